Context: an optimization exercise on an open-source flow, tuned for small area, a short achievable clock period and few clock cycles. The choices shown serve that exercise and are no tape-out recipe.
In this exercise RTL edits were held to simulation tests only and were not proved equivalent to the original.
Order is by start time. A run may have started before the one above it ended, and the first run may already hold edits.
Not every run is shown, and edits may drop behaviour that the tests do not exercise.
No activity file was given, so power comes from the tool's default toggle rates.

$ cat design/flow/config.mk
export PLATFORM = sky130hd
export DESIGN_NAME = TPU
export DESIGN_NICKNAME = TPU
export VERILOG_FILES = /design/flow/design.v
export SDC_FILE = /design/flow/constraint.sdc
export NUM_CORES = 4
export LEC_CHECK = 0
export CAP_MARGIN = 20
export CORE_MARGIN = 2
export CORE_UTILIZATION = 40
export SLEW_MARGIN = 20
$ cat design/flow/constraint.sdc
create_clock -name core_clock -period 10.0 [get_ports {clk}]
set_input_delay 2.0000 -clock core_clock [delete_from_list [all_inputs] [get_ports {clk}]]
set_output_delay 2.0000 -clock core_clock [all_outputs]
set_load 0.01 [all_outputs]
$ cat design/flow/design.v
module PE(
    input           clk,
    input           rst_n,
    input           done,
    input [7:0]     west_in,
    input [7:0]     north_in,
    output reg [7:0]    east_out,
    output reg [7:0]    south_out,
    output reg [31:0]   result
);
reg [31:0] mult_res;
always @(negedge clk or negedge rst_n) begin
    if(!rst_n) begin
        east_out <= 8'b0;
        south_out <= 8'b0;
        result <= 32'b0;
        mult_res <= 32'b0;
    end
    else if(done) begin
        mult_res <= 32'b0;
        result <= 32'b0;
    end
    else begin
        mult_res <= west_in * north_in;
        result <= result + mult_res;
        east_out <= west_in;
        south_out <= north_in;
    end
end
endmodule
module TPU(
    clk,
    rst_n,
    in_valid,
    K,
    M,
    N,
    busy,
    A_wr_en,
    A_index,
    A_data_in,
    A_data_out,
    B_wr_en,
    B_index,
    B_data_in,
    B_data_out,
    C_wr_en,
    C_index,
    C_data_in,
    C_data_out
);
input               clk;
input               rst_n;
input               in_valid;
input [7:0]         K;
input [7:0]         M;
input [7:0]         N;
output reg          busy;
output reg          A_wr_en;
output reg [15:0]   A_index;
output reg [31:0]   A_data_in;
input      [31:0]   A_data_out;
output reg          B_wr_en;
output reg [15:0]   B_index;
output reg [31:0]   B_data_in;
input      [31:0]   B_data_out;
output reg          C_wr_en;
output reg [15:0]   C_index;
output reg [127:0]  C_data_in;
input      [127:0]  C_data_out;
integer i, j;
reg     done;
wire [7:0]      east_out[3:0][3:0];
wire [7:0]      south_out[3:0][3:0];
wire [127:0]    result[3:0];
reg [7:0]   A_data_reg [3:0][3:0];
reg [7:0]   B_data_reg [3:0][3:0];
reg [15:0]  counter;
reg [7:0]   K_reg, M_per_compute, M_reg, N_per_compute, N_reg;
reg [7:0]   M_div, M_mod, N_div, N_mod;
reg [7:0]   row_grp, col_grp;
PE P00(clk, rst_n, done, A_data_reg[0][0], B_data_reg[0][0], east_out[0][0], south_out[0][0], result[0][127:96]);
PE P01(clk, rst_n, done, east_out[0][0], B_data_reg[1][0], east_out[0][1], south_out[0][1], result[0][95:64]);
PE P02(clk, rst_n, done, east_out[0][1], B_data_reg[2][0], east_out[0][2], south_out[0][2], result[0][63:32]);
PE P03(clk, rst_n, done, east_out[0][2], B_data_reg[3][0], east_out[0][3], south_out[0][3], result[0][31:0]);
PE P10(clk, rst_n, done, A_data_reg[1][0], south_out[0][0], east_out[1][0], south_out[1][0], result[1][127:96]);
PE P11(clk, rst_n, done, east_out[1][0], south_out[0][1], east_out[1][1], south_out[1][1], result[1][95:64]);
PE P12(clk, rst_n, done, east_out[1][1], south_out[0][2], east_out[1][2], south_out[1][2], result[1][63:32]);
PE P13(clk, rst_n, done, east_out[1][2], south_out[0][3], east_out[1][3], south_out[1][3], result[1][31:0]);
PE P20(clk, rst_n, done, A_data_reg[2][0], south_out[1][0], east_out[2][0], south_out[2][0], result[2][127:96]);
PE P21(clk, rst_n, done, east_out[2][0], south_out[1][1], east_out[2][1], south_out[2][1], result[2][95:64]);
PE P22(clk, rst_n, done, east_out[2][1], south_out[1][2], east_out[2][2], south_out[2][2], result[2][63:32]);
PE P23(clk, rst_n, done, east_out[2][2], south_out[1][3], east_out[2][3], south_out[2][3], result[2][31:0]);
PE P30(clk, rst_n, done, A_data_reg[3][0], south_out[2][0], east_out[3][0], south_out[3][0], result[3][127:96]);
PE P31(clk, rst_n, done, east_out[3][0], south_out[2][1], east_out[3][1], south_out[3][1], result[3][95:64]);
PE P32(clk, rst_n, done, east_out[3][1], south_out[2][2], east_out[3][2], south_out[3][2], result[3][63:32]);
PE P33(clk, rst_n, done, east_out[3][2], south_out[2][3], east_out[3][3], south_out[3][3], result[3][31:0]);
always @ (posedge clk or negedge rst_n) begin
    if(!rst_n) begin
        busy <= 1'b0;
        done <= 1'b0;
        A_wr_en <= 1'b0;
        A_index <= 16'b0;
        A_data_in <= 32'b0;
        B_wr_en <= 1'b0;
        B_index <= 16'b0;
        B_data_in <= 32'b0;
        C_wr_en <= 1'b0;
        C_index <= 16'b0;
        C_data_in <= 128'b0;
        counter <= 16'b0;
        K_reg <= 8'b0;
        M_reg <= 8'b0;
        N_reg <= 8'b0;
        for(i=0; i<4; i=i+1) begin
            for(j=0; j<4; j=j+1) begin
                A_data_reg[i][j] <= 8'b0;
                B_data_reg[i][j] <= 8'b0;
            end
        end
    end
    else if(in_valid) begin
        busy <= 1'b1;
        done <= 1'b0;
        M_reg <= M;
        K_reg <= K;
        N_reg <= N;
        M_mod = M % 4;
        N_mod = N % 4;
        M_div = (M_mod == 0 ? M/4 : M/4 + 1);
        N_div = (N_mod == 0 ? N/4 : N/4 + 1);
        col_grp <= 8'b0;
        row_grp <= 8'b0;
    end
    else if(busy) begin
        done = 1'b0;
        N_per_compute = (col_grp+1 == N_div && N_mod != 0 ? N_mod : 4);
        M_per_compute = (row_grp+1 == M_div && M_mod != 0 ? M_mod : 4);
        for(i=0; i<4; i=i+1) begin
            A_data_reg[i][0] = A_data_reg[i][1];
            A_data_reg[i][1] = A_data_reg[i][2];
            A_data_reg[i][2] = A_data_reg[i][3];
            A_data_reg[i][3] = 8'b0;
            B_data_reg[i][0] = B_data_reg[i][1];
            B_data_reg[i][1] = B_data_reg[i][2];
            B_data_reg[i][2] = B_data_reg[i][3];
            B_data_reg[i][3] = 8'b0;
        end
        if(counter < K_reg) begin
            A_data_reg[0][0] = A_data_out[31: 24];
            A_data_reg[1][1] = A_data_out[23: 16];
            A_data_reg[2][2] = A_data_out[15: 8];
            A_data_reg[3][3] = A_data_out[7: 0];
            B_data_reg[0][0] = B_data_out[31: 24];
            B_data_reg[1][1] = B_data_out[23: 16];
            B_data_reg[2][2] = B_data_out[15: 8];
            B_data_reg[3][3] = B_data_out[7: 0];
        end
        if(counter < K_reg) begin
            A_index = A_index + 1;
            B_index = B_index + 1;
        end
        else begin
            A_index = (row_grp+1 == M_div ? 16'b0 : K_reg * (row_grp + 1));
            B_index = (row_grp+1 == M_div ? K_reg * (col_grp + 1) : K_reg * col_grp);
        end
        if(counter >= K_reg + N_per_compute) begin
            C_wr_en = 1'b1;
            C_index = col_grp * M_reg + row_grp * 4 + counter - K_reg - N_per_compute;
            C_data_in = result[counter - K_reg - N_per_compute];
        end
        else begin
            C_wr_en = 1'b0;
            C_index = 16'b0;
        end
        counter <= counter + 1;
        if(counter == K_reg + M_per_compute + N_per_compute) begin
            if(row_grp+1 == M_div && col_grp+1 == N_div) begin
                busy <= 1'b0;
                A_index = 16'b0;
                B_index = 16'b0;
            end
            else if(row_grp+1 < M_div) begin
                row_grp = row_grp + 1;
            end
            else if(row_grp+1 == M_div) begin
                col_grp = col_grp + 1;
                row_grp = 0;
            end
            done = 1'b1;
            counter <= 8'b0;
        end
    end
end
endmodule
$ cat design/flow/run.sh
#!/bin/bash
# synth_recipe.tcl (not shown) runs the flow's synth.tcl, then flattens the netlist and writes it again
# the make line also repeats each setting of config.mk as NAME=value (left out here)
make -C /OpenROAD-flow-scripts/flow DESIGN_CONFIG=/design/flow/config.mk WORK_HOME=/design/flow/orfs CLKGATE_MAP_FILE= SYNTH_SCRIPT=/design/flow/synth_recipe.tcl finish
==> results of run 1 <==
==> cell families (layout without fill, tap and decap cells) <==
| kind of cell | after synthesis | count (layout) | share of synthesized area, % |
|---|---|---|---|
| muxes | 516 | 516 | 6.65 |
| other | 1 | 81 | 0.00344 |
| adders and majority gates | 1812 | 1812 | 26.2 |
| AOI/OAI and AO/OA | 1398 | 1398 | 8.19 |
| DFF | 1365 | 1365 | 31.5 |
| and+or+nand+nor | 3769 | 3769 | 16.5 |
| xor gates and xnor gates | 602 | 602 | 4.88 |
| buffers and inverters | 1685 | 1860 | 6.13 |
==> worst paths after layout <==
check	endpoint	slack [ps]	startpoint	cells after the start
max	P01.mult_res[15]	210	B_data_reg[11][2]	15
min	B_data_reg[7][6]	440	B_data_reg[6][6]	2
max reg2reg	P01.mult_res[15]	210	B_data_reg[11][2]	15
min reg2reg	B_data_reg[7][6]	440	B_data_reg[6][6]	2
max in group asynchronous	P03.result[14]	2840	rst_n	2
min in group asynchronous	C_data_in[41]	1490	rst_n	2
==> power groups by stage <==
stage               logic (mW)  registers, mW  clock network (mW)
detailed placement        19.3           9.67                   0
CTS                       19.5           9.58                6.59
global placement          18.8           9.61                   0
floorplan                 14.8           8.42                   0
finish                    19.5           9.59                6.40
global route              22.0           9.81                6.81
==> layer usage <==
layer,wire (um),global-route usage (%)
met4,6170,4.82
met5,128,0
met2,126000,31.6
met3,16500,3.19
met1,134000,30.0
==> cell type report <==
| class | count | area (um2) | share of cell area (%) |
|---|---|---|---|
| Clock inverter | 64 | 778 | 0.641 |
| Tap cell | 3570 | 4470 | 3.68 |
| Inverter | 1144 | 4290 | 3.54 |
| Timing Repair Buffer | 409 | 4030 | 3.32 |
| Sequential cell | 1365 | 34300 | 28.3 |
| Antenna cell | 14 | 35.0 | 0.0289 |
| Multi-Input combinational cell | 8164 | 68400 | 56.4 |
| Clock buffer | 243 | 4970 | 4.09 |
==> metrics by stage <==
| step | utilization [%] | power, mW | std cells | hold slack (ps) |
|---|---|---|---|---|
| after CTS | 44.7 | 35.6 | 15000 | 444 |
| after global routing | 44.8 | 38.6 | 15000 | 458 |
| final | 44.8 | 35.5 | 15000 | 444 |
| after detailed placement | 42.6 | 29.0 | 14700 | 455 |
| after global placement | 42.6 | 28.4 | 14700 | 453 |
| after floorplan | - | 23.2 | 11200 | 439 |
==> placed cells by master, fill, tap and decap left out, types with 324 or more instances in the layout <==
cell type | synthesis | final
dfrtn_1 | 960 | 960
nor2_1 | 792 | 792
a21oi_1 | 373 | 372
fa_1 | 787 | 787
xnor2_1 | 324 | 324
mux2_2 | 385 | 385
nand2_1 | 1393 | 1392
ha_1 | 1025 | 1025
dfrtp_1 | 371 | 369
inv_1 | 1143 | 1143
o21ai_0 | 327 | 327
and2_1 | 635 | 635
==> critical path: stages (launching register included) <==
cell,delay (ps)
dfrtp_1,430
and2_1,200
fa_1,440
fa_1,500
inv_1,60
fa_1,530
inv_1,50
fa_1,430
ha_1,300
a21oi_1,220
nor2b_1,80
o21a_1,180
o41ai_1,370
o21ai_0,250
a31oi_1,230
mux2_2,350
==> results.txt, run 1 <==
status=timing/DRC/antenna clean; Leakage Power=59.2 nW; ys async rst share=97.5%; register area share after synthesis=31.5%; max reg flops=128; worst vdd ir=271 uV; P_int=19.9 mW; number of H-tree levels=4; Setup WS pre-CTS=129 ps; Post-Layout Inst Area=121000 um2; Antenna Nets Post-Route=0; 1st-iter DRT viols=5281; clk sinks=1365; critical path startpoint category=flop; clock latency (worst-skew pair)=860 ps; top cells by area, synth=dfrtn_1 22%, fa_1 14%, ha_1 12%, dfrtp_1 8.5%, nand2_1 4.8%; Cell Area, Synth=109000 um2; worst-path maximum fanout=6; PostCTS Resize Cnt=0; Final Max Slew Viols=0; Area Growth Syn to Fin=11.3%; drt first pass iters=6; largest net degree at the start of global routing=168; Longest Clk Path Bufs=4; DP Area=115000 um2; grt total ovfl=0; Final Setup Violations=0; Initial Utilization=40.2%; die height=526 um; Die ar.=277000 um2; DP HPWL=215000 um; crit path kind=flop to flop; Fill cells=25800; Global Route Usage Sum=20.4%; port bufs=268; ys flop type=dfrtn_1; Required @ worst endpoint=5660 ps; most frequent cell after synthesis=nand2_1; Sw Share=44.0%; Root Buffer=clkbuf_16; first-pass GRT wire length=456000 um; clock share of power=18.0%; Layout Nets=13300; max-capacitance violation count=0; drc violations=0; hold buffer count at CTS=0; share of layout cells above drive strength 1=8.66%; Yosys reg bits=1365; combinational share of power=54.9%; Fin. Hold Viols=0; post-synthesis cell count=11100; Net Sw Power=15.6 mW; Syn. warnings=6; Worst Skew=74.9 ps; Sequential Power Share=27.0%; via/cell ratio=5.29; Post-synth EDFFs=34; DR WL/cell=18.9 um; Routability Congestion=0.899; Worst EP arrival=5440 ps; TritonCTS buffer count=172; Core Box Area=271000 um2; Post CTS Setup Buffer Count=0; total negative slack=0 ps; Slew HR=22.4%; Worst Setup End Kind=flop; initial antenna violation count=26; DRT Wirelength=283000 um; Hold Path Class=flop to flop; DR vias=79200; Mapped Avg Cell Area=9.78 um2; RSZ-0062 raised after global routing=no; row count=191; # IOs=463; Commonest cells post-synth=1393 x nand2_1, 1143 x inv_1, 1025 x ha_1; vias in the first global route=81500; Synth cell types=95; Worst-path clk slew=60 ps; DIE WIDTH=526 um; Final WS setup=214 ps; area leader, netlist=dfrtn_1; CTS tree=built; P per Cell Area=292 nW/um2; post-synth top area share=22.0%; Least-Margin Pin Slew=1150 ps
Testbench counts, summed over its fixed seeds: cycles 469,779.
==> run 2, diff against run 1 <==
==> design/flow/design.v (replaced) <==
module PE(
    input               clk,
    input               clr,
    input      [7:0]    a,
    input      [7:0]    b,
    output reg [23:0]   acc
);
wire [23:0] q = clr ? 24'd0 : acc;
wire s1, c2, s3, c4, s5, c6, s7, c8, s9, c10, s11, c12;
wire s13, c14, s15, c16, s17, c18, s19, c20, s21, c22, s23, c24;
wire s25, c26, s27, c28, s29, c30, s31, c32, s33, c34, s35, c36;
wire s37, c38, s39, c40, s41, c42, s43, c44, s45, c46, s47, c48;
wire s49, c50, s51, c52, s53, c54, s55, c56, s57, c58, s59, c60;
wire s61, c62, s63, c64, s65, c66, s67, c68, s69, c70, s71, c72;
wire s73, c74, s75, c76, s77, c78, s79, c80, s81, c82, s83, c84;
wire s85, c86, s87, c88, s89, c90, s91, c92, s93, c94, s95, c96;
wire s97, c98, s99, c100, s101, c102, s103, c104, s105, c106, s107, c108;
wire s109, c110, s111, c112;
assign {c2, s1} = (a[0]&b[5]) + (a[1]&b[4]);
assign {c4, s3} = (a[0]&b[6]) + (a[1]&b[5]) + (a[2]&b[4]);
assign {c6, s5} = (a[3]&b[3]) + (a[4]&b[2]);
assign {c8, s7} = (a[0]&b[7]) + (a[1]&b[6]) + (a[2]&b[5]);
assign {c10, s9} = (a[3]&b[4]) + (a[4]&b[3]) + (a[5]&b[2]);
assign {c12, s11} = (a[6]&b[1]) + (a[7]&b[0]);
assign {c14, s13} = (a[1]&b[7]) + (a[2]&b[6]) + (a[3]&b[5]);
assign {c16, s15} = (a[4]&b[4]) + (a[5]&b[3]) + (a[6]&b[2]);
assign {c18, s17} = (a[7]&b[1]) + q[8];
assign {c20, s19} = (a[2]&b[7]) + (a[3]&b[6]) + (a[4]&b[5]);
assign {c22, s21} = (a[5]&b[4]) + (a[6]&b[3]) + (a[7]&b[2]);
assign {c24, s23} = (a[3]&b[7]) + (a[4]&b[6]) + (a[5]&b[5]);
assign {c26, s25} = (a[0]&b[3]) + (a[1]&b[2]);
assign {c28, s27} = (a[0]&b[4]) + (a[1]&b[3]) + (a[2]&b[2]);
assign {c30, s29} = (a[3]&b[1]) + (a[4]&b[0]);
assign {c32, s31} = s1 + (a[2]&b[3]) + (a[3]&b[2]);
assign {c34, s33} = (a[4]&b[1]) + (a[5]&b[0]) + q[5];
assign {c36, s35} = s3 + s5 + (a[5]&b[1]);
assign {c38, s37} = (a[6]&b[0]) + q[6] + c2;
assign {c40, s39} = s7 + s9 + s11;
assign {c42, s41} = q[7] + c4 + c6;
assign {c44, s43} = s13 + s15 + s17;
assign {c46, s45} = c8 + c10 + c12;
assign {c48, s47} = s19 + s21 + q[9];
assign {c50, s49} = c14 + c16 + c18;
assign {c52, s51} = s23 + (a[6]&b[4]) + (a[7]&b[3]);
assign {c54, s53} = q[10] + c20 + c22;
assign {c56, s55} = (a[4]&b[7]) + (a[5]&b[6]) + (a[6]&b[5]);
assign {c58, s57} = (a[7]&b[4]) + q[11] + c24;
assign {c60, s59} = (a[5]&b[7]) + (a[6]&b[6]) + (a[7]&b[5]);
assign {c62, s61} = (a[0]&b[2]) + (a[1]&b[1]);
assign {c64, s63} = s25 + (a[2]&b[1]) + (a[3]&b[0]);
assign {c66, s65} = s27 + s29 + q[4];
assign {c68, s67} = s31 + s33 + c28;
assign {c70, s69} = s35 + s37 + c32;
assign {c72, s71} = s39 + s41 + c36;
assign {c74, s73} = s43 + s45 + c40;
assign {c76, s75} = s47 + s49 + c44;
assign {c78, s77} = s51 + s53 + c48;
assign {c80, s79} = s55 + s57 + c52;
assign {c82, s81} = s59 + q[12] + c56;
assign {c84, s83} = (a[6]&b[7]) + (a[7]&b[6]) + q[13];
assign {c86, s85} = (a[0]&b[1]) + (a[1]&b[0]);
assign {c88, s87} = s61 + (a[2]&b[0]) + q[2];
assign {c90, s89} = s63 + q[3] + c62;
assign {c92, s91} = s65 + c26 + c64;
assign {c94, s93} = s67 + c30 + c66;
assign {c96, s95} = s69 + c34 + c68;
assign {c98, s97} = s71 + c38 + c70;
assign {c100, s99} = s73 + c42 + c72;
assign {c102, s101} = s75 + c46 + c74;
assign {c104, s103} = s77 + c50 + c76;
assign {c106, s105} = s79 + c54 + c78;
assign {c108, s107} = s81 + c58 + c80;
assign {c110, s109} = s83 + c60 + c82;
assign {c112, s111} = (a[7]&b[7]) + q[14] + c84;
wire [23:0] x = {q[23], q[22], q[21], q[20], q[19], q[18], q[17], q[16], q[15], s111, s109, s107, s105, s103, s101, s99, s97, s95, s93, s91, s89, s87, s85, (a[0]&b[0])};
wire [23:0] y = {1'b0, 1'b0, 1'b0, 1'b0, 1'b0, 1'b0, 1'b0, 1'b0, c112, c110, c108, c106, c104, c102, c100, c98, c96, c94, c92, c90, c88, c86, q[1], q[0]};
always @(posedge clk)
    acc <= x + y;
endmodule
module TPU(
    clk,
    rst_n,
    in_valid,
    K,
    M,
    N,
    busy,
    A_wr_en,
    A_index,
    A_data_in,
    A_data_out,
    B_wr_en,
    B_index,
    B_data_in,
    B_data_out,
    C_wr_en,
    C_index,
    C_data_in,
    C_data_out
);
input               clk;
input               rst_n;
input               in_valid;
input [7:0]         K;
input [7:0]         M;
input [7:0]         N;
output reg          busy;
output              A_wr_en;
output [15:0]       A_index;
output [31:0]       A_data_in;
input  [31:0]       A_data_out;
output              B_wr_en;
output [15:0]       B_index;
output [31:0]       B_data_in;
input  [31:0]       B_data_out;
output reg          C_wr_en;
output [15:0]       C_index;
output [127:0]      C_data_in;
input  [127:0]      C_data_out;
assign A_wr_en   = 1'b0;
assign B_wr_en   = 1'b0;
assign A_data_in = 32'd0;
assign B_data_in = 32'd0;
reg [7:0]   km1;         
reg [5:0]   mgm1;        
reg [1:0]   mlast;       
reg         iss;         
reg         first;       
reg [1:0]   stall;       
reg [7:0]   kdown;       
reg [5:0]   gdown;       
reg [5:0]   hdown;       
reg [13:0]  a_idx, b_idx, b_base;
assign A_index = {2'b00, a_idx};
assign B_index = {2'b00, b_idx};
wire        v      = iss & (stall == 2'd0);
wire        k_last = (kdown == 8'd0);
wire        g_last = (gdown == 6'd0);
wire        h_last = (hdown == 6'd0);
wire [1:0]  rows_m1 = g_last ? mlast : 2'd3;
reg [7:0]   a_op [0:3];
reg [7:0]   b_op [0:3];
reg         f1, l1, j1;
reg [1:0]   r1;
reg [1:0]   wr_row, wr_left;
reg         wr_job_last;
reg [13:0]  c_idx;
assign C_index = {2'b00, c_idx};
always @(posedge clk or negedge rst_n) begin
    if (!rst_n) begin
        busy    <= 1'b0;
        iss     <= 1'b0;
        first   <= 1'b0;
        stall   <= 2'd0;
        kdown   <= 8'd0;
        gdown   <= 6'd0;
        hdown   <= 6'd0;
        km1     <= 8'd0;
        mgm1    <= 6'd0;
        mlast   <= 2'd0;
        a_idx   <= 14'd0;
        b_idx   <= 14'd0;
        b_base  <= 14'd0;
        f1      <= 1'b0;
        l1      <= 1'b0;
        j1      <= 1'b0;
        r1      <= 2'd0;
        C_wr_en <= 1'b0;
        wr_row  <= 2'd0;
        wr_left <= 2'd0;
        wr_job_last <= 1'b0;
        c_idx   <= 14'd0;
    end else begin
        if (in_valid) begin
            busy   <= 1'b1;
            iss    <= 1'b1;
            first  <= 1'b1;
            stall  <= 2'd0;
            km1    <= K - 8'd1;
            kdown  <= K - 8'd1;
            mgm1   <= (M - 8'd1) >> 2;
            gdown  <= (M - 8'd1) >> 2;
            hdown  <= (N - 8'd1) >> 2;
            mlast  <= M[1:0] - 2'd1;
            a_idx  <= 14'd0;
            b_idx  <= 14'd0;
            b_base <= 14'd0;
            c_idx  <= 14'd0;
        end else if (iss) begin
            if (stall != 2'd0) begin
                stall <= stall - 2'd1;
            end else begin
                first <= 1'b0;
                if (!k_last) begin
                    kdown <= kdown - 8'd1;
                    a_idx <= a_idx + 14'd1;
                    b_idx <= b_idx + 14'd1;
                end else begin
                    kdown <= km1;
                    first <= 1'b1;
                    stall <= rows_m1;
                    if (!g_last) begin
                        gdown <= gdown - 6'd1;
                        a_idx <= a_idx + 14'd1;
                        b_idx <= b_base;
                    end else if (!h_last) begin
                        gdown  <= mgm1;
                        hdown  <= hdown - 6'd1;
                        a_idx  <= 14'd0;
                        b_idx  <= b_idx + 14'd1;
                        b_base <= b_idx + 14'd1;
                    end else begin
                        iss   <= 1'b0;
                        stall <= 2'd0;
                        a_idx <= 14'd0;
                        b_idx <= 14'd0;
                    end
                end
            end
        end
        f1 <= v & first;
        l1 <= v & k_last;
        j1 <= v & k_last & g_last & h_last;
        r1 <= rows_m1;
        if (l1) begin
            C_wr_en     <= 1'b1;
            wr_row      <= 2'd0;
            wr_left     <= r1;
            wr_job_last <= j1;
        end else if (C_wr_en && wr_left != 2'd0) begin
            wr_row  <= wr_row + 2'd1;
            wr_left <= wr_left - 2'd1;
        end else begin
            C_wr_en <= 1'b0;
        end
        if (C_wr_en) begin
            c_idx <= c_idx + 14'd1;
            if (wr_left == 2'd0 && wr_job_last)
                busy <= 1'b0;
        end
        if (in_valid)
            c_idx <= 14'd0;
    end
end
integer i;
always @(posedge clk) begin
    for (i = 0; i < 4; i = i + 1) begin
        a_op[i] <= v ? A_data_out[31-8*i -: 8] : 8'd0;
        b_op[i] <= B_data_out[31-8*i -: 8];
    end
end
wire [23:0] acc [0:15];
genvar r, c;
generate
    for (r = 0; r < 4; r = r + 1) begin : row
        for (c = 0; c < 4; c = c + 1) begin : col
            PE pe(
                .clk(clk),
                .clr(f1),
                .a(a_op[r]),
                .b(b_op[c]),
                .acc(acc[4*r+c])
            );
        end
    end
endgenerate
reg [95:0] wr_data;
always @(*) begin
    case (wr_row)
        2'd0: wr_data = {acc[0],  acc[1],  acc[2],  acc[3]};
        2'd1: wr_data = {acc[4],  acc[5],  acc[6],  acc[7]};
        2'd2: wr_data = {acc[8],  acc[9],  acc[10], acc[11]};
        default: wr_data = {acc[12], acc[13], acc[14], acc[15]};
    endcase
end
assign C_data_in = {8'd0, wr_data[95:72], 8'd0, wr_data[71:48],
                    8'd0, wr_data[47:24], 8'd0, wr_data[23:0]};
endmodule
==> results.txt, run 2 <==
global route hottest layer=met2; Slew HR=31.4%; DR vias=47000; M3 GR Usage=4.34%; post-synth top area share=26.4%; Leakage Power=29.8 nW; Initial Utilization=40.3%; Yosys reg bits=556; number of H-tree levels=3; DP HPWL=118000 um; crit path max-delay cell type=clkdlybuf4s50_1; Antenna Nets Post-Route=0; commonest non-fill, non-tap cell in the layout=nand2_1; Longest Clk Path Bufs=3; Sw Share=46.6%; Commonest cells post-synth=1030 x nand2_1, 1023 x inv_1, 784 x fa_1; DRT Wirelength=168000 um; most frequent cell after synthesis=nand2_1; row count=141; Cell Area, Synth=59500 um2; max-capacitance violation count=0; Least-Margin Pin Slew=1030 ps; 1st-iter DRT viols=3263; Hold Path Class=flop to flop; die height=390 um; critical path startpoint category=flop; met2 GRT Util=36.4%; share of layout cells above drive strength 1=4.37%; Required @ worst endpoint=8000 ps; Die ar.=152000 um2; port bufs=230; Fill cells=14400; R2R Setup Slk=3910 ps; clock latency (worst-skew pair)=710 ps; drt first pass iters=9; Global Route Usage Sum=22.6%; post-layout min period=6370 ps; Layout Nets=8301; register area share after synthesis=19.6%; crit path kind=flop to primary output; DIE WIDTH=390 um; area leader, netlist=fa_1; Worst Skew=38.5 ps; Core Box Area=148000 um2; Synth cell types=100; first-pass GRT wire length=271000 um; clk sinks=556; Net Sw Power=8.87 mW; ys flop type=dfxtp_1; clock share of power=15.8%; worst vdd ir=174 uV; Worst-path clk slew=60 ps; # IOs=463; final cell count without fillers=8892; met1 Resource Use GR=30.9%; grt total ovfl=0; PostCTS Resize Cnt=0; period utilization=63.7%; Fin. Hold Viols=0; CP Cell Sequence=inv_1 > ha_4 > buf_4 > a222oi_1 > mux2i_1 > clkdlybuf4s50_1; dpl cells=8749; initial antenna violation count=5; combinational share of power=66.2%; DR WL/cell=18.9 um; Routability Congestion=0.868; P_int=10.2 mW; largest net degree at the start of global routing=72; Root Buffer=clkbuf_16; commonest non-fill, non-tap cells in the layout=1030 x nand2_1, 1022 x inv_1, 784 x fa_1; Worst Setup End Kind=primary output; Final Max Slew Viols=0; worst-path maximum fanout=49; TritonCTS buffer count=79; top cells by area, synth=fa_1 26%, dfxtp_1 15%, ha_1 8.4%, nand2_1 6.5%, inv_1 6.5%; vias in the first global route=48300; drc violations=0; Final Setup Violations=0; RSZ-0062 raised after global routing=no; P per Cell Area=288 nW/um2; Fmax achieved=157 MHz; Worst EP arrival=4370 ps; Sequential Power Share=18.0%; status=timing/DRC/antenna clean; Post CTS Setup Buffer Count=0; Design Power=19.0 mW; via/cell ratio=5.28; Reg2Reg Depth=14; Mapped Avg Cell Area=8.71 um2; ys async rst share=19.4%; Crit path largest cell delay=740 ps; Syn. warnings=6; Post-synth EDFFs=0; Area Growth Syn to Fin=11.0%; post-synthesis cell count=6829; CTS tree=built; Hold Path Depth=2; hold buffer count at CTS=0; total negative slack=0 ps; max reg flops=384
## run 2: final timing paths
| kind | to | start |
|---|---|---|
| worst max-delay path | C_data_in[73] | wr_row[0] |
| worst min-delay path | wr_left[0] | r1[0] |
| worst max register to register | row[3].col[0].pe.acc[23] | f1 |
| worst min register to register | wr_left[0] | r1[0] |
| max in group asynchronous | a_idx[9] | rst_n |
| min in group asynchronous | mgm1[0] | rst_n |
## run 2: area by class of cell
cell class	instances	area, um2	share of cell area [%]
multi-input cells	4929	42400	64.3
flip-flops and latches	556	11700	17.7
inverters	1023	3840	5.83
repair buffers	311	2920	4.42
well taps	1930	2410	3.66
clock buffers	107	2230	3.38
clock inverters	33	463	0.701
diodes	3	7.51	0.0114
## run 2: metal layers
metal / vias to the layer above / part of all wire [%] / wire length (um)
met2: 1457 / 45 / 76300
met3: 236 / 7.8 / 13200
met5: - / 0.0065 / 11
met4: 2 / 2.8 / 4760
li1: 21900 / - / -
met1: 23400 / 44 / 74200
## run 2: worst max-delay path: cells and delay by family (launching register included)
kind | cells | cell delay, ps
buffers and inverters | 3 | 1670
muxes | 1 | 680
adders and majority gates | 1 | 620
DFF | 1 | 440
AOI/OAI and AO/OA | 1 | 240
## run 2: cells by family after synthesis
kind of cell / synth area share [%]
other: 0.00630
adder cells (fa/ha/maj): 34.8
flip-flops: 19.6
XOR/XNOR: 4.40
AND/OR/NAND/NOR: 17.6
buffers and inverters: 9.80
multiplexers: 2.31
AO/OA/AOI/OAI: 11.5
## run 2: power groups by stage
stage / clock (mW) / combinational, mW / sequential (mW)
6_report: 3.01 / 12.6 / 3.42
5_1_grt: 3.16 / 14.4 / 3.48
4_1_cts: 3.10 / 12.6 / 3.43
3_5_place_dp: 0 / 12.5 / 3.46
3_3_place_gp: 0 / 12.3 / 3.46
2_1_floorplan: 0 / 9.65 / 3.26
## run 2: through the flow
stage / instance area, um2 / hold slack, ps / setup WS, ps / util, %
CTS: 66000 / 461 / 3620 / 44.7
floorplan: 59900 / 422 / 4720 / -
global route: 66000 / 478 / 3470 / 44.7
finish: 66000 / 461 / 3630 / 44.7
global placement: 63300 / 445 / 3900 / 42.9
detailed placement: 63300 / 448 / 3890 / 42.9
Testbench counts for the RTL of run 2, summed over its fixed seeds: cycles 423,546.
==> run 3, diff against run 2 <==
==> design/flow/design.v (replaced) <==
module PE(
    input               clk,
    input               clr,
    input      [7:0]    a,
    input      [7:0]    b,
    output reg [23:0]   acc
);
wire s1, c2, s3, c4, s5, c6, s7, c8, s9, c10, s11, c12;
wire s13, c14, s15, c16, s17, c18, s19, c20, s21, c22, s23, c24;
wire s25, c26, s27, c28, s29, c30, s31, c32, s33, c34, s35, c36;
wire s37, c38, s39, c40, s41, c42, s43, c44, s45, c46, s47, c48;
wire s49, c50, s51, c52, s53, c54, s55, c56, s57, c58, s59, c60;
wire s61, c62, s63, c64, s65, c66, s67, c68, s69, c70, s71, c72;
wire s73, c74, s75, c76, s77, c78, s79, c80, s81, c82, s83, c84;
wire s85, c86, s87, c88, s89, c90, s91, c92, s93, c94, s95, c96;
wire s97, c98, s99, c100, s101, c102, s103, c104, s105, c106, s107, c108;
wire s109, c110, s111, c112;
reg p0_0, p0_1, p1_1, p0_2, p1_2, p0_3, p1_3, p0_4, p1_4, p0_5, p1_5, p0_6, p1_6, p0_7, p1_7, p0_8, p1_8, p0_9, p1_9, p0_10, p1_10, p0_11, p1_11, p0_12, p1_12, p0_13, p1_13, p0_14, p1_14;
wire [23:0] q = clr ? 24'd0 : acc;
assign s1 = (a[0]&b[6]) ^ (a[1]&b[5]);
assign c2 = (a[0]&b[6]) & (a[1]&b[5]);
assign s3 = (a[0]&b[7]) ^ (a[1]&b[6]) ^ (a[2]&b[5]);
assign c4 = ((a[0]&b[7]) & (a[1]&b[6])) | ((a[0]&b[7]) & (a[2]&b[5])) | ((a[1]&b[6]) & (a[2]&b[5]));
assign s5 = (a[3]&b[4]) ^ (a[4]&b[3]);
assign c6 = (a[3]&b[4]) & (a[4]&b[3]);
assign s7 = (a[1]&b[7]) ^ (a[2]&b[6]) ^ (a[3]&b[5]);
assign c8 = ((a[1]&b[7]) & (a[2]&b[6])) | ((a[1]&b[7]) & (a[3]&b[5])) | ((a[2]&b[6]) & (a[3]&b[5]));
assign s9 = (a[4]&b[4]) ^ (a[5]&b[3]);
assign c10 = (a[4]&b[4]) & (a[5]&b[3]);
assign s11 = (a[2]&b[7]) ^ (a[3]&b[6]) ^ (a[4]&b[5]);
assign c12 = ((a[2]&b[7]) & (a[3]&b[6])) | ((a[2]&b[7]) & (a[4]&b[5])) | ((a[3]&b[6]) & (a[4]&b[5]));
assign s13 = (a[0]&b[4]) ^ (a[1]&b[3]);
assign c14 = (a[0]&b[4]) & (a[1]&b[3]);
assign s15 = (a[0]&b[5]) ^ (a[1]&b[4]) ^ (a[2]&b[3]);
assign c16 = ((a[0]&b[5]) & (a[1]&b[4])) | ((a[0]&b[5]) & (a[2]&b[3])) | ((a[1]&b[4]) & (a[2]&b[3]));
assign s17 = (a[3]&b[2]) ^ (a[4]&b[1]);
assign c18 = (a[3]&b[2]) & (a[4]&b[1]);
assign s19 = s1 ^ (a[2]&b[4]) ^ (a[3]&b[3]);
assign c20 = (s1 & (a[2]&b[4])) | (s1 & (a[3]&b[3])) | ((a[2]&b[4]) & (a[3]&b[3]));
assign s21 = (a[4]&b[2]) ^ (a[5]&b[1]) ^ (a[6]&b[0]);
assign c22 = ((a[4]&b[2]) & (a[5]&b[1])) | ((a[4]&b[2]) & (a[6]&b[0])) | ((a[5]&b[1]) & (a[6]&b[0]));
assign s23 = s3 ^ s5 ^ (a[5]&b[2]);
assign c24 = (s3 & s5) | (s3 & (a[5]&b[2])) | (s5 & (a[5]&b[2]));
assign s25 = (a[6]&b[1]) ^ (a[7]&b[0]) ^ c2;
assign c26 = ((a[6]&b[1]) & (a[7]&b[0])) | ((a[6]&b[1]) & c2) | ((a[7]&b[0]) & c2);
assign s27 = s7 ^ s9 ^ (a[6]&b[2]);
assign c28 = (s7 & s9) | (s7 & (a[6]&b[2])) | (s9 & (a[6]&b[2]));
assign s29 = (a[7]&b[1]) ^ c4 ^ c6;
assign c30 = ((a[7]&b[1]) & c4) | ((a[7]&b[1]) & c6) | (c4 & c6);
assign s31 = s11 ^ (a[5]&b[4]) ^ (a[6]&b[3]);
assign c32 = (s11 & (a[5]&b[4])) | (s11 & (a[6]&b[3])) | ((a[5]&b[4]) & (a[6]&b[3]));
assign s33 = (a[7]&b[2]) ^ c8 ^ c10;
assign c34 = ((a[7]&b[2]) & c8) | ((a[7]&b[2]) & c10) | (c8 & c10);
assign s35 = (a[3]&b[7]) ^ (a[4]&b[6]) ^ (a[5]&b[5]);
assign c36 = ((a[3]&b[7]) & (a[4]&b[6])) | ((a[3]&b[7]) & (a[5]&b[5])) | ((a[4]&b[6]) & (a[5]&b[5]));
assign s37 = (a[6]&b[4]) ^ (a[7]&b[3]) ^ c12;
assign c38 = ((a[6]&b[4]) & (a[7]&b[3])) | ((a[6]&b[4]) & c12) | ((a[7]&b[3]) & c12);
assign s39 = (a[4]&b[7]) ^ (a[5]&b[6]) ^ (a[6]&b[5]);
assign c40 = ((a[4]&b[7]) & (a[5]&b[6])) | ((a[4]&b[7]) & (a[6]&b[5])) | ((a[5]&b[6]) & (a[6]&b[5]));
assign s41 = (a[0]&b[3]) ^ (a[1]&b[2]);
assign c42 = (a[0]&b[3]) & (a[1]&b[2]);
assign s43 = s13 ^ (a[2]&b[2]) ^ (a[3]&b[1]);
assign c44 = (s13 & (a[2]&b[2])) | (s13 & (a[3]&b[1])) | ((a[2]&b[2]) & (a[3]&b[1]));
assign s45 = s15 ^ s17 ^ (a[5]&b[0]);
assign c46 = (s15 & s17) | (s15 & (a[5]&b[0])) | (s17 & (a[5]&b[0]));
assign s47 = s19 ^ s21 ^ c16;
assign c48 = (s19 & s21) | (s19 & c16) | (s21 & c16);
assign s49 = s23 ^ s25 ^ c20;
assign c50 = (s23 & s25) | (s23 & c20) | (s25 & c20);
assign s51 = s27 ^ s29 ^ c24;
assign c52 = (s27 & s29) | (s27 & c24) | (s29 & c24);
assign s53 = s31 ^ s33 ^ c28;
assign c54 = (s31 & s33) | (s31 & c28) | (s33 & c28);
assign s55 = s35 ^ s37 ^ c32;
assign c56 = (s35 & s37) | (s35 & c32) | (s37 & c32);
assign s57 = s39 ^ (a[7]&b[4]) ^ c36;
assign c58 = (s39 & (a[7]&b[4])) | (s39 & c36) | ((a[7]&b[4]) & c36);
assign s59 = (a[5]&b[7]) ^ (a[6]&b[6]) ^ (a[7]&b[5]);
assign c60 = ((a[5]&b[7]) & (a[6]&b[6])) | ((a[5]&b[7]) & (a[7]&b[5])) | ((a[6]&b[6]) & (a[7]&b[5]));
assign s61 = (a[0]&b[2]) ^ (a[1]&b[1]);
assign c62 = (a[0]&b[2]) & (a[1]&b[1]);
assign s63 = s41 ^ (a[2]&b[1]) ^ (a[3]&b[0]);
assign c64 = (s41 & (a[2]&b[1])) | (s41 & (a[3]&b[0])) | ((a[2]&b[1]) & (a[3]&b[0]));
assign s65 = s43 ^ (a[4]&b[0]) ^ c42;
assign c66 = (s43 & (a[4]&b[0])) | (s43 & c42) | ((a[4]&b[0]) & c42);
assign s67 = s45 ^ c14 ^ c44;
assign c68 = (s45 & c14) | (s45 & c44) | (c14 & c44);
assign s69 = s47 ^ c18 ^ c46;
assign c70 = (s47 & c18) | (s47 & c46) | (c18 & c46);
assign s71 = s49 ^ c22 ^ c48;
assign c72 = (s49 & c22) | (s49 & c48) | (c22 & c48);
assign s73 = s51 ^ c26 ^ c50;
assign c74 = (s51 & c26) | (s51 & c50) | (c26 & c50);
assign s75 = s53 ^ c30 ^ c52;
assign c76 = (s53 & c30) | (s53 & c52) | (c30 & c52);
assign s77 = s55 ^ c34 ^ c54;
assign c78 = (s55 & c34) | (s55 & c54) | (c34 & c54);
assign s79 = s57 ^ c38 ^ c56;
assign c80 = (s57 & c38) | (s57 & c56) | (c38 & c56);
assign s81 = s59 ^ c40 ^ c58;
assign c82 = (s59 & c40) | (s59 & c58) | (c40 & c58);
assign s83 = (a[6]&b[7]) ^ (a[7]&b[6]) ^ c60;
assign c84 = ((a[6]&b[7]) & (a[7]&b[6])) | ((a[6]&b[7]) & c60) | ((a[7]&b[6]) & c60);
assign s85 = p0_1 ^ p1_1;
assign c86 = p0_1 & p1_1;
assign s87 = p0_2 ^ p1_2 ^ q[2];
assign c88 = (p0_2 & p1_2) | (p0_2 & q[2]) | (p1_2 & q[2]);
assign s89 = p0_3 ^ p1_3 ^ q[3];
assign c90 = (p0_3 & p1_3) | (p0_3 & q[3]) | (p1_3 & q[3]);
assign s91 = p0_4 ^ p1_4 ^ q[4];
assign c92 = (p0_4 & p1_4) | (p0_4 & q[4]) | (p1_4 & q[4]);
assign s93 = p0_5 ^ p1_5 ^ q[5];
assign c94 = (p0_5 & p1_5) | (p0_5 & q[5]) | (p1_5 & q[5]);
assign s95 = p0_6 ^ p1_6 ^ q[6];
assign c96 = (p0_6 & p1_6) | (p0_6 & q[6]) | (p1_6 & q[6]);
assign s97 = p0_7 ^ p1_7 ^ q[7];
assign c98 = (p0_7 & p1_7) | (p0_7 & q[7]) | (p1_7 & q[7]);
assign s99 = p0_8 ^ p1_8 ^ q[8];
assign c100 = (p0_8 & p1_8) | (p0_8 & q[8]) | (p1_8 & q[8]);
assign s101 = p0_9 ^ p1_9 ^ q[9];
assign c102 = (p0_9 & p1_9) | (p0_9 & q[9]) | (p1_9 & q[9]);
assign s103 = p0_10 ^ p1_10 ^ q[10];
assign c104 = (p0_10 & p1_10) | (p0_10 & q[10]) | (p1_10 & q[10]);
assign s105 = p0_11 ^ p1_11 ^ q[11];
assign c106 = (p0_11 & p1_11) | (p0_11 & q[11]) | (p1_11 & q[11]);
assign s107 = p0_12 ^ p1_12 ^ q[12];
assign c108 = (p0_12 & p1_12) | (p0_12 & q[12]) | (p1_12 & q[12]);
assign s109 = p0_13 ^ p1_13 ^ q[13];
assign c110 = (p0_13 & p1_13) | (p0_13 & q[13]) | (p1_13 & q[13]);
assign s111 = p0_14 ^ p1_14 ^ q[14];
assign c112 = (p0_14 & p1_14) | (p0_14 & q[14]) | (p1_14 & q[14]);
wire [23:0] x = {q[23], q[22], q[21], q[20], q[19], q[18], q[17], q[16], q[15], s111, s109, s107, s105, s103, s101, s99, s97, s95, s93, s91, s89, s87, s85, p0_0};
wire [23:0] y = {1'b0, 1'b0, 1'b0, 1'b0, 1'b0, 1'b0, 1'b0, 1'b0, c112, c110, c108, c106, c104, c102, c100, c98, c96, c94, c92, c90, c88, c86, q[1], q[0]};
always @(posedge clk) begin
    p0_0 <= (a[0]&b[0]);
    p0_1 <= (a[0]&b[1]);
    p1_1 <= (a[1]&b[0]);
    p0_2 <= s61;
    p1_2 <= (a[2]&b[0]);
    p0_3 <= s63;
    p1_3 <= c62;
    p0_4 <= s65;
    p1_4 <= c64;
    p0_5 <= s67;
    p1_5 <= c66;
    p0_6 <= s69;
    p1_6 <= c68;
    p0_7 <= s71;
    p1_7 <= c70;
    p0_8 <= s73;
    p1_8 <= c72;
    p0_9 <= s75;
    p1_9 <= c74;
    p0_10 <= s77;
    p1_10 <= c76;
    p0_11 <= s79;
    p1_11 <= c78;
    p0_12 <= s81;
    p1_12 <= c80;
    p0_13 <= s83;
    p1_13 <= c82;
    p0_14 <= (a[7]&b[7]);
    p1_14 <= c84;
    acc <= x + y;
end
endmodule
module TPU(
    clk,
    rst_n,
    in_valid,
    K,
    M,
    N,
    busy,
    A_wr_en,
    A_index,
    A_data_in,
    A_data_out,
    B_wr_en,
    B_index,
    B_data_in,
    B_data_out,
    C_wr_en,
    C_index,
    C_data_in,
    C_data_out
);
input               clk;
input               rst_n;
input               in_valid;
input [7:0]         K;
input [7:0]         M;
input [7:0]         N;
output reg          busy;
output              A_wr_en;
output [15:0]       A_index;
output [31:0]       A_data_in;
input  [31:0]       A_data_out;
output              B_wr_en;
output [15:0]       B_index;
output [31:0]       B_data_in;
input  [31:0]       B_data_out;
output reg          C_wr_en;
output [15:0]       C_index;
output [127:0]      C_data_in;
input  [127:0]      C_data_out;
assign A_wr_en   = 1'b0;
assign B_wr_en   = 1'b0;
assign A_data_in = 32'd0;
assign B_data_in = 32'd0;
reg [7:0]   k_r, m_r, n_r;
wire [7:0]  km1   = k_r - 8'd1;
wire [7:0]  mm1   = m_r - 8'd1;
wire [5:0]  mgm1  = mm1[7:2];    
wire [1:0]  mlast = mm1[1:0];    
wire [7:0]  nm1   = n_r - 8'd1;
reg         setup;       
reg         iss;         
reg         first;       
reg [1:0]   stall;       
reg [7:0]   kdown;       
reg [5:0]   gdown;       
reg [5:0]   hdown;       
reg [13:0]  a_idx, b_idx, b_base;
assign A_index = {2'b00, a_idx};
assign B_index = {2'b00, b_idx};
wire        v      = iss & (stall == 2'd0);
wire        k_last = (kdown == 8'd0);
wire        g_last = (gdown == 6'd0);
wire        h_last = (hdown == 6'd0);
wire [1:0]  rows_m1 = g_last ? mlast : 2'd3;
reg [7:0]   a_op [0:3];
reg [7:0]   b_op [0:3];
reg         f1, l1, j1;
reg [1:0]   r1;
reg         f2, l2, j2;
reg [1:0]   r2;
reg         rd_act, rd_job_last;
reg [1:0]   rd_row, rd_left;
reg         wr_job_last;
reg [13:0]  c_idx;
reg [95:0]  wr_data;
assign C_index = {2'b00, c_idx};
always @(posedge clk or negedge rst_n) begin
    if (!rst_n) begin
        k_r     <= 8'd0;
        m_r     <= 8'd0;
        n_r     <= 8'd0;
        busy    <= 1'b0;
        setup   <= 1'b0;
        iss     <= 1'b0;
        first   <= 1'b0;
        stall   <= 2'd0;
        kdown   <= 8'd0;
        gdown   <= 6'd0;
        hdown   <= 6'd0;
        a_idx   <= 14'd0;
        b_idx   <= 14'd0;
        b_base  <= 14'd0;
        f1      <= 1'b0;
        l1      <= 1'b0;
        j1      <= 1'b0;
        r1      <= 2'd0;
        f2      <= 1'b0;
        l2      <= 1'b0;
        j2      <= 1'b0;
        r2      <= 2'd0;
        rd_act  <= 1'b0;
        rd_job_last <= 1'b0;
        rd_row  <= 2'd0;
        rd_left <= 2'd0;
        C_wr_en <= 1'b0;
        wr_job_last <= 1'b0;
        c_idx   <= 14'd0;
    end else begin
        if (in_valid) begin
            k_r  <= K;
            m_r  <= M;
            n_r  <= N;
            busy <= 1'b1;
        end
        setup <= in_valid;
        if (setup) begin
            iss    <= 1'b1;
            first  <= 1'b1;
            stall  <= 2'd0;
            kdown  <= km1;
            gdown  <= mgm1;
            hdown  <= nm1[7:2];
            a_idx  <= 14'd0;
            b_idx  <= 14'd0;
            b_base <= 14'd0;
        end else if (iss) begin
            if (stall != 2'd0) begin
                stall <= stall - 2'd1;
            end else begin
                first <= 1'b0;
                if (!k_last) begin
                    kdown <= kdown - 8'd1;
                    a_idx <= a_idx + 14'd1;
                    b_idx <= b_idx + 14'd1;
                end else begin
                    kdown <= km1;
                    first <= 1'b1;
                    stall <= rows_m1;
                    if (!g_last) begin
                        gdown <= gdown - 6'd1;
                        a_idx <= a_idx + 14'd1;
                        b_idx <= b_base;
                    end else if (!h_last) begin
                        gdown  <= mgm1;
                        hdown  <= hdown - 6'd1;
                        a_idx  <= 14'd0;
                        b_idx  <= b_idx + 14'd1;
                        b_base <= b_idx + 14'd1;
                    end else begin
                        iss   <= 1'b0;
                        stall <= 2'd0;
                    end
                end
            end
        end
        f1 <= v & first;
        l1 <= v & k_last;
        j1 <= v & k_last & g_last & h_last;
        r1 <= rows_m1;
        f2 <= f1;
        l2 <= l1;
        j2 <= j1;
        r2 <= r1;
        if (l2) begin
            rd_act      <= 1'b1;
            rd_row      <= 2'd0;
            rd_left     <= r2;
            rd_job_last <= j2;
        end else if (rd_act && rd_left != 2'd0) begin
            rd_row  <= rd_row + 2'd1;
            rd_left <= rd_left - 2'd1;
        end else begin
            rd_act  <= 1'b0;
        end
        C_wr_en     <= rd_act;
        wr_job_last <= rd_act & (rd_left == 2'd0) & rd_job_last;
        if (setup)
            c_idx <= 14'd0;
        else if (C_wr_en)
            c_idx <= c_idx + 14'd1;
        if (C_wr_en && wr_job_last)
            busy <= 1'b0;
    end
end
integer i;
always @(posedge clk) begin
    for (i = 0; i < 4; i = i + 1) begin
        a_op[i] <= v ? A_data_out[31-8*i -: 8] : 8'd0;
        b_op[i] <= B_data_out[31-8*i -: 8];
    end
end
wire [23:0] acc [0:15];
genvar r, c;
generate
    for (r = 0; r < 4; r = r + 1) begin : row
        for (c = 0; c < 4; c = c + 1) begin : col
            PE pe(
                .clk(clk),
                .clr(f2),
                .a(a_op[r]),
                .b(b_op[c]),
                .acc(acc[4*r+c])
            );
        end
    end
endgenerate
always @(posedge clk) begin
    case (rd_row)
        2'd0: wr_data <= {acc[0],  acc[1],  acc[2],  acc[3]};
        2'd1: wr_data <= {acc[4],  acc[5],  acc[6],  acc[7]};
        2'd2: wr_data <= {acc[8],  acc[9],  acc[10], acc[11]};
        default: wr_data <= {acc[12], acc[13], acc[14], acc[15]};
    endcase
end
assign C_data_in = {8'd0, wr_data[95:72], 8'd0, wr_data[71:48],
                    8'd0, wr_data[47:24], 8'd0, wr_data[23:0]};
endmodule
==> results.txt, run 3 <==
status=timing/DRC/antenna clean; max-capacitance violation count=0; share of layout cells above drive strength 1=4.86%; # IOs=463; period utilization=53.0%; Worst Setup End Kind=flop; crit path max-delay cell type=o31ai_1; clk sinks=1132; Post-synth EDFFs=0; Slew HR=31.3%; commonest non-fill, non-tap cell in the layout=inv_1; total negative slack=0 ps; crit path launch=f2; PostCTS Resize Cnt=0; Routability Congestion=0.850; row count=157; hold buffer count at CTS=0; Post-Layout Inst Area=83400 um2; Global Route Usage Sum=20.3%; first-pass GRT wire length=301000 um; 1st-iter DRT viols=3525; drc violations=0; commonest non-fill, non-tap cells in the layout=1521 x inv_1, 997 x dfxtp_1, 784 x fa_1; Final Hold Slack=349 ps; worst r2r dst=row[3].col[2].pe.acc[18]; via/cell ratio=4.98; Crit path largest cell delay=710 ps; Reg2Reg Depth=13; Required @ worst endpoint=10710 ps; worst-path maximum fanout=125; ys async rst share=11.0%; Fin. Hold Viols=0; drt first pass iters=7; crit path kind=flop to flop; number of H-tree levels=4; Fmax achieved=189 MHz; post-layout min period=5300 ps; RSZ-0062 raised after global routing=no; Synth cell types=81; Final Setup Violations=0; post-synthesis cell count=8007; Antenna Nets Post-Route=0; DP Area=78400 um2; initial antenna violation count=32; Yosys reg bits=1132; worst vdd ir=163 uV; max reg flops=384; top cells by area, synth=dfxtp_1 27%, fa_1 21%, inv_1 7.7%, ha_1 6.7%, and2_1 6.3%; TritonCTS buffer count=142; CTS tree=built; ys flop type=dfxtp_1; port bufs=230; DRT Wirelength=190000 um; Longest Clk Path Bufs=3; Core Box Area=183000 um2; Crit path max-delay family=compound AO/OA/AOI/OAI gates; largest net degree at the start of global routing=126; Die ar.=189000 um2; post-synth top area share=27.2%; critical path startpoint category=flop; Post CTS Setup Buffer Count=0; Worst EP arrival=6010 ps; Initial Utilization=40.4%; Commonest cells post-synth=1521 x inv_1, 1008 x dfxtp_1, 784 x fa_1; Syn. warnings=6; Root Buffer=clkbuf_16; Hold Crit Start=r1[0]; DIE WIDTH=434 um; vias in the first global route=54800; Worst-path clk slew=60 ps; critical path's most frequent cell=a21oi_1; R2R Setup Slk=4700 ps; most frequent cell after synthesis=inv_1; register area share after synthesis=31.4%; grt total ovfl=0; area leader, netlist=dfxtp_1; Design Power=22.9 mW; DP HPWL=132000 um; Layout Nets=9521; DR WL/cell=17.7 um; Least-Margin Pin Slew=1030 ps; Mapped Avg Cell Area=9.25 um2; Hold Path Depth=0; Cell Area, Synth=74100 um2; clock latency (worst-skew pair)=810 ps; Hold Path End=r2[0]; R2R Path Start=f2; CP Cell Sequence=inv_8 > buf_12 > nand2_1 > fa_1 > inv_1 > ha_1 > a211oi_1 > o21ai_0 > a21oi_1 > o31ai_1 > a31oi_1 > or3_1 > a21oi_1; DR vias=53300; Final Max Slew Viols=0; P per Cell Area=274 nW/um2; Worst Skew=43.4 ps; Hold Path Class=flop to flop; Buf/Inv on CP=3; Leakage Power=39.3 nW; die height=434 um; Area Growth Syn to Fin=12.6%
[run 3: changes by cell type after synthesis, sizes merged, moves of 14 or more]
| cell | delta |
|---|---|
| xnor2 | +37 |
| o31ai | -29 |
| clkbuf | +21 |
| dfxtp | +560 |
| and2 | +376 |
| o21ai | +71 |
| nor2b | -63 |
| nand2 | -289 |
| xor2 | -35 |
| inv | +498 |
| nor2 | -23 |
| o21a | -17 |
| mux2 | +14 |
| dfrtp | +16 |
[run 3: per-stage QoR]
stage / instances / setup WS (ps) / util (%)
after floorplan: 8110 / 5970 / -
after global placement: 10400 / 4570 / 42.8
after detailed placement: 10400 / 4560 / 42.8
after CTS: 10700 / 4520 / 45.4
after global routing: 10700 / 4170 / 45.5
final: 10700 / 4700 / 45.5
[run 3: cells by family after synthesis]
family	count (synthesis)	synth area share (%)
fa+ha+maj	1182	27.9
compound gates	1020	9.03
other cells	1	0.00506
buf+inv	1959	10.5
flops	1132	31.4
mux	155	2.16
xor+xnor	301	3.56
simple gates	2257	15.4
[run 3: worst max-delay path by stage]
stage | end | slack, ps | cells after the start
final | row[3].col[2].pe.acc[18] | 4700 | 13
after CTS | row[3].col[2].pe.acc[18] | 4520 | 13
after global placement | row[3].col[2].pe.acc[22] | 4570 | 13
after detailed placement | row[3].col[2].pe.acc[18] | 4560 | 13
after floorplan | row[0].col[0].pe.acc[19] | 5970 | 15
after global routing | row[3].col[2].pe.acc[22] | 4170 | 13
[run 3: cell type report]
type                            count  area (um2)
Antenna cell                        6        15.0
Clock buffer                      185        3980
Clock inverter                     72         953
Fill cell                       17700      100000
Inverter                         1523        5720
Multi-Input combinational cell   5019       43500
Sequential cell                  1132       23300
Tap cell                         2464        3080
Timing Repair Buffer              302        2860
[run 3: power by group]
group / switching (mW) / internal, mW
Sequential: 0.669 / 5.90
Clock: 2.17 / 3.20
Combinational: 6.31 / 4.63
Total: 9.15 / 13.7
[run 3: metal layers]
| layer | vias to the layer above | wire, um | GRT usage, % |
|---|---|---|---|
| li1 | 25100 | - | - |
| met1 | 26400 | 81000 | 25.9 |
| met2 | 1457 | 88400 | 33.4 |
| met3 | 341 | 12400 | 4.18 |
| met4 | 22 | 7630 | 8.44 |
| met5 | - | 147 | 0 |
Testbench counts for the RTL of run 3, summed over its fixed seeds: cycles 424,122.
==> run 4, diff against run 3 <==
==> design/flow/design.v (replaced) <==
module PE(
    input               clk,
    input               clr,
    input      [11:0]   s,
    input      [7:0]    b,
    input      [9:0]    b3,
    output reg [15:0]   acc_lo,
    output reg [7:0]    acc_hi,
    output reg          cy
);
wire pp0_0, pp0_1, pp0_2, pp0_3, pp0_4, pp0_5, pp0_6, pp0_7, pp0_8, pp0_9;
wire pp1_0, pp1_1, pp1_2, pp1_3, pp1_4, pp1_5, pp1_6, pp1_7, pp1_8, pp1_9;
wire pp2_0, pp2_1, pp2_2, pp2_3, pp2_4, pp2_5, pp2_6, pp2_7, pp2_8, pp2_9;
wire pp3_0, pp3_1, pp3_2, pp3_3, pp3_4, pp3_5, pp3_6, pp3_7, pp3_8, pp3_9;
wire s1, c2, s3, c4, s5, c6, s7, c8, s9, c10, s11, c12;
wire s13, c14, s15, c16, s17, c18, s19, c20, s21, c22, s23, c24;
wire s25, c26, s27, c28, s29, c30, s31, c32, s33, c34, s35, c36;
wire s37, c38, s39, c40, s41, c42, s43, c44, s45, c46, s47, c48;
wire s49, c50, s51, c52, s53, c54, s55, c56, s57, c58, s59, c60;
reg p0_0, p0_1, p0_2, p1_2, p0_3, p1_3, p0_4, p1_4, p0_5, p1_5, p0_6, p1_6, p0_7, p1_7, p0_8, p1_8, p0_9, p1_9, p0_10, p1_10, p0_11, p1_11, p0_12, p1_12, p0_13, p1_13, p0_14, p1_14, p0_15;
wire [15:0] q = clr ? 16'd0 : acc_lo;
assign pp0_0 = ((s[0] & b[0]) | (s[2] & b3[0]));
assign pp0_1 = ((s[0] & b[1]) | (s[1] & b[0]) | (s[2] & b3[1]));
assign pp0_2 = ((s[0] & b[2]) | (s[1] & b[1]) | (s[2] & b3[2]));
assign pp0_3 = ((s[0] & b[3]) | (s[1] & b[2]) | (s[2] & b3[3]));
assign pp0_4 = ((s[0] & b[4]) | (s[1] & b[3]) | (s[2] & b3[4]));
assign pp0_5 = ((s[0] & b[5]) | (s[1] & b[4]) | (s[2] & b3[5]));
assign pp0_6 = ((s[0] & b[6]) | (s[1] & b[5]) | (s[2] & b3[6]));
assign pp0_7 = ((s[0] & b[7]) | (s[1] & b[6]) | (s[2] & b3[7]));
assign pp0_8 = ((s[1] & b[7]) | (s[2] & b3[8]));
assign pp0_9 = ((s[2] & b3[9]));
assign pp1_0 = ((s[3] & b[0]) | (s[5] & b3[0]));
assign pp1_1 = ((s[3] & b[1]) | (s[4] & b[0]) | (s[5] & b3[1]));
assign pp1_2 = ((s[3] & b[2]) | (s[4] & b[1]) | (s[5] & b3[2]));
assign pp1_3 = ((s[3] & b[3]) | (s[4] & b[2]) | (s[5] & b3[3]));
assign pp1_4 = ((s[3] & b[4]) | (s[4] & b[3]) | (s[5] & b3[4]));
assign pp1_5 = ((s[3] & b[5]) | (s[4] & b[4]) | (s[5] & b3[5]));
assign pp1_6 = ((s[3] & b[6]) | (s[4] & b[5]) | (s[5] & b3[6]));
assign pp1_7 = ((s[3] & b[7]) | (s[4] & b[6]) | (s[5] & b3[7]));
assign pp1_8 = ((s[4] & b[7]) | (s[5] & b3[8]));
assign pp1_9 = ((s[5] & b3[9]));
assign pp2_0 = ((s[6] & b[0]) | (s[8] & b3[0]));
assign pp2_1 = ((s[6] & b[1]) | (s[7] & b[0]) | (s[8] & b3[1]));
assign pp2_2 = ((s[6] & b[2]) | (s[7] & b[1]) | (s[8] & b3[2]));
assign pp2_3 = ((s[6] & b[3]) | (s[7] & b[2]) | (s[8] & b3[3]));
assign pp2_4 = ((s[6] & b[4]) | (s[7] & b[3]) | (s[8] & b3[4]));
assign pp2_5 = ((s[6] & b[5]) | (s[7] & b[4]) | (s[8] & b3[5]));
assign pp2_6 = ((s[6] & b[6]) | (s[7] & b[5]) | (s[8] & b3[6]));
assign pp2_7 = ((s[6] & b[7]) | (s[7] & b[6]) | (s[8] & b3[7]));
assign pp2_8 = ((s[7] & b[7]) | (s[8] & b3[8]));
assign pp2_9 = ((s[8] & b3[9]));
assign pp3_0 = ((s[9] & b[0]) | (s[11] & b3[0]));
assign pp3_1 = ((s[9] & b[1]) | (s[10] & b[0]) | (s[11] & b3[1]));
assign pp3_2 = ((s[9] & b[2]) | (s[10] & b[1]) | (s[11] & b3[2]));
assign pp3_3 = ((s[9] & b[3]) | (s[10] & b[2]) | (s[11] & b3[3]));
assign pp3_4 = ((s[9] & b[4]) | (s[10] & b[3]) | (s[11] & b3[4]));
assign pp3_5 = ((s[9] & b[5]) | (s[10] & b[4]) | (s[11] & b3[5]));
assign pp3_6 = ((s[9] & b[6]) | (s[10] & b[5]) | (s[11] & b3[6]));
assign pp3_7 = ((s[9] & b[7]) | (s[10] & b[6]) | (s[11] & b3[7]));
assign pp3_8 = ((s[10] & b[7]) | (s[11] & b3[8]));
assign pp3_9 = ((s[11] & b3[9]));
assign s1 = pp0_6 ^ pp1_4;
assign c2 = pp0_6 & pp1_4;
assign s3 = pp0_7 ^ pp1_5 ^ pp2_3;
assign c4 = (pp0_7 & pp1_5) | (pp0_7 & pp2_3) | (pp1_5 & pp2_3);
assign s5 = pp0_8 ^ pp1_6 ^ pp2_4;
assign c6 = (pp0_8 & pp1_6) | (pp0_8 & pp2_4) | (pp1_6 & pp2_4);
assign s7 = pp0_9 ^ pp1_7 ^ pp2_5;
assign c8 = (pp0_9 & pp1_7) | (pp0_9 & pp2_5) | (pp1_7 & pp2_5);
assign s9 = pp1_8 ^ pp2_6;
assign c10 = pp1_8 & pp2_6;
assign s11 = pp1_9 ^ pp2_7;
assign c12 = pp1_9 & pp2_7;
assign s13 = pp0_4 ^ pp1_2;
assign c14 = pp0_4 & pp1_2;
assign s15 = pp0_5 ^ pp1_3 ^ pp2_1;
assign c16 = (pp0_5 & pp1_3) | (pp0_5 & pp2_1) | (pp1_3 & pp2_1);
assign s17 = s1 ^ pp2_2 ^ pp3_0;
assign c18 = (s1 & pp2_2) | (s1 & pp3_0) | (pp2_2 & pp3_0);
assign s19 = s3 ^ pp3_1 ^ c2;
assign c20 = (s3 & pp3_1) | (s3 & c2) | (pp3_1 & c2);
assign s21 = s5 ^ pp3_2 ^ c4;
assign c22 = (s5 & pp3_2) | (s5 & c4) | (pp3_2 & c4);
assign s23 = s7 ^ pp3_3 ^ c6;
assign c24 = (s7 & pp3_3) | (s7 & c6) | (pp3_3 & c6);
assign s25 = s9 ^ pp3_4 ^ c8;
assign c26 = (s9 & pp3_4) | (s9 & c8) | (pp3_4 & c8);
assign s27 = s11 ^ pp3_5 ^ c10;
assign c28 = (s11 & pp3_5) | (s11 & c10) | (pp3_5 & c10);
assign s29 = pp2_8 ^ pp3_6 ^ c12;
assign c30 = (pp2_8 & pp3_6) | (pp2_8 & c12) | (pp3_6 & c12);
assign s31 = pp2_9 ^ pp3_7;
assign c32 = pp2_9 & pp3_7;
assign s33 = p0_2 ^ p1_2;
assign c34 = p0_2 & p1_2;
assign s35 = p0_3 ^ p1_3 ^ q[3];
assign c36 = (p0_3 & p1_3) | (p0_3 & q[3]) | (p1_3 & q[3]);
assign s37 = p0_4 ^ p1_4 ^ q[4];
assign c38 = (p0_4 & p1_4) | (p0_4 & q[4]) | (p1_4 & q[4]);
assign s39 = p0_5 ^ p1_5 ^ q[5];
assign c40 = (p0_5 & p1_5) | (p0_5 & q[5]) | (p1_5 & q[5]);
assign s41 = p0_6 ^ p1_6 ^ q[6];
assign c42 = (p0_6 & p1_6) | (p0_6 & q[6]) | (p1_6 & q[6]);
assign s43 = p0_7 ^ p1_7 ^ q[7];
assign c44 = (p0_7 & p1_7) | (p0_7 & q[7]) | (p1_7 & q[7]);
assign s45 = p0_8 ^ p1_8 ^ q[8];
assign c46 = (p0_8 & p1_8) | (p0_8 & q[8]) | (p1_8 & q[8]);
assign s47 = p0_9 ^ p1_9 ^ q[9];
assign c48 = (p0_9 & p1_9) | (p0_9 & q[9]) | (p1_9 & q[9]);
assign s49 = p0_10 ^ p1_10 ^ q[10];
assign c50 = (p0_10 & p1_10) | (p0_10 & q[10]) | (p1_10 & q[10]);
assign s51 = p0_11 ^ p1_11 ^ q[11];
assign c52 = (p0_11 & p1_11) | (p0_11 & q[11]) | (p1_11 & q[11]);
assign s53 = p0_12 ^ p1_12 ^ q[12];
assign c54 = (p0_12 & p1_12) | (p0_12 & q[12]) | (p1_12 & q[12]);
assign s55 = p0_13 ^ p1_13 ^ q[13];
assign c56 = (p0_13 & p1_13) | (p0_13 & q[13]) | (p1_13 & q[13]);
assign s57 = p0_14 ^ p1_14 ^ q[14];
assign c58 = (p0_14 & p1_14) | (p0_14 & q[14]) | (p1_14 & q[14]);
assign s59 = p0_15 ^ q[15];
assign c60 = p0_15 & q[15];
wire [16:0] x = {c60, s59, s57, s55, s53, s51, s49, s47, s45, s43, s41, s39, s37, s35, s33, p0_1, p0_0};
wire [16:0] y = {1'b0, c58, c56, c54, c52, c50, c48, c46, c44, c42, c40, c38, c36, c34, q[2], q[1], q[0]};
always @(posedge clk) begin
    p0_0 <= pp0_0;
    p0_1 <= pp0_1;
    p0_2 <= pp0_2;
    p1_2 <= pp1_0;
    p0_3 <= pp0_3;
    p1_3 <= pp1_1;
    p0_4 <= s13;
    p1_4 <= pp2_0;
    p0_5 <= s15;
    p1_5 <= c14;
    p0_6 <= s17;
    p1_6 <= c16;
    p0_7 <= s19;
    p1_7 <= c18;
    p0_8 <= s21;
    p1_8 <= c20;
    p0_9 <= s23;
    p1_9 <= c22;
    p0_10 <= s25;
    p1_10 <= c24;
    p0_11 <= s27;
    p1_11 <= c26;
    p0_12 <= s29;
    p1_12 <= c28;
    p0_13 <= s31;
    p1_13 <= c30;
    p0_14 <= pp3_8;
    p1_14 <= c32;
    p0_15 <= pp3_9;
    {cy, acc_lo} <= x + y;
    acc_hi <= clr ? 8'd0 : acc_hi + cy;
end
endmodule
module TPU(
    clk,
    rst_n,
    in_valid,
    K,
    M,
    N,
    busy,
    A_wr_en,
    A_index,
    A_data_in,
    A_data_out,
    B_wr_en,
    B_index,
    B_data_in,
    B_data_out,
    C_wr_en,
    C_index,
    C_data_in,
    C_data_out
);
input               clk;
input               rst_n;
input               in_valid;
input [7:0]         K;
input [7:0]         M;
input [7:0]         N;
output reg          busy;
output              A_wr_en;
output [15:0]       A_index;
output [31:0]       A_data_in;
input  [31:0]       A_data_out;
output              B_wr_en;
output [15:0]       B_index;
output [31:0]       B_data_in;
input  [31:0]       B_data_out;
output reg          C_wr_en;
output [15:0]       C_index;
output [127:0]      C_data_in;
input  [127:0]      C_data_out;
assign A_wr_en   = 1'b0;
assign B_wr_en   = 1'b0;
assign A_data_in = 32'd0;
assign B_data_in = 32'd0;
reg [7:0]   k_r, m_r, n_r;
wire [7:0]  km1   = k_r - 8'd1;
wire [7:0]  mm1   = m_r - 8'd1;
wire [5:0]  mgm1  = mm1[7:2];    
wire [1:0]  mlast = mm1[1:0];    
wire [7:0]  nm1   = n_r - 8'd1;
reg         setup;       
reg         iss;         
reg         first;       
reg [1:0]   stall;       
reg [7:0]   kdown;       
reg [5:0]   gdown;       
reg [5:0]   hdown;       
reg [13:0]  a_idx, b_idx, b_base;
assign A_index = {2'b00, a_idx};
assign B_index = {2'b00, b_idx};
wire        v      = iss & (stall == 2'd0);
wire        k_last = (kdown == 8'd0);
wire        g_last = (gdown == 6'd0);
wire        h_last = (hdown == 6'd0);
wire [1:0]  rows_m1 = g_last ? mlast : 2'd3;
reg [11:0]  a_op [0:3];      
reg [7:0]   b_op [0:3];
reg [9:0]   b3_op [0:3];     
reg         f1, l1, j1;
reg [1:0]   r1;
reg         f2, l2, j2;
reg [1:0]   r2;
reg         rd_act, rd_job_last;
reg [1:0]   rd_row, rd_left;
reg         wr_job_last;
reg [13:0]  c_idx;
reg [95:0]  wr_data;
assign C_index = {2'b00, c_idx};
always @(posedge clk) begin
    if (in_valid) begin
        k_r <= K;
        m_r <= M;
        n_r <= N;
    end
    if (setup) begin
        kdown  <= km1;
        gdown  <= mgm1;
        hdown  <= nm1[7:2];
        a_idx  <= 14'd0;
        b_idx  <= 14'd0;
        b_base <= 14'd0;
    end else if (v) begin
        if (!k_last) begin
            kdown <= kdown - 8'd1;
            a_idx <= a_idx + 14'd1;
            b_idx <= b_idx + 14'd1;
        end else begin
            kdown <= km1;
            if (!g_last) begin
                gdown <= gdown - 6'd1;
                a_idx <= a_idx + 14'd1;
                b_idx <= b_base;
            end else if (!h_last) begin
                gdown  <= mgm1;
                hdown  <= hdown - 6'd1;
                a_idx  <= 14'd0;
                b_idx  <= b_idx + 14'd1;
                b_base <= b_idx + 14'd1;
            end
        end
    end
    if (setup)
        c_idx <= 14'd0;
    else if (C_wr_en)
        c_idx <= c_idx + 14'd1;
    f2 <= f1;
end
always @(posedge clk or negedge rst_n) begin
    if (!rst_n) begin
        busy    <= 1'b0;
        setup   <= 1'b0;
        iss     <= 1'b0;
        first   <= 1'b0;
        stall   <= 2'd0;
        f1      <= 1'b0;
        l1      <= 1'b0;
        j1      <= 1'b0;
        r1      <= 2'd0;
        l2      <= 1'b0;
        j2      <= 1'b0;
        r2      <= 2'd0;
        rd_act  <= 1'b0;
        rd_job_last <= 1'b0;
        rd_row  <= 2'd0;
        rd_left <= 2'd0;
        C_wr_en <= 1'b0;
        wr_job_last <= 1'b0;
    end else begin
        if (in_valid)
            busy <= 1'b1;
        setup <= in_valid;
        if (setup) begin
            iss   <= 1'b1;
            first <= 1'b1;
            stall <= 2'd0;
        end else if (iss) begin
            if (stall != 2'd0) begin
                stall <= stall - 2'd1;
            end else begin
                first <= 1'b0;
                if (k_last) begin
                    first <= 1'b1;
                    stall <= rows_m1;
                    if (g_last && h_last) begin
                        iss   <= 1'b0;
                        stall <= 2'd0;
                    end
                end
            end
        end
        f1 <= v & first;
        l1 <= v & k_last;
        j1 <= v & k_last & g_last & h_last;
        r1 <= rows_m1;
        l2 <= l1;
        j2 <= j1;
        r2 <= r1;
        if (l2) begin
            rd_act      <= 1'b1;
            rd_row      <= 2'd0;
            rd_left     <= r2;
            rd_job_last <= j2;
        end else if (rd_act && rd_left != 2'd0) begin
            rd_row  <= rd_row + 2'd1;
            rd_left <= rd_left - 2'd1;
        end else begin
            rd_act  <= 1'b0;
        end
        C_wr_en     <= rd_act;
        wr_job_last <= rd_act & (rd_left == 2'd0) & rd_job_last;
        if (C_wr_en && wr_job_last)
            busy <= 1'b0;
    end
end
integer i, d;
always @(posedge clk) begin
    for (i = 0; i < 4; i = i + 1) begin
        for (d = 0; d < 4; d = d + 1) begin
            a_op[i][3*d]   <= v & (A_data_out[24-8*i+2*d +: 2] == 2'd1);
            a_op[i][3*d+1] <= v & (A_data_out[24-8*i+2*d +: 2] == 2'd2);
            a_op[i][3*d+2] <= v & (A_data_out[24-8*i+2*d +: 2] == 2'd3);
        end
        b_op[i]  <= B_data_out[31-8*i -: 8];
        b3_op[i] <= {2'b00, B_data_out[31-8*i -: 8]} + {1'b0, B_data_out[31-8*i -: 8], 1'b0};
    end
end
wire [15:0] acc_lo [0:15];
wire [7:0]  acc_hi [0:15];
wire        cy     [0:15];
genvar r, c;
generate
    for (r = 0; r < 4; r = r + 1) begin : row
        for (c = 0; c < 4; c = c + 1) begin : col
            PE pe(
                .clk(clk),
                .clr(f2),
                .s(a_op[r]),
                .b(b_op[c]),
                .b3(b3_op[c]),
                .acc_lo(acc_lo[4*r+c]),
                .acc_hi(acc_hi[4*r+c]),
                .cy(cy[4*r+c])
            );
        end
    end
endgenerate
integer l;
always @(posedge clk) begin
    for (l = 0; l < 4; l = l + 1)
        wr_data[95-24*l -: 24] <= {acc_hi[{rd_row, 2'b00} + l] + cy[{rd_row, 2'b00} + l],
                                   acc_lo[{rd_row, 2'b00} + l]};
end
assign C_data_in = {8'd0, wr_data[95:72], 8'd0, wr_data[71:48],
                    8'd0, wr_data[47:24], 8'd0, wr_data[23:0]};
endmodule
==> results.txt, run 4 <==
clock share of power=25.0%; commonest non-fill, non-tap cell in the layout=inv_1; combinational share of power=43.4%; largest family of logic cells by synthesized area=adder cells; first-pass GRT wire length=323000 um; drc violations=0; # IOs=463; largest net degree at the start of global routing=177; Adder-Cell Fraction of Synth Area=19.9%; post-layout util=45.5%; Design Power=21.7 mW; Antenna Nets Post-Route=0; period utilization=45.0%; max-capacitance violation count=0; Post CTS Setup Buffer Count=0; grt total ovfl=0; R2R Setup Slk=5500 ps; Sw Share=38.4%; max reg flops=256; Mapped Avg Cell Area=9.40 um2; row count=151; Area Growth Syn to Fin=13.1%; Commonest cells post-synth=1294 x inv_1, 1133 x dfxtp_1, 473 x a222oi_1; Final Max Slew Viols=0; register area share after synthesis=36.2%; clock latency (worst-skew pair)=790 ps; Required @ worst endpoint=10720 ps; crit path kind=flop to flop; post-layout min period=4500 ps; Synth Area in Simple Gates=11.0%; Die ar.=173000 um2; Initial Utilization=40.2%; Worst EP arrival=5210 ps; Final WS setup=5500 ps; area leader, netlist=dfxtp_1; total negative slack=0 ps; most frequent cell after synthesis=inv_1; status=timing/DRC/antenna clean; Synth cell types=76; Fmax achieved=222 MHz; Fin. Hold Viols=0; ys flop type=dfxtp_1; Core Box Area=169000 um2; initial antenna violation count=25; Setup WS pre-CTS=5460 ps; vias in the first global route=53300; Compound-Gate Fraction of Synth Area=16.7%; multiplexer area fraction after synthesis=0.342%; DP HPWL=146000 um; PostCTS Resize Cnt=0; Root Buffer=clkbuf_16; Leakage Power=36.3 nW; drt first pass iters=15; worst-path maximum fanout=176; RSZ-0062 raised after global routing=no; critical path startpoint category=flop; CTS tree=built; Hold Path Class=flop to flop; Worst Setup End Kind=flop; Least-Margin Pin Slew=1180 ps; Final Setup Violations=0; Yosys reg bits=1200; share of layout cells above drive strength 1=5.12%; P per Cell Area=282 nW/um2; Net Sw Power=8.34 mW; post-synthesis cell count=7232; Slew HR=21.3%; Worst-path clk slew=60 ps; via/cell ratio=5.57; Sequential Power Share=31.6%; Cell Area, Synth=68000 um2; clk sinks=1200; 1st-iter DRT viols=7409; hold buffer count at CTS=0; xor/xnor share of the synthesized area=5.22%; port bufs=230; P_int=13.4 mW; die height=416 um; DRT Wirelength=216000 um; TritonCTS buffer count=140; post-synth top area share=33.4%; Longest Clk Path Bufs=3; number of H-tree levels=4; ys async rst share=1.92%; Post-synth EDFFs=44; Global Route Usage Sum=24.3%; Routability Congestion=0.915; DR WL/cell=22.5 um; Layout Nets=8345; worst vdd ir=188 uV; DR vias=53600; Worst Skew=27.8 ps; DIE WIDTH=416 um; commonest non-fill, non-tap cells in the layout=1294 x inv_1, 1124 x dfxtp_1, 473 x a222oi_1; Syn. warnings=8; top cells by area, synth=dfxtp_1 33%, fa_1 11%, ha_1 8.5%, inv_1 7.1%, a222oi_1 7.0%
## run 4: cell families (layout without fill, tap and decap cells)
logic type / Yosys count / count (layout)
compound gates: 1449 / 1449
xor+xnor: 405 / 405
fa+ha+maj: 849 / 849
buf+inv: 1843 / 1893
flops: 1200 / 1200
mux: 23 / 23
other cells: 1 / 114
simple gates: 1462 / 1462
## run 4: power groups by stage
| stage | logic, mW | clock network, mW | registers, mW |
|---|---|---|---|
| global route | 10.5 | 5.70 | 6.95 |
| detailed placement | 9.30 | 0 | 6.93 |
| finish | 9.43 | 5.43 | 6.85 |
| CTS | 9.37 | 5.51 | 6.84 |
| floorplan | 6.82 | 0 | 6.64 |
| global placement | 9.06 | 0 | 6.92 |
## run 4: area by class of cell
type / instances / area [um2]
Inverter: 1295 / 4860
Sequential cell: 1200 / 24600
Timing Repair Buffer: 348 / 3200
Clock inverter: 47 / 661
Multi-Input combinational cell: 4292 / 36600
Fill cell: 15900 / 92200
Clock buffer: 203 / 4190
Antenna cell: 10 / 25.0
Tap cell: 2218 / 2780
## run 4: critical path, cell delays in order, from the launching register on
cell      delay, ps
dfxtp_4         350
buf_12          490
buf_4           660
nand2b_1        210
fa_1            410
inv_1            70
ha_1            270
nor3_1          260
nor3_1          100
a21boi_0        530
a21oi_1         220
a311o_1         420
a21oi_1         190
xnor2_1         130
## run 4: final timing paths
check / from / to / cells past startpoint
worst min-delay path: f1 / f2 / 0
min in group asynchronous: rst_n / rd_row[0] / 2
worst max register to register: f2 / row[2].col[3].pe.acc_lo[15] / 13
worst min register to register: f1 / f2 / 0
max in group asynchronous: rst_n / setup / 2
worst max-delay path: f2 / row[2].col[3].pe.acc_lo[15] / 13
## run 4: routing by layer
layer / GRT usage, % / vias up / routed length [um]
li1: - / 24400 / -
met1: 30.1 / 25900 / 84600
met2: 40.0 / 2652 / 99600
met3: 6.51 / 504 / 23300
met4: 10.1 / 28 / 8600
met5: 0.417 / - / 249
## run 4: metrics by stage
stage                     hold WS, ps  instance area, um2  std cells
after floorplan                   324               68400       7335
after global placement            328               72000       9352
after detailed placement          334               72000       9353
after CTS                         347               76800       9603
after global routing              355               76800       9604
final                             343               76900       9613
Testbench counts for the RTL of run 4, summed over its fixed seeds: cycles 424,122.
==> run 5, diff against run 4 <==
==> design/flow/flow/run.sh (new file) <==
#!/bin/bash
# Layout: the standard flow (standard.sh, unchanged synthesis), with the
# timing repair aimed at a shorter period than the 10 ns constraint, so that
# the layout's achieved period is pushed down. The make output goes to
# standard.log; ORFS keeps each step's own log under orfs/logs/.
set -euo pipefail
cd "$(dirname "${BASH_SOURCE[0]}")/.."
bash standard.sh SETUP_SLACK_MARGIN=6.5 finish > standard.log 2>&1
==> design/flow/standard.sh (new file) <==
#!/bin/bash
# synth_recipe.tcl (not shown) runs the flow's synth.tcl, then flattens the netlist and writes it again
# the make line also repeats each setting of config.mk as NAME=value (left out here)
make -C /OpenROAD-flow-scripts/flow DESIGN_CONFIG=/design/flow/config.mk WORK_HOME=/design/flow/orfs CLKGATE_MAP_FILE= SYNTH_SCRIPT=/design/flow/synth_recipe.tcl "${@:-finish}"
removed: design/flow/run.sh
==> results.txt, run 5 <==
crit path kind=flop to flop; row count=151; largest family of logic cells by synthesized area=adder cells; Yosys reg bits=1200; register area share after synthesis=36.2%; Syn. warnings=8; post-synthesis cell count=7232; Post-Layout Inst Area=77800 um2; Die ar.=173000 um2; crit path max-delay cell type=or4b_4; CTS tree=built; port bufs=230; Worst EP arrival=4240 ps; crit path launch=f2; Layout Nets=8379; worst vdd ir=184 uV; Leakage Power=37.1 nW; Root Buffer=clkbuf_16; max reg flops=256; drc violations=0; first-pass GRT wire length=329000 um; Slew HR=20.3%; clock latency (worst-skew pair)=790 ps; largest net degree at the start of global routing=100; share of layout cells above drive strength 1=7.05%; Hold Crit Start=f1; Mapped Avg Cell Area=9.40 um2; Area Growth Syn to Fin=14.4%; Least-Margin Pin Slew=1190 ps; Post-synth EDFFs=44; DRT Wirelength=224000 um; critical path startpoint category=flop; grt total ovfl=0; Worst Skew=29.3 ps; area leader, netlist=dfxtp_1; Initial Utilization=40.2%; CP Cell Sequence=buf_4 > buf_16 > nand2b_4 > fa_1 > inv_1 > ha_4 > o21a_1 > nor2b_1 > o41a_1 > o311ai_4 > or4b_4 > o311ai_2; Final Max Slew Viols=0; worst-path maximum fanout=13; Cell Area, Synth=68000 um2; RSZ-0062 raised after global routing=yes; Fmax achieved=281 MHz; R2R Path Start=f2; hold buffer count at CTS=0; DR WL/cell=23.2 um; Longest Clk Path Bufs=3; Required @ worst endpoint=10680 ps; multiplexer area fraction after synthesis=0.342%; die height=416 um; Hold Path Class=flop to flop; 1st-iter DRT viols=7687; period utilization=35.6%; Synth Area in Simple Gates=11.0%; Routability Congestion=0.915; # IOs=463; Compound-Gate Fraction of Synth Area=16.7%; DP Area=72000 um2; drt first pass iters=14; post-synth top area share=33.4%; max-capacitance violation count=0; Crit path largest cell delay=510 ps; Commonest cells post-synth=1294 x inv_1, 1133 x dfxtp_1, 473 x a222oi_1; ys async rst share=1.92%; post-layout min period=3560 ps; commonest non-fill, non-tap cells in the layout=1294 x inv_1, 1103 x dfxtp_1, 473 x a222oi_1; Final Setup Violations=0; status=timing/DRC/antenna clean; Worst-path clk slew=60 ps; Worst Setup End Kind=flop; Final Hold Slack=343 ps; DR vias=54100; Buf/Inv on CP=3; DP HPWL=146000 um; total negative slack=0 ps; Design Power=22.0 mW; clk sinks=1200; Antenna Nets Post-Route=0; TritonCTS buffer count=140; DIE WIDTH=416 um; post-layout util=46.0%; Fin. Hold Viols=0; xor/xnor share of the synthesized area=5.22%; Crit path max-delay family=compound AO/OA/AOI/OAI gates; most frequent cell after synthesis=inv_1; Core Box Area=169000 um2; ys flop type=dfxtp_1; P per Cell Area=283 nW/um2; top cells by area, synth=dfxtp_1 33%, fa_1 11%, ha_1 8.5%, inv_1 7.1%, a222oi_1 7.0%; Global Route Usage Sum=25.0%; initial antenna violation count=25; Adder-Cell Fraction of Synth Area=19.9%; via/cell ratio=5.61; vias in the first global route=53700; number of H-tree levels=4; Synth cell types=76; commonest non-fill, non-tap cell in the layout=inv_1
[run 5: cell types whose count changed in the layout (fill, tap and decap cells not counted), moves of 12 or more]
cell             previous run  this run
clkdlybuf4s50_1           229        88
dlygate4sd2_1               0       106
a21oi_1                   266       245
dfxtp_1                  1124      1103
dfxtp_2                     8        27
a21oi_2                     0        18
o21ai_0                   139       124
clkdlybuf4s15_1             0        14
o21ai_1                     1        13
[run 5: path summary, 6_finish.rpt]
check,depth (start not counted),to,slack [ps]
max,12,row[3].col[2].pe.cy,6440
min,0,f2,340
max reg2reg,12,row[3].col[2].pe.cy,6440
min reg2reg,0,f2,340
max in group asynchronous,2,C_wr_en,8140
min in group asynchronous,2,rd_row[0],1600
[run 5: worst register-to-register path, delay by kind of cell, from the launching register on]
family | cells | cell delay, ps
adder cells (fa/ha/maj) | 2 | 620
AND/OR/NAND/NOR | 3 | 850
AO/OA/AOI/OAI | 4 | 1020
flip-flops | 1 | 490
buffers and inverters | 3 | 500
[run 5: layout make-up]
| cell class | instances | area (um2) |
|---|---|---|
| Multi-Input combinational cell | 4292 | 37000 |
| Fill cell | 15900 | 91300 |
| Antenna cell | 8 | 20.0 |
| Sequential cell | 1200 | 24600 |
| Timing Repair Buffer | 382 | 3660 |
| Inverter | 1295 | 4860 |
| Clock inverter | 47 | 661 |
| Clock buffer | 203 | 4190 |
| Tap cell | 2218 | 2780 |
[run 5: cell families (layout without fill, tap and decap cells)]
logic type	Yosys count	in the layout
flops	1200	1200
fa+ha+maj	849	849
compound gates	1449	1449
buf+inv	1843	1927
xor+xnor	405	405
mux	23	23
other cells	1	112
simple gates	1462	1462
[run 5: power by group]
part	internal, mW	total (mW)	switching (mW)
Combinational	4.05	9.74	5.68
Sequential	6.11	6.85	0.742
Clock	3.29	5.43	2.14
Total	13.5	22.0	8.57
[run 5: routing by layer]
layer	track usage [%]	wire (um)	part of all wire (%)
met1	30.7	86900	39
met5	0.111	195	0.087
met2	40.9	102000	46
met3	6.75	24100	11
met4	11.1	10500	4.7
[run 5: stage by stage]
stage / instances / setup WS [ps]
2_1_floorplan: 7335 / 6510
3_3_place_gp: 9352 / 5480
3_5_place_dp: 9353 / 5460
4_1_cts: 9620 / 6460
5_1_grt: 9639 / 6390
6_report: 9645 / 6440
[run 5: timing repair]
action | 4_1_cts | 5_1_grt
endpoints found under the setup margin | 270 | 71
endpoints found under the hold margin | 0 | 0
gates cloned | 8 | 2
buffers inserted | 9 | 14
resized for setup | 255 | 93
pin swaps | 5 | 16
==> run 6, diff against run 5 <==
--- a/design/flow/design.v
+++ b/design/flow/design.v
@@ -18,7 +18,7 @@
 wire s37, c38, s39, c40, s41, c42, s43, c44, s45, c46, s47, c48;
 wire s49, c50, s51, c52, s53, c54, s55, c56, s57, c58, s59, c60;
 reg p0_0, p0_1, p0_2, p1_2, p0_3, p1_3, p0_4, p1_4, p0_5, p1_5, p0_6, p1_6, p0_7, p1_7, p0_8, p1_8, p0_9, p1_9, p0_10, p1_10, p0_11, p1_11, p0_12, p1_12, p0_13, p1_13, p0_14, p1_14, p0_15;
-wire [15:0] q = clr ? 16'd0 : acc_lo;
+wire [15:0] q = acc_lo;
 assign pp0_0 = ((s[0] & b[0]) | (s[2] & b3[0]));
 assign pp0_1 = ((s[0] & b[1]) | (s[1] & b[0]) | (s[2] & b3[1]));
 assign pp0_2 = ((s[0] & b[2]) | (s[1] & b[1]) | (s[2] & b3[2]));
@@ -151,7 +151,7 @@
     p0_14 <= pp3_8;
     p1_14 <= c32;
     p0_15 <= pp3_9;
-    {cy, acc_lo} <= x + y;
+    {cy, acc_lo} <= clr ? 17'd0 : x + y;
     acc_hi <= clr ? 8'd0 : acc_hi + cy;
 end
 endmodule
@@ -207,15 +207,15 @@
 wire [7:0]  nm1   = n_r - 8'd1;
 reg         setup;       
 reg         iss;         
-reg         first;       
-reg [1:0]   stall;       
+reg [2:0]   stall;       
 reg [7:0]   kdown;       
 reg [5:0]   gdown;       
 reg [5:0]   hdown;       
 reg [13:0]  a_idx, b_idx, b_base;
 assign A_index = {2'b00, a_idx};
 assign B_index = {2'b00, b_idx};
-wire        v      = iss & (stall == 2'd0);
+wire        v      = iss & (stall == 3'd0);
+wire        cm     = setup | (iss & (stall == 3'd1));
 wire        k_last = (kdown == 8'd0);
 wire        g_last = (gdown == 6'd0);
 wire        h_last = (hdown == 6'd0);
@@ -223,9 +223,9 @@
 reg [11:0]  a_op [0:3];      
 reg [7:0]   b_op [0:3];
 reg [9:0]   b3_op [0:3];     
-reg         f1, l1, j1;
+reg         c1, l1, j1;
 reg [1:0]   r1;
-reg         f2, l2, j2;
+reg         c2, l2, j2;
 reg [1:0]   r2;
 reg         rd_act, rd_job_last;
 reg [1:0]   rd_row, rd_left;
@@ -270,16 +270,15 @@
         c_idx <= 14'd0;
     else if (C_wr_en)
         c_idx <= c_idx + 14'd1;
-    f2 <= f1;
+    c2 <= c1;
 end
 always @(posedge clk or negedge rst_n) begin
     if (!rst_n) begin
         busy    <= 1'b0;
         setup   <= 1'b0;
         iss     <= 1'b0;
-        first   <= 1'b0;
-        stall   <= 2'd0;
-        f1      <= 1'b0;
+        stall   <= 3'd0;
+        c1      <= 1'b0;
         l1      <= 1'b0;
         j1      <= 1'b0;
         r1      <= 2'd0;
@@ -298,24 +297,21 @@
         setup <= in_valid;
         if (setup) begin
             iss   <= 1'b1;
-            first <= 1'b1;
-            stall <= 2'd0;
+            stall <= 3'd0;
         end else if (iss) begin
-            if (stall != 2'd0) begin
-                stall <= stall - 2'd1;
+            if (stall != 3'd0) begin
+                stall <= stall - 3'd1;
             end else begin
-                first <= 1'b0;
                 if (k_last) begin
-                    first <= 1'b1;
-                    stall <= rows_m1;
+                    stall <= {1'b0, rows_m1} + 3'd1;
                     if (g_last && h_last) begin
                         iss   <= 1'b0;
-                        stall <= 2'd0;
+                        stall <= 3'd0;
                     end
                 end
             end
         end
-        f1 <= v & first;
+        c1 <= cm;
         l1 <= v & k_last;
         j1 <= v & k_last & g_last & h_last;
         r1 <= rows_m1;
@@ -360,7 +356,7 @@
         for (c = 0; c < 4; c = c + 1) begin : col
             PE pe(
                 .clk(clk),
-                .clr(f2),
+                .clr(c2),
                 .s(a_op[r]),
                 .b(b_op[c]),
                 .b3(b3_op[c]),
==> results.txt, run 6 <==
Required @ worst endpoint=8000 ps; 1st-iter DRT viols=6801; Design Power=22.7 mW; grt total ovfl=0; Cell Area, Synth=64400 um2; DP Area=68300 um2; max-capacitance violation count=0; Global Route Usage Sum=24.8%; area leader, netlist=dfxtp_1; max reg flops=256; xor/xnor share of the synthesized area=5.40%; Worst-path clk slew=60 ps; clock latency (worst-skew pair)=790 ps; register area=24600 um2; critical path startpoint category=flop; CTS tree=built; Post-synth EDFFs=44; commonest non-fill, non-tap cells in the layout=1097 x dfxtp_1, 545 x nor2_1, 510 x inv_1; largest net degree at the start of global routing=182; Yosys reg bits=1200; die height=405 um; Final Setup Violations=0; wire length on met3=20900 um; post-layout util=45.7%; Initial Utilization=40.2%; Longest Clk Path Bufs=3; Worst Setup End Kind=primary output; crit path kind=flop to primary output; Root Buffer=clkbuf_16; DR vias=50800; Least-Margin Pin Slew=1200 ps; Leakage Power=34.1 nW; Worst EP arrival=1440 ps; Compound-Gate Fraction of Synth Area=17.3%; Final Max Slew Viols=0; RSZ-0062 raised after global routing=no; Syn. warnings=8; worst-path maximum fanout=1; initial antenna violation count=31; Buf/Inv on CP=1; crit path max-delay cell type=dfxtp_1; CP Cell Sequence=dlygate4sd2_1; Fin. Hold Viols=0; Crit path largest cell delay=370 ps; clk sinks=1200; Synth Area in Simple Gates=11.0%; post-layout min period=3440 ps; Core Box Area=160000 um2; Hold Path Class=flop to flop; Routability Congestion=0.884; Worst Skew=34.3 ps; DRT Wirelength=207000 um; number of H-tree levels=4; Fmax achieved=291 MHz; Adder-Cell Fraction of Synth Area=21.1%; Antenna Nets Post-Route=0; commonest non-fill, non-tap cell in the layout=dfxtp_1; total negative slack=0 ps; # IOs=463; port bufs=230; DR WL/cell=23.9 um; Die ar.=164000 um2; ys flop type=dfxtp_1; ys async rst share=1.92%; share of layout cells above drive strength 1=6.72%; Post-Layout Inst Area=73200 um2; DP HPWL=134000 um; Crit path max-delay family=flip-flops; most frequent cell after synthesis=dfxtp_1; period utilization=34.4%; Area Growth Syn to Fin=13.6%; DIE WIDTH=405 um; largest family of logic cells by synthesized area=adder cells; top cells by area, synth=dfxtp_1 35%, fa_1 12%, ha_1 9.0%, a222oi_1 7.3%, nor2_1 3.2%; Commonest cells post-synth=1133 x dfxtp_1, 554 x nor2_1, 510 x inv_1; P per Cell Area=310 nW/um2; post-synth top area share=35.2%; post-synthesis cell count=6381; area of the multi-input gates=35900 um2; Mapped Avg Cell Area=10.1 um2; TritonCTS buffer count=139; vias in the first global route=51600; worst vdd ir=196 uV; Fill cells=15000; multiplexer area fraction after synthesis=0.262%; drc violations=0; Layout Nets=7489; row count=147; register area share after synthesis=38.2%; Synth cell types=75; met2 wire len=97200 um; via/cell ratio=5.84; Slew HR=19.5%; first-pass GRT wire length=309000 um; drt first pass iters=12; max layer used=met5; status=timing/DRC/antenna clean; met1 WL=78800 um
[run 6: where the power goes]
group | switching (mW) | total (mW) | internal [mW]
logic | 6.14 | 10.2 | 4.09
registers | 0.922 | 7.02 | 6.09
clock network | 2.17 | 5.43 | 3.26
[run 6: cell type report]
cell class                 count  area share [%]
tap                         2160            3.69
multi-input combinational   4219            49.1
sequential                  1200            33.7
antenna                        3          0.0103
clock buffer                 197            5.49
inverter                     511            2.62
clock inverter                60            1.20
timing repair buffer         346            4.24
[run 6: final timing paths]
path                                        startpoint             endpoint  slack (ps)  depth (start not counted)
max in group asynchronous                        rst_n            rd_row[0]        7790                          2
min reg2reg                                         l1                   l2         350                          0
min                                                 l1                   l2         350                          0
min in group asynchronous                        rst_n                 busy        1640                          1
max reg2reg                row[3].col[2].pe.acc_lo[12]  row[3].col[2].pe.cy        6640                          7
max                                        wr_data[26]        C_data_in[34]        6560                          1
[run 6: metrics by stage]
step	hold WS [ps]	std cells	worst slack (ps)
finish	347	8696	6560
global route	362	8693	6500
CTS	348	8692	6230
detailed placement	335	8433	5740
global placement	333	8432	5730
floorplan	324	6484	6640
[run 6: metal layers]
layer / track usage (%) / vias to the layer above
li1: - / 22700
met1: 29.8 / 25000
met2: 41.3 / 2463
met3: 5.97 / 621
met4: 12.8 / 44
met5: 0 / -
[run 6: kinds of logic after synthesis]
| kind of cell | Yosys count |
|---|---|
| other | 1 |
| AO/OA/AOI/OAI | 1413 |
| buffers and inverters | 1065 |
| flip-flops | 1200 |
| multiplexers | 16 |
| adder cells (fa/ha/maj) | 853 |
| AND/OR/NAND/NOR | 1436 |
| XOR/XNOR | 397 |
[run 6: what timing repair did]
item,in CTS,in global routing
endpoints found under the setup margin,155,30
buffers inserted,2,1
hold buffers,0,0
pin swaps,0,1
gates resized for setup,205,23
Testbench counts for the RTL of run 6, summed over its fixed seeds: cycles 431,998.
==> run 7, diff against run 6 <==
--- a/design/flow/config.mk
+++ b/design/flow/config.mk
@@ -7,5 +7,6 @@
 export LEC_CHECK = 0
 export CAP_MARGIN = 20
 export CORE_MARGIN = 2
-export CORE_UTILIZATION = 40
+export CORE_UTILIZATION = 60
+export PLACE_DENSITY = 0.72
 export SLEW_MARGIN = 20
==> results.txt, run 7 <==
post-layout min period=3490 ps; Slew HR=19.1%; CTS tree=built; Layout Nets=7481; Crit path max-delay family=flip-flops; drt first pass iters=14; post-synth top area share=35.2%; Least-Margin Pin Slew=1210 ps; Mapped Avg Cell Area=10.1 um2; Worst-path clk slew=60 ps; Root Buffer=clkbuf_16; Hold Path Class=flop to flop; initial antenna violation count=14; worst r2r dst=wr_data[70]; area leader, netlist=dfxtp_1; max-capacitance violation count=0; Syn. warnings=8; R2R Setup Slk=6620 ps; number of H-tree levels=4; Adder-Cell Fraction of Synth Area=21.1%; row count=120; crit path kind=flop to primary output; Longest Clk Path Bufs=3; Fmax achieved=286 MHz; Required @ worst endpoint=8000 ps; first-pass GRT wire length=294000 um; Synth cell types=75; 1st-iter DRT viols=7961; max reg flops=256; drc violations=0; Design Power=22.3 mW; DR WL/cell=24.6 um; Worst Skew=28.7 ps; most frequent cell after synthesis=dfxtp_1; DP HPWL=124000 um; Cell Area, Synth=64400 um2; ys flop type=dfxtp_1; # IOs=463; worst-path maximum fanout=1; Worst Setup End Kind=primary output; Reg2Reg Depth=11; status=timing/DRC/antenna clean; via/cell ratio=6.50; Yosys reg bits=1200; R2R Path Start=rd_row[0]; ys async rst share=1.92%; period utilization=34.9%; Buf/Inv on CP=1; largest net degree at the start of global routing=178; port bufs=230; grt total ovfl=0; post-synthesis cell count=6381; Core Box Area=107000 um2; Fill cells=8247; P per Cell Area=311 nW/um2; Synth Area in Simple Gates=11.0%; Area Growth Syn to Fin=11.4%; Routability Congestion=0.942; largest family of logic cells by synthesized area=adder cells; Final Setup Violations=0; Die ar.=110000 um2; Leakage Power=34.0 nW; Fin. Hold Viols=0; DRT Wirelength=195000 um; crit path max-delay cell type=dfxtp_1; Antenna Nets Post-Route=0; Global Route Usage Sum=34.6%; RSZ-0062 raised after global routing=no; commonest non-fill, non-tap cells in the layout=1109 x dfxtp_1, 550 x nor2_1, 510 x inv_1; Hold Path Depth=0; commonest non-fill, non-tap cell in the layout=dfxtp_1; multiplexer area fraction after synthesis=0.262%; vias in the first global route=51100; TritonCTS buffer count=133; xor/xnor share of the synthesized area=5.40%; Post-synth EDFFs=44; Initial Utilization=60.4%; DIE WIDTH=332 um; die height=332 um; CP Cell Sequence=dlygate4sd2_1; share of layout cells above drive strength 1=6.02%; clk sinks=1200; Compound-Gate Fraction of Synth Area=17.3%; top cells by area, synth=dfxtp_1 35%, fa_1 12%, ha_1 9.0%, a222oi_1 7.3%, nor2_1 3.2%; DR vias=51500; Hold Crit Start=c1; Final Max Slew Viols=0; Commonest cells post-synth=1133 x dfxtp_1, 554 x nor2_1, 510 x inv_1; critical path startpoint category=flop; total negative slack=0 ps; Crit path largest cell delay=420 ps; clock latency (worst-skew pair)=770 ps; worst vdd ir=172 uV; Hold Path End=c2; register area share after synthesis=38.2%; Worst path depth=1; Worst EP arrival=1490 ps
==> run 7: cell counts after synthesis <==
Identical to the previous run, type by type.
==> run 7: cell type report <==
type                            instances  area, um2  share of cell area [%]
Timing Repair Buffer                  344       3070                    4.28
Inverter                              511       1920                    2.68
Multi-Input combinational cell       4219      35900                    50.0
Antenna cell                            3       7.51                  0.0105
Clock inverter                         44        523                   0.729
Tap cell                             1403       1760                    2.45
Clock buffer                          195       3960                    5.52
Sequential cell                      1200      24600                    34.3
==> run 7: cell families (layout without fill, tap and decap cells) <==
family | count (synthesis) | in the layout
compound gates | 1413 | 1413
xor+xnor | 397 | 397
fa+ha+maj | 853 | 853
buf+inv | 1065 | 1094
flops | 1200 | 1200
mux | 16 | 16
other cells | 1 | 107
simple gates | 1436 | 1436
==> run 7: through the flow <==
step                      worst slack (ps)  instance area [um2]  utilization, %  cells  hold slack (ps)
after floorplan                       6640                64800               -   6484              324
after CTS                             6320                71700            67.2   7914              346
after global placement                5810                67300            63.0   7672              324
after global routing                  6500                71800            67.2   7916              358
final                                 6510                71800            67.2   7919              340
after detailed placement              5760                67300            63.1   7672              336
==> run 7: worst max-delay path by stage <==
stage	from	to	slack, ps
after CTS	C_wr_en	C_wr_en	6320
final	wr_data[26]	C_data_in[34]	6510
after floorplan	B_data_out[25]	b3_op[0][8]	6640
after detailed placement	B_data_out[1]	b3_op[3][8]	5760
after global routing	a_idx[8]	A_index[8]	6500
after global placement	B_data_out[0]	b3_op[3][7]	5810
==> run 7: power breakdown <==
group	leakage (nW)	internal (mW)	switching, mW
sequential	10.0	6.09	0.912
combinational	21.8	4.12	6.15
clock	2.21	2.99	2.05
==> run 7: layer usage <==
layer	up-vias	GRT usage, %	share of wire, %
li1	22600	-	-
met1	24900	42.6	36
met2	3178	54.9	45
met3	766	8.58	12
met4	18	21.0	6.4
met5	-	0	0.062
==> run 7: repair_timing <==
| action | in CTS | in global routing |
|---|---|---|
| pin swaps | 1 | 0 |
| hold buffers | 0 | 0 |
| endpoints found under the setup margin | 182 | 16 |
| setup buffers | 3 | 1 |
| gates resized for setup | 161 | 13 |
==> run 8, diff against run 7 <==
--- a/design/flow/flow/run.sh
+++ b/design/flow/flow/run.sh
@@ -5,4 +5,4 @@
 # standard.log; ORFS keeps each step's own log under orfs/logs/.
 set -euo pipefail
 cd "$(dirname "${BASH_SOURCE[0]}")/.."
-bash standard.sh SETUP_SLACK_MARGIN=6.5 finish > standard.log 2>&1
+bash standard.sh SETUP_SLACK_MARGIN=7.0 finish > standard.log 2>&1
--- a/design/flow/config.mk
+++ b/design/flow/config.mk
@@ -8,5 +8,7 @@
 export CAP_MARGIN = 20
 export CORE_MARGIN = 2
 export CORE_UTILIZATION = 60
+export CTS_CLUSTER_DIAMETER = 90
+export CTS_CLUSTER_SIZE = 22
 export PLACE_DENSITY = 0.72
 export SLEW_MARGIN = 20
==> results.txt, run 8 <==
share of layout cells above drive strength 1=9.49%; crit path kind=flop to primary output; DRT Wirelength=195000 um; Routability Congestion=0.938; grt total ovfl=0; total negative slack=0 ps; Global Route Usage Sum=34.4%; initial antenna violation count=16; combinational share of power=51.1%; Synth cell types=75; CTS tree=built; Root Buffer=clkbuf_16; Post-synth EDFFs=44; row count=120; DP HPWL=125000 um; R2R Setup Slk=7020 ps; # IOs=463; Area Growth Syn to Fin=8.90%; crit path launch=C_wr_en; register area share after synthesis=38.2%; crit path max-delay cell type=dfrtp_2; hold buffer count at CTS=0; Layout Nets=7467; RSZ-0062 raised after global routing=yes; Slew HR=10.2%; Hold Crit Start=l1; Leakage Power=32.9 nW; R2R Path Start=row[1].col[2].pe.acc_lo[3]; global route hottest layer=met2; vias in the first global route=51000; end of the critical path=C_wr_en; top cells by area, synth=dfxtp_1 35%, fa_1 12%, ha_1 9.0%, a222oi_1 7.3%, nor2_1 3.2%; Crit path max-delay family=flip-flops; Fmax achieved=304 MHz; commonest non-fill, non-tap cells in the layout=1031 x dfxtp_1, 550 x nor2_1, 506 x inv_1; met1 Resource Use GR=42.6%; Yosys reg bits=1200; post-layout min period=3290 ps; Core Box Area=107000 um2; post-synthesis cell count=6381; Sequential Power Share=35.0%; DIE WIDTH=332 um; drt first pass iters=13; status=timing/DRC/antenna clean; Longest Clk Path Bufs=3; drc violations=0; Die ar.=110000 um2; Antenna Nets Post-Route=0; Cell Area, Synth=64400 um2; Crit path largest cell delay=430 ps; Initial Utilization=60.4%; worst vdd ir=185 uV; ys async rst share=1.92%; P_int=11.5 mW; Worst path depth=1; Fin. Hold Viols=0; Sw Share=43.2%; largest net degree at the start of global routing=169; most frequent cell after synthesis=dfxtp_1; clock latency (worst-skew pair)=750 ps; clk sinks=1200; port bufs=230; Hold Path Class=flop to flop; max-capacitance violation count=0; TritonCTS buffer count=61; critical path startpoint category=flop; Commonest cells post-synth=1133 x dfxtp_1, 554 x nor2_1, 510 x inv_1; clock share of power=13.9%; Required @ worst endpoint=8000 ps; M3 GR Usage=7.79%; ys flop type=dfxtp_1; post-layout util=65.7%; met2 GRT Util=55.5%; Buf/Inv on CP=1; area leader, netlist=dfxtp_1; Final Setup Violations=0; P per Cell Area=289 nW/um2; Worst-path clk slew=90 ps; Worst Setup End Kind=primary output; DR WL/cell=24.9 um; CP Cell Sequence=buf_6; 1st-iter DRT viols=7486; Syn. warnings=8; worst-path maximum fanout=2; die height=332 um; Worst Skew=22.4 ps; via/cell ratio=6.54; period utilization=32.9%; first-pass GRT wire length=293000 um; Reg2Reg Depth=8; max reg flops=256; number of H-tree levels=2; worst r2r dst=row[1].col[2].pe.cy; Mapped Avg Cell Area=10.1 um2; Final Max Slew Viols=0; commonest non-fill, non-tap cell in the layout=dfxtp_1; post-synth top area share=35.2%; Net Sw Power=8.75 mW; DR vias=51100; Worst EP arrival=1290 ps; Least-Margin Pin Slew=1340 ps
[run 8: metal layers]
layer  vias to the layer above  part of all wire [%]
li1                      22500                     -
met1                     24900                    37
met2                      3023                    45
met3                       689                    12
met4                        20                   6.2
met5                         -                 0.065
[run 8: kinds of logic after synthesis]
family                     count (synthesis)  share of synthesized area, %
AOI/OAI and AO/OA                       1413                          17.3
xor gates and xnor gates                 397                          5.40
adders and majority gates                853                          21.1
buffers and inverters                   1065                          6.84
DFF                                     1200                          38.2
muxes                                     16                         0.262
other                                      1                       0.00582
and+or+nand+nor                         1436                          11.0
[run 8: layout make-up]
class,count,area (um2)
timing repair buffer,402,3600
sequential,1200,24800
multi-input combinational,4219,36400
fill,8392,36600
tap,1403,1760
inverter,511,1920
clock inverter,7,97.6
antenna,6,15.0
clock buffer,71,1620
[run 8: worst min-delay path by stage]
stage               end  slack, ps  depth (start not counted)
CTS                  l2        360                          0
global route         l2        370                          0
finish               l2        350                          0
detailed placement   j2        340                          0
global placement     c2        330                          0
floorplan            c2        320                          0
[run 8: repair_timing]
action,in CTS,in global routing
resized for setup,777,129
setup buffers,50,18
setup endpoints to repair,225,195
pin swaps,10,24
cloned,1,1
[run 8: power groups by stage]
stage          logic [mW]  registers [mW]  clock network (mW)
4_1_cts              9.98            7.06                2.84
6_report             10.4            7.10                2.81
5_1_grt              11.4            7.23                2.99
2_1_floorplan        7.34            6.81                   0
3_5_place_dp         9.88            7.16                   0
3_3_place_gp         9.53            7.12                   0
[run 8: per-stage QoR]
stage	worst slack (ps)	power [mW]	std cells	hold WS, ps	area, um2
floorplan	6770	14.1	6484	324	64900
global placement	5840	16.6	7665	326	67400
detailed placement	5800	17.0	7665	338	67400
CTS	6680	19.9	7794	357	69500
global route	6680	21.6	7813	366	70100
finish	6710	20.3	7819	351	70200
==> run 9, diff against run 8 <==
--- a/design/flow/config.mk
+++ b/design/flow/config.mk
@@ -12,3 +12,4 @@
 export CTS_CLUSTER_SIZE = 22
 export PLACE_DENSITY = 0.72
 export SLEW_MARGIN = 20
+export TNS_END_PERCENT = 50
==> results.txt, run 9 <==
crit path kind=flop to primary output; Final WS setup=6780 ps; max reg flops=256; Slew HR=13.7%; hold buffer count at CTS=0; top cells by area, synth=dfxtp_1 35%, fa_1 12%, ha_1 9.0%, a222oi_1 7.3%, nor2_1 3.2%; Least-Margin Pin Slew=1290 ps; Crit path max-delay family=flip-flops; Worst EP arrival=1220 ps; Design Power=20.4 mW; dpl cells=7680; clk sinks=1200; Post-Layout Inst Area=70100 um2; largest net degree at the start of global routing=155; Final Max Slew Viols=0; # IOs=463; Worst-path clk slew=90 ps; Hold Path Class=flop to flop; Post-synth EDFFs=44; initial antenna violation count=15; worst-path maximum fanout=2; 1st-iter DRT viols=8410; first-pass GRT wire length=295000 um; Layout Nets=7474; Leakage Power=32.9 nW; Root Buffer=clkbuf_16; most frequent cell after synthesis=dfxtp_1; register area share after synthesis=38.2%; total negative slack=0 ps; post-synthesis cell count=6381; Buf/Inv on CP=1; drt first pass iters=15; Fin. Hold Viols=0; CTS tree=built; die height=332 um; commonest non-fill, non-tap cell in the layout=dfxtp_1; DR vias=51300; Setup WS pre-CTS=5820 ps; Commonest cells post-synth=1133 x dfxtp_1, 554 x nor2_1, 510 x inv_1; R2R Path Start=row[2].col[2].pe.acc_lo[4]; Core Box Area=107000 um2; DP HPWL=126000 um; share of layout cells above drive strength 1=8.97%; Syn. warnings=8; Hold Crit Start=j1; Antenna Nets Post-Route=0; crit path launch=C_wr_en; DIE WIDTH=332 um; Final Setup Violations=0; CP Cell Sequence=buf_6; P per Cell Area=291 nW/um2; Mapped Avg Cell Area=10.1 um2; Yosys reg bits=1200; worst vdd ir=173 uV; post-layout min period=3220 ps; port bufs=230; Longest Clk Path Bufs=3; Fill cells=8515; DR WL/cell=25.2 um; Cell Area, Synth=64400 um2; TritonCTS buffer count=66; Fmax achieved=310 MHz; DRT Wirelength=197000 um; row count=120; Routability Congestion=0.936; critical path startpoint category=flop; Die ar.=110000 um2; Initial Utilization=60.4%; post-layout util=65.6%; Synth cell types=75; Final Hold Slack=355 ps; Worst Skew=30.9 ps; DP Area=67500 um2; Global Route Usage Sum=34.6%; max-capacitance violation count=0; Worst Setup End Kind=primary output; period utilization=32.2%; final cell count without fillers=7825; status=timing/DRC/antenna clean; area leader, netlist=dfxtp_1; Crit path largest cell delay=430 ps; via/cell ratio=6.55; RSZ-0062 raised after global routing=yes; vias in the first global route=51200; crit path max-delay cell type=dfrtp_2; grt total ovfl=0; commonest non-fill, non-tap cells in the layout=1055 x dfxtp_1, 550 x nor2_1, 506 x inv_1; Area Growth Syn to Fin=8.74%; ys async rst share=1.92%; number of H-tree levels=3; clock latency (worst-skew pair)=690 ps; ys flop type=dfxtp_1; Required @ worst endpoint=8000 ps; drc violations=0; post-synth top area share=35.2%
run 9: report_power, final:
| group | internal (mW) | switching (mW) | total (mW) |
|---|---|---|---|
| Combinational | 4.19 | 6.24 | 10.4 |
| Clock | 1.31 | 1.66 | 2.97 |
| Sequential | 6.09 | 0.900 | 6.99 |
| Total | 11.6 | 8.80 | 20.4 |
run 9: routing by layer:
metal  GRT usage [%]  routed length [um]  vias to the layer above  part of all wire [%]
li1                -                   -                    22500                     -
met2            54.7               87900                     3187                    45
met1            43.0               71500                    24800                    36
met5               0                  92                        -                 0.047
met3            8.18               24100                      756                    12
met4            21.3               13400                       14                   6.8
run 9: final cells by class:
cell class,instances,area (um2),area share (%)
Clock inverter,6,70.1,0.100
Clock buffer,81,1830,2.62
Sequential cell,1200,24700,35.3
Timing Repair Buffer,404,3480,4.97
Multi-Input combinational cell,4219,36300,51.8
Tap cell,1403,1760,2.51
Antenna cell,1,2.50,0.00357
Inverter,511,1920,2.74
run 9: repair_timing:
action | 4_1_cts | 5_1_grt
buffers inserted | 43 | 13
setup endpoints to repair | 289 | 305
pin swaps | 2 | 9
cloned | 0 | 1
gates resized for setup | 738 | 108
run 9: final timing paths:
| check | depth (start not counted) | endpoint | slack (ps) |
|---|---|---|---|
| setup reg to reg | 9 | row[2].col[2].pe.acc_lo[14] | 6980 |
| max in group asynchronous | 1 | C_wr_en | 8320 |
| hold / removal | 0 | j2 | 350 |
| setup / recovery | 1 | C_wr_en | 6780 |
| min in group asynchronous | 1 | setup | 1280 |
| hold reg to reg | 0 | j2 | 350 |
run 9: cell families after synthesis:
group                      count (synthesis)  synth area share (%)
AOI/OAI and AO/OA                       1413                  17.3
xor gates and xnor gates                 397                  5.40
adders and majority gates                853                  21.1
buffers and inverters                   1065                  6.84
DFF                                     1200                  38.2
muxes                                     16                 0.262
other                                      1               0.00582
and+or+nand+nor                         1436                  11.0
==> run 10, diff against run 9 <==
--- a/design/flow/config.mk
+++ b/design/flow/config.mk
@@ -7,9 +7,9 @@
 export LEC_CHECK = 0
 export CAP_MARGIN = 20
 export CORE_MARGIN = 2
-export CORE_UTILIZATION = 60
+export CORE_UTILIZATION = 70
 export CTS_CLUSTER_DIAMETER = 90
 export CTS_CLUSTER_SIZE = 22
-export PLACE_DENSITY = 0.72
+export PLACE_DENSITY = 0.8
 export SLEW_MARGIN = 20
 export TNS_END_PERCENT = 50
==> results.txt, run 10 <==
Required @ worst endpoint=8000 ps; max reg flops=256; max-capacitance violation count=0; die height=307 um; row count=111; TritonCTS buffer count=60; Routability Congestion=0.924; commonest non-fill, non-tap cells in the layout=1052 x dfxtp_1, 546 x nor2_1, 506 x inv_1; period utilization=32.9%; ys async rst share=1.92%; DR vias=51400; dpl cells=7449; Crit path max-delay family=flip-flops; Crit path largest cell delay=440 ps; Final Max Slew Viols=0; Buf/Inv on CP=1; most frequent cell after synthesis=dfxtp_1; Area Growth Syn to Fin=7.89%; Mapped Avg Cell Area=10.1 um2; final cell count without fillers=7590; crit path kind=flop to primary output; 1st-iter DRT viols=8374; Worst Setup End Kind=primary output; Hold Path Class=flop to flop; Worst EP arrival=1290 ps; drc violations=0; Worst-path clk slew=90 ps; grt total ovfl=0; DIE WIDTH=307 um; hold buffer count at CTS=0; Leakage Power=32.8 nW; status=timing/DRC/antenna clean; clock latency (worst-skew pair)=730 ps; Root Buffer=clkbuf_16; port bufs=230; worst vdd ir=172 uV; register area share after synthesis=38.2%; post-layout min period=3290 ps; number of H-tree levels=2; Core Box Area=91400 um2; DRT Wirelength=194000 um; DP HPWL=124000 um; ys flop type=dfxtp_1; CTS tree=built; drt first pass iters=15; Die ar.=94500 um2; CP Cell Sequence=buf_6; Final Setup Violations=0; P per Cell Area=289 nW/um2; post-synth top area share=35.2%; Layout Nets=7466; Cell Area, Synth=64400 um2; initial antenna violation count=10; DR WL/cell=25.5 um; Syn. warnings=8; Fill cells=6255; Initial Utilization=70.5%; Worst Skew=20.6 ps; top cells by area, synth=dfxtp_1 35%, fa_1 12%, ha_1 9.0%, a222oi_1 7.3%, nor2_1 3.2%; Longest Clk Path Bufs=3; total negative slack=0 ps; # IOs=463; Fmax achieved=304 MHz; RSZ-0062 raised after global routing=yes; Yosys reg bits=1200; Fin. Hold Viols=0; Global Route Usage Sum=39.9%; Least-Margin Pin Slew=1240 ps; crit path max-delay cell type=dfrtp_2; Commonest cells post-synth=1133 x dfxtp_1, 554 x nor2_1, 510 x inv_1; Slew HR=17.0%; largest net degree at the start of global routing=170; via/cell ratio=6.77; first-pass GRT wire length=290000 um; Antenna Nets Post-Route=0; Post-synth EDFFs=44; Synth cell types=75; post-synthesis cell count=6381; share of layout cells above drive strength 1=8.82%; vias in the first global route=51700; area leader, netlist=dfxtp_1; commonest non-fill, non-tap cell in the layout=dfxtp_1; clk sinks=1200; critical path startpoint category=flop; worst-path maximum fanout=2
run 10: cell counts after synthesis:
Identical to the previous run, type by type.
run 10: repair_timing:
action                                  in CTS  in global routing
gates resized for setup                    672                140
endpoints found under the setup margin     236                276
gates cloned                                 0                  2
buffers inserted                            41                 26
pin swaps                                    0                 11
run 10: cell families after synthesis:
logic type	count (synthesis)	synth area share, %
AO/OA/AOI/OAI	1413	17.3
XOR/XNOR	397	5.40
flip-flops	1200	38.2
multiplexers	16	0.262
buffers and inverters	1065	6.84
AND/OR/NAND/NOR	1436	11.0
other	1	0.00582
adder cells (fa/ha/maj)	853	21.1
run 10: area by class of cell:
type / instances / area [um2] / area share [%]
clock buffers: 66 / 1550 / 2.22
diodes: 1 / 2.50 / 0.00360
repair buffers: 402 / 3490 / 5.02
multi-input cells: 4219 / 36300 / 52.2
flip-flops and latches: 1200 / 24700 / 35.6
well taps: 1186 / 1480 / 2.13
inverters: 511 / 1920 / 2.76
clock inverters: 5 / 57.6 / 0.0828
run 10: final timing paths:
| path | slack, ps | start | cells after the start | to |
|---|---|---|---|---|
| max in group asynchronous | 8340 | rst_n | 1 | rd_row[1] |
| worst max register to register | 6910 | row[0].col[2].pe.acc_lo[4] | 9 | row[0].col[2].pe.acc_lo[13] |
| worst min register to register | 350 | c1 | 0 | c2 |
| worst min-delay path | 350 | c1 | 0 | c2 |
| min in group asynchronous | 1250 | rst_n | 1 | wr_job_last |
| worst max-delay path | 6710 | C_wr_en | 1 | C_wr_en |
run 10: report_power, final:
part / total [mW] / internal [mW] / switching (mW)
Clock: 2.70 / 1.12 / 1.58
Sequential: 7.05 / 6.09 / 0.965
Combinational: 10.4 / 4.19 / 6.16
run 10: per-stage QoR:
step | hold slack [ps] | area [um2] | setup slack, ps | power [mW] | utilization [%]
global route | 363 | 69500 | 6690 | 21.4 | 76.1
global placement | 327 | 67100 | 5920 | 16.6 | 73.4
floorplan | 324 | 64900 | 6770 | 14.1 | -
finish | 346 | 69500 | 6710 | 20.1 | 76.1
detailed placement | 327 | 67100 | 5900 | 17.1 | 73.4
CTS | 347 | 69000 | 6690 | 19.7 | 75.5
run 10: metal layers:
metal / up-vias / GRT usage (%) / wire (um)
met2: 3396 / 64.3 / 88100
met5: - / 0 / 140
met3: 791 / 10.7 / 26300
li1: 22500 / - / -
met4: 14 / 24.2 / 13100
met1: 24600 / 48.0 / 66200
==> run 11, diff against run 10 <==
==> design/flow/run.sh (new file) <==
#!/bin/bash
# synth_recipe.tcl (not shown) runs the flow's synth.tcl, then flattens the netlist and writes it again
# the make line also repeats each setting of config.mk as NAME=value (left out here)
make -C /OpenROAD-flow-scripts/flow DESIGN_CONFIG=/design/flow/config.mk WORK_HOME=/design/flow/orfs CLKGATE_MAP_FILE= SYNTH_SCRIPT=/design/flow/synth_recipe.tcl finish
--- a/design/flow/config.mk
+++ b/design/flow/config.mk
@@ -7,9 +7,10 @@
 export LEC_CHECK = 0
 export CAP_MARGIN = 20
 export CORE_MARGIN = 2
-export CORE_UTILIZATION = 70
+export CORE_UTILIZATION = 60
 export CTS_CLUSTER_DIAMETER = 90
 export CTS_CLUSTER_SIZE = 22
-export PLACE_DENSITY = 0.8
+export PLACE_DENSITY = 0.72
+export SETUP_SLACK_MARGIN = 5
 export SLEW_MARGIN = 20
 export TNS_END_PERCENT = 50
removed: design/flow/flow/run.sh
removed: design/flow/standard.sh
==> results.txt, run 11 <==
post-layout min period=4030 ps; worst-path maximum fanout=42; crit path kind=flop to flop; Reg2Reg Depth=12; Hold Path Depth=0; drc violations=0; Hold Path Class=flop to flop; number of H-tree levels=3; register area=24600 um2; Mapped Avg Cell Area=10.1 um2; DR WL/cell=24.7 um; worst r2r dst=wr_data[22]; ys async rst share=1.92%; Design Power=20.2 mW; status=timing/DRC/antenna clean; port bufs=230; Slew HR=18.4%; Fmax achieved=248 MHz; crit path max-delay cell type=nor4_2; R2R Path Start=rd_row[0]; worst vdd ir=160 uV; Commonest cells post-synth=1133 x dfxtp_1, 554 x nor2_1, 510 x inv_1; critical path startpoint category=flop; wire length on met3=23300 um; DP HPWL=124000 um; Crit path largest cell delay=690 ps; Longest Clk Path Bufs=3; 1st-iter DRT viols=7982; post-synthesis cell count=6381; share of layout cells above drive strength 1=3.67%; clk sinks=1200; Synth cell types=75; Fin. Hold Viols=0; largest net degree at the start of global routing=178; Final Max Slew Viols=0; Leakage Power=32.1 nW; DRT Wirelength=192000 um; ys flop type=dfxtp_1; initial antenna violation count=15; Area Growth Syn to Fin=7.34%; Post CTS Setup Buffer Count=0; register area share after synthesis=38.2%; CTS tree=built; row count=120; DR vias=50600; max reg flops=256; Routability Congestion=0.942; Die ar.=110000 um2; post-synth top area share=35.2%; first-pass GRT wire length=290000 um; Worst EP arrival=4590 ps; Cell Area, Synth=64400 um2; commonest non-fill, non-tap cell in the layout=dfxtp_1; drt first pass iters=17; vias in the first global route=50300; clock latency (worst-skew pair)=700 ps; Core Box Area=107000 um2; CP Cell Sequence=inv_1 > ha_4 > buf_4 > nor4_2 > buf_4 > a221oi_1 > a21oi_1 > ha_1 > ha_1 > and3_1 > nand3_1 > xnor2_1; Global Route Usage Sum=34.0%; Required @ worst endpoint=10560 ps; TritonCTS buffer count=66; area of the multi-input gates=35900 um2; # IOs=463; Hold Crit Start=c1; Final Setup Violations=0; most frequent cell after synthesis=dfxtp_1; Syn. warnings=8; max-capacitance violation count=0; met1 WL=69800 um; Fill cells=8554; R2R Setup Slk=5970 ps; Layout Nets=7409; commonest non-fill, non-tap cells in the layout=1127 x dfxtp_1, 551 x nor2_1, 510 x inv_1; Root Buffer=clkbuf_16; max layer used=met5; top cells by area, synth=dfxtp_1 35%, fa_1 12%, ha_1 9.0%, a222oi_1 7.3%, nor2_1 3.2%; P per Cell Area=292 nW/um2; Hold Path End=c2; DIE WIDTH=332 um; Post-synth EDFFs=44; area leader, netlist=dfxtp_1; grt total ovfl=0; met2 wire len=86500 um; Least-Margin Pin Slew=1220 ps; Initial Utilization=60.4%; Yosys reg bits=1200; total negative slack=0 ps; via/cell ratio=6.53; RSZ-0062 raised after global routing=no; Antenna Nets Post-Route=0; PostCTS Resize Cnt=0; Worst-path clk slew=90 ps; Worst Setup End Kind=flop; period utilization=40.3%; die height=332 um; hold buffer count at CTS=0; Worst Skew=28.8 ps
run 11: changes by cell type in the layout (fill, tap and decap cells not counted), moves of 54 or more:
cell             change
clkdlybuf4s50_1    +157
dfxtp_2             -57
buf_2               -66
buf_6               -77
buf_4               -54
dfxtp_1             +75
run 11: logic make-up (layout without fill, tap and decap cells):
family,count (synthesis),count (layout),synth area share (%)
multiplexers,16,16,0.262
other,1,106,0.00582
buffers and inverters,1065,935,6.84
AO/OA/AOI/OAI,1413,1413,17.3
AND/OR/NAND/NOR,1436,1436,11.0
adder cells (fa/ha/maj),853,853,21.1
flip-flops,1200,1200,38.2
XOR/XNOR,397,397,5.40
run 11: power by group:
| group | total (mW) | leakage, nW | switching, mW | internal, mW |
|---|---|---|---|---|
| clock network | 2.92 | 0.907 | 1.65 | 1.27 |
| logic | 10.3 | 21.1 | 6.11 | 4.19 |
| registers | 6.99 | 10.0 | 0.912 | 6.08 |
| total | 20.2 | 32.1 | 8.68 | 11.5 |
run 11: layer usage:
layer	vias up	GRT usage, %
met4	18	19.9
met2	3046	54.3
met5	-	0
met3	682	7.95
met1	24500	42.3
li1	22400	-
run 11: layout make-up:
type / instances / share of cell area (%)
clock inverters: 8 / 0.114
inverters: 511 / 2.77
diodes: 2 / 0.00724
clock buffers: 77 / 2.55
repair buffers: 339 / 4.56
multi-input cells: 4219 / 51.9
well taps: 1403 / 2.54
flip-flops and latches: 1200 / 35.6
run 11: per-stage QoR:
stage	area, um2	hold WS, ps	setup WS [ps]	utilization, %	instances
floorplan	64800	324	6640	-	6484
global placement	67300	324	5810	63.0	7672
detailed placement	67300	336	5760	63.1	7672
CTS	69200	353	6040	64.8	7757
global route	69200	366	5710	64.8	7757
finish	69200	352	5970	64.8	7759
run 11: how the worst max path moves through the flow:
stage	from	to	depth (start not counted)
after global placement	B_data_out[0]	b3_op[3][7]	10
after floorplan	B_data_out[25]	b3_op[0][8]	8
after global routing	rd_row[0]	wr_data[22]	12
after detailed placement	B_data_out[1]	b3_op[3][8]	9
after CTS	rd_row[0]	wr_data[22]	12
final	rd_row[0]	wr_data[22]	12
run 11: worst max-delay path, delay by kind of cell (launching register included):
family / cells / cell delay [ps]
AO/OA/AOI/OAI: 2 / 320
XOR/XNOR: 1 / 150
adder cells (fa/ha/maj): 3 / 820
buffers and inverters: 3 / 1090
flip-flops: 1 / 510
AND/OR/NAND/NOR: 3 / 990

static timing again, ports no longer ideal:
The results above use ideal ports. As a check the final layouts listed here were re-extracted and re-timed, cells and wires unchanged.
Step 1 assumes that a clkbuf_16 drives the clock port and a buf_2 every other input.
Step 2, shift: input delay + t, output delay - t, t = (earliest + latest rising clock arrival at the registers) / 2. This alone moves slack from input paths to output paths.
a / b / c = ideal ports / drivers / drivers and shift; a / b = the first two.
| run | t (ns) | setup slack, ns | latest minus earliest clock arrival (ns) | worst data-port slew with drivers (ns) | pins driven straight from the clock port |
|---|---|---|---|---|---|
| run 2 | 0.774 | 3.633 / 3.553 / 3.915 | 0.039 / 0.039 | 0.06 | 1 |
| run 3 | 0.877 | 4.697 / 4.697 / 4.697 | 0.044 / 0.043 | 0.11 | 1 |
| run 4 | 0.863 | 5.503 / 5.503 / 5.503 | 0.029 / 0.029 | 0.22 | 1 |
| run 5 | 0.858 | 6.437 / 6.437 / 5.678 | 0.030 / 0.030 | 0.23 | 1 |
| run 6 | 0.856 | 6.561 / 6.477 / 5.733 | 0.037 / 0.036 | 0.22 | 1 |
| run 7 | 0.822 | 6.509 / 6.438 / 5.752 | 0.032 / 0.032 | 0.17 | 1 |
| run 8 | 0.810 | 6.710 / 6.633 / 6.181 | 0.029 / 0.029 | 0.18 | 1 |
| run 9 | 0.749 | 6.777 / 6.704 / 6.227 | 0.038 / 0.038 | 0.18 | 1 |
| run 10 | 0.795 | 6.706 / 6.630 / 6.239 | 0.022 / 0.022 | 0.19 | 1 |
| run 11 | 0.758 | 5.971 / 5.971 / 5.693 | 0.036 / 0.035 | 0.17 | 1 |
After both steps setup and hold are still met in every run listed. For run 6, which loses most, drivers alone change the setup slack by -0.084 ns; drivers and shift together by -0.828 ns.
